What follows belongs to an exercise in optimizing a design on an open flow for a short achievable clock period and few clock cycles; a production flow would make more cautious choices.
RTL that was checked went through simulation tests only; none was proved equivalent to the original.
Order is by start time. A run may have started before the one above it ended, and the first run may already hold edits.
Not every run is shown, and edits may drop behaviour that the tests do not exercise.
The RTL of runs 1 to 4, 6, 8 and 10 to 14 was laid out without a check of its function.
Power and IR drop assume default switching activity.

## design.v

```verilog
`timescale 1ns / 1ps
module cpu(
    input           clk,               
    input           resetn,            
    output          inst_sram_en,       
    output[31:0]    inst_sram_addr,     
    input[31:0]     inst_sram_rdata, 
    output          data_sram_en,      
    output[3:0]     data_sram_wen,    
    output[31:0]    data_sram_addr,   
    output[31:0]    data_sram_wdata,  
    input[31:0]     data_sram_rdata,  
    output[31:0]    debug_wb_pc,       
    (*mark_debug = "true"*)output          debug_wb_rf_wen,
    (*mark_debug = "true"*)output[4:0]     debug_wb_rf_wnum,
    (*mark_debug = "true"*)output[31:0]    debug_wb_rf_wdata
);
    reg[3:1] T;
    always @(posedge clk ) begin 
            if (!resetn) begin
                T <= 3'b100;
            end else begin
                T <= {T[2:1], T[3]};
            end
    end
    assign inst_sram_en = T[3];
    (*mark_debug = "true"*)wire[31:0] inst;
    assign inst = inst_sram_rdata;
    wire[25:0] jmp_part = inst[25:0];
    wire[15:0] bbt_part = inst[15:0];
    wire[1:0] sel;
    wire[31:0] pc;
    PC_select PC_select(
        .clk(clk),
        .T(T[1]),
        .resetn(resetn),
        .sel(sel),
        .jmp_part(jmp_part),
        .bbt_part(bbt_part),
        .pc_val(pc)
    );
    assign inst_sram_addr = pc;
    reg[31:0] pc_keep;
    always @(posedge clk) begin
        if (T[3])
            begin 
            pc_keep <= pc;
            end
        if (!resetn) pc_keep <= 0;
    end
    assign debug_wb_pc = pc_keep;
    wire wen;
    wire[4:0] waddr;
    wire[4:0] raddr1;
    wire[4:0] raddr2;
    wire[4:0] alu_card;
    wire mem_rd;
    wire mem_wr;
    wire jmp;
    wire mov;
    wire sll;
    wire cmp;
    wire bbt;
    (*mark_debug = "true"*)wire reg_wen;
    assign data_sram_wen = mem_wr;
    assign data_sram_en = mem_wr | mem_rd;
    wire[31:0] rs_data;
    wire[31:0] rt_data;   
    wire[31:0] wb_data;
    assign sel = (jmp)?2'b01:(bbt&rs_data[inst[20:16]])?2'b10:2'b00;
    assign reg_wen = (wen&mov)? (!rt_data):wen;
    cpu_decoder cpu_decoder(
        .inst(inst),
        .resetn(resetn),
        .wen(wen),
        .waddr(waddr),
        .raddr1(raddr1),
        .raddr2(raddr2),
        .alu_card(alu_card),
        .mem_rd(mem_rd),
        .mem_wr(mem_wr),
        .jmp(jmp),
        .mov(mov),
        .sll(sll),
        .cmp(cmp),
        .bbt(bbt)
    );
    Reg_ Reg_(
        .clk(clk),
        .resetn(resetn),
        .T3(T[3]),
        .raddr1(raddr1),
        .raddr2(raddr2),
        .we(reg_wen),
        .waddr(waddr),
        .wdata(wb_data),
        .rdata1(rs_data),
        .rdata2(rt_data)
    );
    wire[31:0] alu_res;
    wire zero;
    wire Cout;
    alu_ alu_(
        .A(rs_data),
        .B(rt_data),
        .Cin(1'b0),
        .Card(alu_card),
        .F(alu_res),
        .Cout(Cout),
        .Zero(zero)
    );
    wire[31:0] cmp_res;
    wire[31:0] sll_res;
    assign sll_res = rt_data<<inst[10:6];
    assign cmp_res[0] = (rs_data == rt_data)?1'b1:1'b0;
    assign cmp_res[1] = ($signed(rs_data)-$signed(rt_data) < 0)?1'b1:1'b0;
    assign cmp_res[3] = ($signed(rs_data)-$signed(rt_data) <= 0)?1'b1:1'b0;
    assign cmp_res[2] = (rs_data < rt_data)?1'b1:1'b0;
    assign cmp_res[4] = (rs_data <= rt_data)?1'b1:1'b0;
    assign cmp_res[9:5] = ~cmp_res[4:0];
    assign cmp_res[31:10] = 0;
    assign wb_data = cmp ? cmp_res:
    sll ? sll_res:
    (mov & zero) ? rs_data:
    mem_rd?data_sram_rdata:
    alu_res;
    assign data_sram_addr = rs_data+{{16{inst[15]}},inst[15:0]};
    assign data_sram_wdata = alu_res;
    assign debug_wb_rf_wdata = wb_data;
    assign debug_wb_rf_wen = ((waddr!=0)&reg_wen) & T[3];
    assign debug_wb_rf_wnum = waddr;
endmodule
module alu_ (
    input  [31:0]   A,
    input  [31:0]   B,
    input           Cin,
    input  [4:0]    Card,
    output [31:0]   F,
    output          Cout,
    output          Zero
);
    wire [31:0]    add1_result;
    wire [31:0]    add2_result;
    wire [31:0]    sub1_result;
    wire [31:0]    sub2_result;
    wire [31:0]    sub3_result;
    wire [31:0]    sub4_result;
    wire [31:0]    and_result;
    wire [31:0]    or_result;
    wire [31:0]    sor_result;
    wire [31:0]    nor_result;
    wire [31:0]    andnot_result;
    wire flag1, flag2;
    assign {flag1, add1_result}  = A + B;
    assign {flag2, add2_result}  = A + B + Cin;
    assign sub1_result  = A - B;
    assign sub2_result  = A - B - Cin;
    assign sub3_result  = B - A;
    assign sub4_result  = B - A - Cin;
    assign and_result  = A & B;
    assign or_result  = A | B;
    assign sor_result  = ~(A ^ B);
    assign nor_result  = A ^ B;
    assign andnot_result  = ~(A & B);
    assign F =   ({32{Card == 5'b00001}}  & add1_result )  |
                 ({32{Card == 5'b00010}}  & add2_result)  |
                 ({32{Card == 5'b00011}}  & sub1_result)  |
                 ({32{Card == 5'b00100}} & sub2_result) |
                 ({32{Card == 5'b00101}}  & sub3_result)  |
                 ({32{Card == 5'b00110}} & sub4_result) |
                 ({32{Card == 5'b00111}}  & A)  |
                 ({32{Card == 5'b01000}} & B) |
                 ({32{Card == 5'b01001}}  & ~A)  |
                 ({32{Card == 5'b01010}} & ~B) |
                 ({32{Card == 5'b01100}}  & and_result)  |
                 ({32{Card == 5'b01011}} & or_result) |
                 ({32{Card == 5'b01101}} & sor_result) |
                 ({32{Card == 5'b01110}} & nor_result) |  
                 ({32{Card == 5'b01111}} & andnot_result);         
    assign Cout = ({32{Card == 5'b00001}}  & flag1) |
                  ({32{Card == 5'b00010}}  & flag2);
    assign Zero = (F == 32'b0);
endmodule
module cpu_decoder (
    input[31:0]     inst,
    input           resetn,
    output          wen,
    output[4:0]     waddr,
    output[4:0]     raddr1,
    output[4:0]     raddr2,
    output[4:0]     alu_card,
    output          mem_rd,
    output          mem_wr,
    output          jmp,
    output          mov,
    output          sll,
    output          cmp,
    output          bbt
);
    reg flag;
    wire [4:0] rs, rt, rd;
    assign rs = inst[25:21];
    assign rt = inst[20:16];
    assign rd = inst[15:11];
    reg [12:1]inst_flag;
    wire [16:0] inst_part;
    assign inst_part = {inst[31:26],inst[10:0]};
    always @(*) begin
        if (!resetn) inst_flag = 0;
        flag = 0;
        casez(inst_part)
            17'b00000000000100000: inst_flag = 12'b000000000001;
            17'b00000000000100010: inst_flag = 12'b000000000010;
            17'b00000000000100100: inst_flag = 12'b000000000100;
            17'b00000000000100101: inst_flag = 12'b000000001000;
            17'b00000000000100110: inst_flag = 12'b000000010000;
            17'b101011???????????: inst_flag = 12'b000000100000;
            17'b100011???????????: inst_flag = 12'b000001000000;
            17'b000010???????????: inst_flag = 12'b000010000000;
            17'b00000000000001010: inst_flag = 12'b000100000000;
            17'b11111000000000000: inst_flag = 12'b010000000000;
            17'b111111???????????: inst_flag = 12'b100000000000;
            17'b000000?????000000: inst_flag = (inst[25:21]==5'b0)?(12'b001000000000):12'b0;
            default:  begin flag = 1; inst_flag = 12'b0; end
        endcase
        if (inst_flag == 12'b0) flag = 1;
    end
    assign wen = inst_flag[1] | inst_flag[2] | inst_flag[3] | inst_flag[4] | inst_flag[5] | inst_flag[7] | inst_flag[9] | inst_flag[10] | inst_flag[11];
    assign waddr = ({5{inst_flag[1] | inst_flag[2] | inst_flag[3] | inst_flag[4] | inst_flag[5] | inst_flag[9] | inst_flag[10] | inst_flag[11]}} & rd) |
                   ({5{inst_flag[7]}} & rt);
    assign raddr1 = rs;
    assign raddr2 = rt;
    assign alu_card = ({5{inst_flag[1]}} & 5'b00001) | ({5{inst_flag[2]}} & 5'b00011) | 
                      ({5{inst_flag[3]}} & 5'b01100) | ({5{inst_flag[4]}} & 5'b01011) | 
                      ({5{inst_flag[5]}} & 5'b01110) | ({5{inst_flag[9] | inst_flag[6]}} & 5'b01000) | 
                      ({5{inst_flag[11]}} & 5'b00111);
    assign mem_rd = inst_flag[7];  
    assign mem_wr = inst_flag[6];   
    assign jmp = inst_flag[8];       
    assign mov = inst_flag[9];          
    assign sll = inst_flag[10];         
    assign cmp = inst_flag[11];         
    assign bbt = inst_flag[12];         
endmodule
module PC_select (
    input clk,
    input T,
    input resetn,
    input [1:0] sel,
    input[25:0] jmp_part,
    input[15:0] bbt_part,
    output [31:0] pc_val
);
    (*mark_debug = "true"*)reg [31:0] pc;
    assign pc_val = pc;
    wire[31:0] npc = pc + 4;
    wire[31:0] jmp_pc = {npc[31:28], jmp_part[25:0], 2'b00};
    wire[31:0] bbt_pc = ({{16{bbt_part[15]}},bbt_part} << 2) + npc;
    wire[31:0] pc_res = (sel == 2'b10) ? bbt_pc : (sel == 2'b01) ? jmp_pc : npc;
    always @(posedge clk) begin             
        if (resetn == 0) 
            pc <= 32'b0;
        else if (T) 
            pc <= pc_res;
    end
endmodule
module Reg_(
    input clk,
    input T3,
    input resetn,
    input [4:0] raddr1,
    input [4:0] raddr2,
    input we,
    input [4:0] waddr,
    input [31:0] wdata,
    output [31:0] rdata1,
    output [31:0] rdata2
);
    integer i;
    reg [31:0] Reg[31:0]; 
    always @(posedge clk) begin
        if (!resetn)
            for (i = 0; i < 32; i = i + 1)
                Reg[i] <= 32'b0;
        else if (T3 & we)
            Reg[waddr] <= wdata;
    end 
    assign rdata1 = Reg[raddr1]; 
    assign rdata2 = Reg[raddr2];
endmodule 
```

## constraint.sdc

```tcl
create_clock -name core_clock -period 12.5 [get_ports {clk}]
set_input_delay 2.5000 -clock core_clock [delete_from_list [all_inputs] [get_ports {clk}]]
set_output_delay 2.5000 -clock core_clock [all_outputs]
set_load 0.01 [all_outputs]
```

## run.sh

```bash
#!/bin/bash
# synth_recipe.tcl (not shown) runs the flow's synth.tcl, then flattens the netlist and writes it again
# the make line also repeats each setting of config.mk as NAME=value (left out here)
make -C /OpenROAD-flow-scripts/flow DESIGN_CONFIG=/design/flow/config.mk WORK_HOME=/design/flow/orfs CLKGATE_MAP_FILE= SYNTH_SCRIPT=/design/flow/synth_recipe.tcl finish
```

## config.mk

```make
export PLATFORM = sky130hd
export DESIGN_NAME = cpu
export DESIGN_NICKNAME = cpu
export VERILOG_FILES = /design/flow/design.v
export SDC_FILE = /design/flow/constraint.sdc
export NUM_CORES = 4
export LEC_CHECK = 0
export CAP_MARGIN = 20
export CORE_MARGIN = 2
export CORE_UTILIZATION = 40
export SETUP_SLACK_MARGIN = 0.5
export SLEW_MARGIN = 20
```

==> results.sh, run 1 <==
export IMPL_multiInputGateArea_um2=34380
export IMPL_r2r_start="Reg_.Reg[11][0]"
export IMPL_critical_path_startpoint="inst_sram_rdata[16]"
export IMPL_setup_viol=0
export IMPL_grt_pass1_vias=56230
export IMPL_area_growth_pct=20.48
export IMPL_intPower_mw=7.278
export IMPL_ys_flop_type="edfxtp_1"
export IMPL_rsz0062_at_grt="no"
export IMPL_cts_buffers=119
export IMPL_overflow=0
export IMPL_period_share_pct=95.83
export IMPL_clk_insertion_delay_late_ns=0.79
export IMPL_drtIter0Drc=9832
export IMPL_instances_no_fill=8910
export IMPL_synth_seq_cells=1087
export IMPL_fillers=15410
export IMPL_io_pins=238
export IMPL_min_period_ns=11.98
export IMPL_ff2ff_path_depth=27
export IMPL_grt_total_usage_pct=38.08
export IMPL_first_pass_iters=10
export IMPL_drc=0
export IMPL_wire_per_inst_um=38.26
export IMPL_post_synth_instance_area_um2=68770
export IMPL_clock_path_buffers=3
export IMPL_crit_path_max_incr_delay_ns=0.56
export IMPL_vias=59520
export IMPL_nets=6798
export IMPL_hold_viol=0
export IMPL_critPathCaptureType="primary output"
export IMPL_clk_pin_slew_ns=0.06
export IMPL_worst_pin_slew_ns=1.237
export IMPL_std_cell_rows=152
export IMPL_grt_max_degree=73
export IMPL_antenna_found_initial=26
export IMPL_yosysUniqueCellTypes=104
export IMPL_cts_root_buf="clkbuf_16"
export IMPL_htree_levels=3
export IMPL_synth_edf_count=1024
export IMPL_yosys_warnings=4
export IMPL_die_y_um=418.6
export IMPL_wl_um=340900
export IMPL_fin_skew_ns=0.07415
export IMPL_slew_headroom_pct=17.28
export IMPL_p_comb_share_pct=27.3
export IMPL_final_hold_worst_slack_ns=0.4112
export IMPL_hold_buffers=0
export IMPL_io_buffers=230
export IMPL_p_seq_share_pct=38.9
export IMPL_vdd_drop_max_mv=0.1765
export IMPL_ys_async_sr_fraction_pct=0
export IMPL_cts_tree="yes"
export IMPL_p_leak_nw=30.49
export IMPL_initial_core_util_pct=40.18
export IMPL_slew_viol_final=0
export IMPL_place_congestion=1.046
export IMPL_power_density_nw_per_um2=129.3
export IMPL_hold_path_cell_count=1
export IMPL_syn_inst=6026
export IMPL_p_clk_share_pct=33.7
export IMPL_drive_gt1_share_pct=24.56
export IMPL_crit_slowest_cell="mux4_2"
export IMPL_worst_setup_path_start_kind="input port"
export IMPL_min_delay_start="T[2]"
export IMPL_outcome="no timing/DRC/antenna violations"
export IMPL_arrival_ns=9.48
export IMPL_core_um2=171200
export IMPL_drv_cap=0
export IMPL_avgViaCountPerCell=6.680
export IMPL_ff_latch_area_um2=32010
export IMPL_ys_seq_area_share_pct=46.55
export IMPL_postRouteAntennaNets=0
export IMPL_dieArea_um2=175200
export IMPL_clock_sinks=1087
export IMPL_max_freq_mhz=83.48
export IMPL_hold_class="reg2reg"
export IMPL_p_total_mw=10.71
export IMPL_path_max_fanout=15
export IMPL_syn_area_per_cell_um2=11.41
export IMPL_placed_cells=8630
export IMPL_die_w_um=418.6
export IMPL_sw_frac_of_total_pct=32.04
export IMPL_required_ns=10.00
export IMPL_critical_path_class="in2out"
export IMPL_grt_pass1_wl_um=463100
export IMPL_hpwl_um=241400
export IMPL_power_switching_mw=3.431
export IMPL_worst_path_most_repeated_cell="buf_4"
[state kept, by name, summed over array words and instances, names as in the netlist]
register,flops
T,3
PC_select.pc,30
Reg_.Reg,1024
pc_keep,30
[through the flow]
stage	worst slack [ns]	TNS [ns]	area [um^2]	util, %
6_report	0.5213	0	82850	48.40
5_1_grt	0.4974	0	82830	48.39
4_1_cts	0.5002	0	82230	48.04
3_5_place_dp	-0.2320	-0.3932	77650	45.36
3_3_place_gp	-0.2098	-0.4351	77590	45.33
2_1_floorplan	1.220	0	68790	-
[power groups by stage]
stage,sequential (mW),combinational (mW),clock [mW]
global route,4.18,3.00,3.74
finish,4.17,2.93,3.61
global placement,4.24,2.75,0
floorplan,4.22,1.38,0
detailed placement,4.25,2.74,0
CTS,4.17,2.79,3.61
[worst paths after layout]
kind              slack (ns)                    to
setup reg to reg        4.82        Reg_.Reg[6][3]
hold reg to reg         0.41                  T[3]
setup / recovery        0.52  debug_wb_rf_wdata[3]
hold / removal          0.41                  T[3]
[cells in the mapped netlist (15+ instances only)]
library cell  instances  area [um^2]
nor2_1             1073         4028
edfxtp_1           1024        30750
mux2i_1             426         4264
mux4_2              393         8851
clkbuf_1            350         1314
nor3_1              263         1316
nand2_1             235        882.1
a21oi_1             192        960.9
inv_1               166        623.1
ha_1                159         1989
o21ai_0             126        630.6
nand3_1             110        550.5
a22oi_1             105        788.3
buf_2               103        515.5
xnor2_1              80        700.7
dfxtp_1              63         1261
mux2_2               60        675.7
o22ai_1              57        356.6
a211oi_1             53        397.9
buf_4                45        337.8
o211ai_1             45        337.8
a221oi_1             41        359.1
a31oi_1              41        256.5
nand4_1              41        256.5
a21o_1               40        300.3
nor2b_1              39        244.0
nor4_1               39        244.0
o221ai_1             38        332.8
and3_1               34        212.7
nand2b_1             32        200.2
xor2_1               32        280.3
nor2_4               30        337.8
a22o_1               29        254.0
buf_1                29        108.9
or3_1                28        175.2
o21a_1               27        202.7
and2_1               24        150.1
buf_6                21        236.5
or2_2                17        106.4
o21bai_1             16        120.1
a2111oi_0            15        131.4
a221o_1              15        150.1
a222oi_1             15        150.1
[layout make-up]
cell class	count	share of cell area, %
multi-input combinational	4205	41.50
antenna	7	0.02114
sequential	1087	38.64
tap	2233	3.372
inverter	179	0.8155
clock buffer	145	3.763
timing repair buffer	977	10.93
clock inverter	77	0.9635
[repair_timing]
action / in CTS / in global routing
pin swaps: 10 / 16
buffers inserted: 12 / 27
hold endpoints to repair: 0 / 0
gates cloned: 5 / 5
gates resized for setup: 83 / 53
endpoints found under the setup margin: 32 / 32
[critical path: cells and delay by family]
family                   cells  cell delay (ns)
AO/OA/AOI/OAI               10             2.09
XOR/XNOR                     1             0.32
adder cells (fa/ha/maj)      1             0.29
buffers and inverters       14             2.68
multiplexers                 2             0.82
AND/OR/NAND/NOR              3             0.68
[kinds of logic (layout without fill, tap and decap cells)]
group                    after synthesis  after routing  synth area share [%]
XOR/XNOR                             112            112                 1.426
adder cells (fa/ha/maj)              163            163                 3.009
other                                  1             14              0.005453
multiplexers                         880            880                 20.09
buffers and inverters                740           1378                 4.965
AO/OA/AOI/OAI                        999            999                 10.26
flip-flops                          1087           1087                 46.55
AND/OR/NAND/NOR                     2044           2044                 13.69
[per-layer routing]
layer | vias up | GRT usage, % | share of wire, %
li1 | 24030 | - | -
met3 | 997 | 11.38 | 13
met4 | 22 | 25.74 | 8.5
met5 | - | 0 | 0.037
met2 | 4575 | 56.58 | 43
met1 | 29900 | 47.83 | 36
[cell usage in the layout (no fill, tap or decap), types with 24 or more instances in the layout]
| cell type | Yosys | routed |
|---|---|---|
| nor2_1 | 1073 | 1069 |
| a211oi_1 | 53 | 45 |
| o211ai_1 | 45 | 45 |
| nand2b_1 | 32 | 32 |
| mux2i_1 | 426 | 421 |
| xor2_1 | 32 | 32 |
| a22oi_1 | 105 | 104 |
| and3_1 | 34 | 31 |
| clkinv_1 | 7 | 38 |
| nand2_2 | 0 | 35 |
| o21ai_0 | 126 | 121 |
| o221ai_1 | 38 | 37 |
| xnor2_1 | 80 | 80 |
| a21oi_1 | 192 | 179 |
| buf_12 | 7 | 48 |
| a22o_1 | 29 | 26 |
| nand4_1 | 41 | 41 |
| nor4_1 | 39 | 33 |
| nand2_1 | 235 | 196 |
| nor2_4 | 30 | 32 |
| inv_1 | 166 | 161 |
| nor2b_1 | 39 | 35 |
| a31oi_1 | 41 | 31 |
| o22ai_1 | 57 | 57 |
| o21a_1 | 27 | 26 |
| buf_4 | 45 | 667 |
| clkbuf_16 | 0 | 127 |
| nor3_1 | 263 | 258 |
| clkbuf_1 | 350 | 24 |
| mux2_2 | 60 | 60 |
| clkdlybuf4s50_1 | 0 | 213 |
| nand3_2 | 2 | 24 |
| ha_1 | 159 | 155 |
| nand3_1 | 110 | 87 |
| a21o_1 | 40 | 40 |
| mux4_2 | 393 | 393 |
| or3_1 | 28 | 27 |
| dfxtp_1 | 63 | 61 |
| edfxtp_1 | 1024 | 1024 |
| a221oi_1 | 41 | 38 |
==> run 2: changes to the inputs <==
==> design.v (replaced) <==
`timescale 1ns / 1ps
module cpu(
    input           clk,
    input           resetn,
    output          inst_sram_en,
    output[31:0]    inst_sram_addr,
    input[31:0]     inst_sram_rdata,
    output          data_sram_en,
    output[3:0]     data_sram_wen,
    output[31:0]    data_sram_addr,
    output[31:0]    data_sram_wdata,
    input[31:0]     data_sram_rdata,
    output[31:0]    debug_wb_pc,
    output          debug_wb_rf_wen,
    output[4:0]     debug_wb_rf_wnum,
    output[31:0]    debug_wb_rf_wdata
);
    reg [31:0] pc_f;
    reg        v_d;
    reg [31:0] pc_d, npc_d;
    reg        v_r;
    reg [31:0] ir, pc_r, npc_r;
    reg        v_e;
    reg [31:0] a_e, b_e;
    reg        fa_e, fb_e;           
    reg [4:0]  rd_e, rt_e, sh_e;
    reg        add_e, sub_e, and_e, or_e, xor_e, sll_e, mov_e, cmp_e;
    reg        wr_e;                 
    reg        ld_e, st_e, bbt_e;
    reg [31:0] imm_e, tgt_e, pc_e;
    reg [31:0] res_m, addr_m, wdata_m, pc_m;
    reg [4:0]  rd_m;
    reg        wen_m, ld_m, st_m;
    reg [31:0] res_w, pc_w;
    reg [4:0]  rd_w;
    reg        wen_w, ld_w;
    reg [31:0] res_x, pc_x;
    reg [4:0]  rd_x;
    reg        wen_x, rep_x;
    reg [31:0] rf [0:31];
    wire [5:0]  op = ir[31:26];
    wire [4:0]  rs = ir[25:21];
    wire [4:0]  rt = ir[20:16];
    wire [4:0]  rd = ir[15:11];
    wire [10:0] lo = ir[10:0];
    wire d_rtype = (op == 6'h00);
    wire d_add  = d_rtype && lo == 11'h020;
    wire d_sub  = d_rtype && lo == 11'h022;
    wire d_and  = d_rtype && lo == 11'h024;
    wire d_or   = d_rtype && lo == 11'h025;
    wire d_xor  = d_rtype && lo == 11'h026;
    wire d_mov  = d_rtype && lo == 11'h00a;
    wire d_sll  = d_rtype && ir[5:0] == 6'd0 && rs == 5'd0;
    wire d_st   = (op == 6'h2b);
    wire d_ld   = (op == 6'h23);
    wire d_j    = (op == 6'h02);
    wire d_cmp  = (op == 6'h3e) && lo == 11'd0;
    wire d_bbt  = (op == 6'h3f);
    wire d_alu  = d_add | d_sub | d_and | d_or | d_xor;
    wire d_wr   = d_alu | d_sll | d_cmp | d_ld;
    wire use_rs = d_alu | d_mov | d_cmp | d_st | d_ld | d_bbt;
    wire use_rt = d_alu | d_mov | d_cmp | d_st | d_sll;
    wire [4:0] d_rd = d_ld ? rt : rd;
    wire haz_e = v_e & ld_e & ((use_rs & rs == rd_e) | (use_rt & rt == rd_e));
    wire haz_m = ld_m & ((use_rs & rs == rd_m) | (use_rt & rt == rd_m));
    wire stall = v_r & (haz_e | haz_m);
    wire [31:0] val_w = ld_w ? data_sram_rdata : res_w;
    wire [31:0] rd_a = (wen_m && rd_m == rs) ? res_m :
                       (wen_w && rd_w == rs) ? val_w :
                       (wen_x && rd_x == rs) ? res_x : rf[rs];
    wire [31:0] rd_b = (wen_m && rd_m == rt) ? res_m :
                       (wen_w && rd_w == rt) ? val_w :
                       (wen_x && rd_x == rt) ? res_x : rf[rt];
    wire [31:0] a = fa_e & wen_m ? res_m : a_e;
    wire [31:0] b = fb_e & wen_m ? res_m : b_e;
    wire [31:0] sum = a + b;
    wire [32:0] dif = {1'b0, a} - {1'b0, b};
    wire        eq  = (a == b);
    wire        ltu = dif[32];
    wire [4:0]  c   = {ltu | eq, dif[31] | eq, ltu, dif[31], eq};
    wire [31:0] sllv = b << sh_e;
    wire        bz  = (b == 32'd0);
    wire [31:0] res = ({32{add_e}} & sum) |
                      ({32{sub_e}} & dif[31:0]) |
                      ({32{and_e}} & (a & b)) |
                      ({32{or_e}}  & (a | b)) |
                      ({32{xor_e}} & (a ^ b)) |
                      ({32{sll_e}} & sllv) |
                      ({32{mov_e}} & a) |
                      ({32{cmp_e}} & {22'd0, ~c, c});
    wire wen_e = wr_e | (mov_e & bz);
    wire [31:0] addr = a + imm_e;
    wire redir_e = bbt_e & a[rt_e];
    wire redir_r = v_r & d_j & ~redir_e;
    wire [31:0] jtgt = {npc_r[31:28], ir[25:0], 2'b00};
    wire [31:0] pc_inc = pc_f + 32'd4;
    assign inst_sram_en   = ~stall;
    assign inst_sram_addr = pc_f;
    always @(posedge clk) begin
        if (!resetn) begin
            pc_f <= 32'd0;
            v_d  <= 1'b0;
            v_r  <= 1'b0;
            v_e  <= 1'b0;
        end else begin
            if (redir_e)      pc_f <= tgt_e;
            else if (redir_r) pc_f <= jtgt;
            else if (!stall)  pc_f <= pc_inc;
            if (redir_e | redir_r) v_d <= 1'b0;
            else if (!stall)       v_d <= 1'b1;
            if (redir_e)     v_r <= 1'b0;
            else if (!stall) v_r <= v_d & ~redir_r;
            v_e <= v_r & ~stall & ~redir_e;
        end
    end
    always @(posedge clk) begin
        if (!stall) begin
            pc_d  <= pc_f;
            npc_d <= pc_inc;
            ir    <= inst_sram_rdata;
            pc_r  <= pc_d;
            npc_r <= npc_d;
        end
    end
    wire go_e = resetn & v_r & ~stall & ~redir_e;
    always @(posedge clk) begin
        a_e   <= rd_a;
        b_e   <= rd_b;
        fa_e  <= v_e & (wr_e | mov_e) & rd_e == rs;
        fb_e  <= v_e & (wr_e | mov_e) & rd_e == rt;
        rd_e  <= d_rd;
        rt_e  <= rt;
        sh_e  <= ir[10:6];
        imm_e <= {{16{ir[15]}}, ir[15:0]};
        tgt_e <= npc_r + {{14{ir[15]}}, ir[15:0], 2'b00};
        pc_e  <= pc_r;
        add_e <= d_add;
        sub_e <= d_sub;
        and_e <= d_and;
        or_e  <= d_or;
        xor_e <= d_xor;
        sll_e <= d_sll;
        cmp_e <= d_cmp;
        mov_e <= go_e & d_mov;
        wr_e  <= go_e & d_wr;
        ld_e  <= go_e & d_ld;
        st_e  <= go_e & d_st;
        bbt_e <= go_e & d_bbt & (ir[15:0] != 16'd0);
    end
    always @(posedge clk) begin
        res_m   <= res;
        addr_m  <= addr;
        wdata_m <= b;
        pc_m    <= pc_e;
        rd_m    <= rd_e;
        wen_m   <= resetn & wen_e;
        ld_m    <= resetn & ld_e;
        st_m    <= resetn & st_e;
        res_w   <= res_m;
        pc_w    <= pc_m;
        rd_w    <= rd_m;
        wen_w   <= resetn & wen_m;
        ld_w    <= resetn & ld_m;
        res_x   <= val_w;
        pc_x    <= pc_w;
        rd_x    <= rd_w;
        wen_x   <= resetn & wen_w;
        rep_x   <= resetn & wen_w & (rd_w != 5'd0);
    end
    integer i;
    always @(posedge clk) begin
        if (!resetn) begin
            for (i = 0; i < 32; i = i + 1)
                rf[i] <= 32'd0;
        end else if (wen_x) begin
            rf[rd_x] <= res_x;
        end
    end
    assign data_sram_en    = ld_m | st_m;
    assign data_sram_wen   = {3'b000, st_m};
    assign data_sram_addr  = addr_m;
    assign data_sram_wdata = wdata_m;
    assign debug_wb_pc       = pc_x;
    assign debug_wb_rf_wen   = rep_x;
    assign debug_wb_rf_wnum  = rd_x;
    assign debug_wb_rf_wdata = res_x;
endmodule
--- a/config.mk
+++ b/config.mk
@@ -7,2 +7,3 @@
 export LEC_CHECK = 0
+export ABC_CLOCK_PERIOD_IN_PS = 3000
 export CAP_MARGIN = 20
@@ -10,3 +11,3 @@
 export CORE_UTILIZATION = 40
-export SETUP_SLACK_MARGIN = 0.5
+export SETUP_SLACK_MARGIN = 5
 export SLEW_MARGIN = 20
==> results.sh, run 2 <==
export IMPL_final_hold_worst_slack_ns=0.3227
export IMPL_die_y_um=463.3
export IMPL_regMostFlops="rf"
export IMPL_grt_total_usage_pct=26.05
export IMPL_wire_per_inst_um=30.52
export IMPL_overflow=0
export IMPL_drive_gt1_share_pct=20.16
export IMPL_io_pins=238
export IMPL_postRouteAntennaNets=0
export IMPL_area_growth_pct=13.97
export IMPL_fin_setup_tns_ns=0
export IMPL_die_w_um=463.3
export IMPL_slew_headroom_pct=25.08
export IMPL_ys_async_sr_fraction_pct=0
export IMPL_fin_skew_ns=0.05214
export IMPL_htree_levels=4
export IMPL_avgViaCountPerCell=6.044
export IMPL_cts_resized=0
export IMPL_final_common_cell="edfxtp_1"
export IMPL_hold_buffers=0
export IMPL_cts_tree="yes"
export IMPL_initial_core_util_pct=40.27
export IMPL_placed_cell_area_um2=90050
export IMPL_syn_inst=6275
export IMPL_yosysMostFrequentCell="edfxtp_1"
export IMPL_drtIter0Drc=7251
export IMPL_hold_class="reg2reg"
export IMPL_antenna_found_initial=25
export IMPL_fin_area_um2=96180
export IMPL_nets=6570
export IMPL_synth_top_area_cell="edfxtp_1"
export IMPL_clock_path_buffers=3
export IMPL_hpwl_um=178800
export IMPL_synth_edf_count=1180
export IMPL_syn_area_per_cell_um2=13.45
export IMPL_p_leak_nw=36.20
export IMPL_power_density_nw_per_um2=147.1
export IMPL_worst_setup_path_start_kind="flip-flop"
export IMPL_cts_root_buf="clkbuf_16"
export IMPL_p_total_mw=14.15
export IMPL_drc=0
export IMPL_yosys_warnings=1
export IMPL_post_place_ws_ns=6.512
export IMPL_place_congestion=0.9698
export IMPL_dieArea_um2=214700
export IMPL_period_share_pct=52.91
export IMPL_synthTopCellsByArea="edfxtp_1, mux4_2, dfxtp_1, and2_1, ha_1"
export IMPL_first_pass_iters=6
export IMPL_grt_pass1_vias=56080
export IMPL_outcome="no timing/DRC/antenna violations"
export IMPL_postCtsSetupRepairBufs=0
export IMPL_synth_common_cells="edfxtp_1, and2_1, mux4_2, dfxtp_1, clkbuf_1"
export IMPL_vdd_drop_max_mv=0.1517
export IMPL_max_freq_mhz=151.2
export IMPL_fillers=18450
export IMPL_vias=56240
export IMPL_cts_buffers=178
export IMPL_ys_flop_type="edfxtp_1"
export IMPL_critical_path_class="reg2out"
export IMPL_io_buffers=234
export IMPL_grt_pass1_wl_um=406200
export IMPL_drv_cap=0
export IMPL_fin_ws_ns=5.886
export IMPL_min_period_ns=6.614
export IMPL_yosysUniqueCellTypes=86
export IMPL_slew_viol_final=0
export IMPL_post_synth_instance_area_um2=84400
export IMPL_clock_sinks=1669
export IMPL_setup_viol=0
export IMPL_wl_um=284000
export IMPL_arrival_ns=4.11
export IMPL_required_ns=10.00
export IMPL_synth_top_area_share_pct=41.99
export IMPL_std_cell_rows=168
export IMPL_hold_viol=0
export IMPL_ys_seq_area_share_pct=53.58
export IMPL_rsz0062_at_grt="no"
export IMPL_clk_pin_slew_ns=0.06
export IMPL_path_max_fanout=77
export IMPL_critPathCaptureType="primary output"
export IMPL_synth_seq_cells=1669
export IMPL_clk_insertion_delay_late_ns=0.86
export IMPL_core_um2=209600
export IMPL_largest_reg_flops=1024
export IMPL_grt_max_degree=108
export IMPL_worst_pin_slew_ns=1.124
export IMPL_layout_common_cells="edfxtp_1, and2_1, mux4_2, dfxtp_1, a21oi_1"
## run 2: kinds of logic (layout without fill, tap and decap cells)
| kind of cell | Yosys count | in the layout | share of synthesized area (%) |
|---|---|---|---|
| adders and majority gates | 161 | 161 | 2.422 |
| and+or+nand+nor | 1836 | 1836 | 12.00 |
| DFF | 1669 | 1669 | 53.58 |
| AOI/OAI and AO/OA | 842 | 842 | 6.197 |
| buffers and inverters | 695 | 912 | 3.230 |
| muxes | 933 | 933 | 21.13 |
| xor gates and xnor gates | 138 | 138 | 1.432 |
| other | 1 | 9 | 0.004443 |
## run 2: power by group
part / internal (mW) / switching (mW)
Clock: 3.10 / 2.38
Combinational: 0.899 / 1.37
Sequential: 6.18 / 0.213
## run 2: critical path: stages, from the launching register on
cell	delay, ns
edfxtp_1	0.46
nor4_2	0.61
o2111ai_1	0.20
a21oi_1	0.31
o211a_1	0.19
o31a_1	0.20
or3b_2	0.25
nand2_8	0.36
clkdlybuf4s50_1	0.63
## run 2: path summary, 6_finish.rpt
path / cells after the start / slack [ns] / endpoint / startpoint
setup reg to reg: 15 / 6.81 / res_m[30] / wen_m
setup / recovery: 8 / 5.89 / inst_sram_en / ir[29]
hold / removal: 0 / 0.32 / pc_m[25] / pc_e[25]
hold reg to reg: 0 / 0.32 / pc_m[25] / pc_e[25]
## run 2: area by class of cell
cell class,count,area (um^2),share of cell area (%)
multi-input combinational,3913,36950,38.42
timing repair buffer,406,3685,3.831
clock buffer,236,4959,5.155
tap,2805,3510,3.649
sequential,1669,45260,47.06
inverter,175,656.9,0.6829
antenna,6,15.01,0.01561
clock inverter,95,1146,1.192
## run 2: routing by layer
| metal | up-vias | GRT usage (%) | wire, um |
|---|---|---|---|
| met2 | 3041 | 40.59 | 130500 |
| met3 | 537 | 6.219 | 28350 |
| li1 | 23670 | - | - |
| met5 | - | 0 | 71 |
| met4 | 12 | 10.63 | 12370 |
| met1 | 28980 | 34.98 | 112700 |
## run 2: metrics by stage
| stage | std cells | util (%) |
|---|---|---|
| after floorplan | 6277 | - |
| after global placement | 8968 | 42.97 |
| after detailed placement | 8968 | 42.97 |
| after CTS | 9299 | 45.88 |
| after global routing | 9303 | 45.89 |
| final | 9305 | 45.90 |
==> run 3: changes to the inputs <==
--- a/design.v
+++ b/design.v
@@ -40,2 +40,3 @@
     reg [31:0] rf [0:31];
+    reg        stall_q;              
     wire [5:0]  op = ir[31:26];
@@ -65,3 +66,20 @@
     wire haz_m = ld_m & ((use_rs & rs == rd_m) | (use_rt & rt == rd_m));
-    wire stall = v_r & (haz_e | haz_m);
+    wire stall = stall_q;
+    wire [5:0] n_op = inst_sram_rdata[31:26];
+    wire [4:0] n_rs = inst_sram_rdata[25:21];
+    wire [4:0] n_rt = inst_sram_rdata[20:16];
+    wire [10:0] n_lo = inst_sram_rdata[10:0];
+    wire n_rtype = (n_op == 6'h00);
+    wire n_use_rs = (n_rtype & (n_lo == 11'h020 | n_lo == 11'h022 | n_lo == 11'h024 |
+                                n_lo == 11'h025 | n_lo == 11'h026 | n_lo == 11'h00a)) |
+                    (n_op == 6'h3e & n_lo == 11'd0) | n_op == 6'h2b | n_op == 6'h23 | n_op == 6'h3f;
+    wire n_use_rt = (n_rtype & (n_lo == 11'h020 | n_lo == 11'h022 | n_lo == 11'h024 |
+                                n_lo == 11'h025 | n_lo == 11'h026 | n_lo == 11'h00a |
+                                (n_lo[5:0] == 6'd0 & n_rs == 5'd0))) |
+                    (n_op == 6'h3e & n_lo == 11'd0) | n_op == 6'h2b;
+    wire n_dep_r = (n_use_rs & n_rs == rt) | (n_use_rt & n_rt == rt);
+    wire n_dep_e = (n_use_rs & n_rs == rd_e) | (n_use_rt & n_rt == rd_e);
+    wire stall_n = redir_e ? 1'b0 :
+                   stall   ? (v_r & ld_e & ((use_rs & rs == rd_e) | (use_rt & rt == rd_e))) :
+                             (v_d & ((v_r & d_ld & n_dep_r) | (ld_e & n_dep_e)));
     wire [31:0] val_w = ld_w ? data_sram_rdata : res_w;
@@ -73,4 +91,4 @@
                        (wen_x && rd_x == rt) ? res_x : rf[rt];
-    wire [31:0] a = fa_e & wen_m ? res_m : a_e;
-    wire [31:0] b = fb_e & wen_m ? res_m : b_e;
+    wire [31:0] a = fa_e ? res_m : a_e;
+    wire [31:0] b = fb_e ? res_m : b_e;
     wire [31:0] sum = a + b;
@@ -93,4 +111,5 @@
     wire redir_e = bbt_e & a[rt_e];
-    wire redir_r = v_r & d_j & ~redir_e;
-    wire [31:0] jtgt = {npc_r[31:28], ir[25:0], 2'b00};
+    wire [31:0] inst = inst_sram_rdata;
+    wire redir_d = v_d & ~stall & (inst[31:26] == 6'h02) & ~redir_e;
+    wire [31:0] jtgt = {npc_d[31:28], inst[25:0], 2'b00};
     wire [31:0] pc_inc = pc_f + 32'd4;
@@ -104,10 +123,12 @@
             v_e  <= 1'b0;
+            stall_q <= 1'b0;
         end else begin
+            stall_q <= stall_n;
             if (redir_e)      pc_f <= tgt_e;
-            else if (redir_r) pc_f <= jtgt;
+            else if (redir_d) pc_f <= jtgt;
             else if (!stall)  pc_f <= pc_inc;
-            if (redir_e | redir_r) v_d <= 1'b0;
+            if (redir_e | redir_d) v_d <= 1'b0;
             else if (!stall)       v_d <= 1'b1;
             if (redir_e)     v_r <= 1'b0;
-            else if (!stall) v_r <= v_d & ~redir_r;
+            else if (!stall) v_r <= v_d;
             v_e <= v_r & ~stall & ~redir_e;
@@ -128,4 +149,4 @@
         b_e   <= rd_b;
-        fa_e  <= v_e & (wr_e | mov_e) & rd_e == rs;
-        fb_e  <= v_e & (wr_e | mov_e) & rd_e == rt;
+        fa_e  <= wen_e & rd_e == rs;
+        fb_e  <= wen_e & rd_e == rt;
         rd_e  <= d_rd;
==> flow/run.sh (new file) <==
#!/bin/bash
set -euo pipefail
MARGIN=${MARGIN:-9}
bash standard.sh synth > synth.log 2>&1
sed "s/SETUP_SLACK_MARGIN=[0-9.]*/SETUP_SLACK_MARGIN=$MARGIN/" standard.sh > layout.sh
bash layout.sh > layout.log 2>&1
==> standard.sh (new file) <==
#!/bin/bash
# synth_recipe.tcl (not shown) runs the flow's synth.tcl, then flattens the netlist and writes it again
# the make line also repeats each setting of config.mk as NAME=value (left out here)
make -C /OpenROAD-flow-scripts/flow DESIGN_CONFIG=/design/flow/config.mk WORK_HOME=/design/flow/orfs CLKGATE_MAP_FILE= SYNTH_SCRIPT=/design/flow/synth_recipe.tcl "${@:-finish}"
removed: run.sh
==> results.sh, run 3 <==
export IMPL_outcome="no timing/DRC/antenna violations"
export IMPL_clock_path_buffers=3
export IMPL_ys_seq_area_share_pct=53.30
export IMPL_yosysMostFrequentCell="edfxtp_1"
export IMPL_instances_no_fill=9841
export IMPL_drc=0
export IMPL_endpoint="data_sram_en"
export IMPL_hold_class="reg2reg"
export IMPL_drtIter0Drc=9091
export IMPL_final_common_cell="edfxtp_1"
export IMPL_hpwl_um=187200
export IMPL_placed_cell_area_um2=90720
export IMPL_syn_area_per_cell_um2=13.25
export IMPL_arrival_ns=1.60
export IMPL_cts_root_buf="clkbuf_16"
export IMPL_htree_levels=4
export IMPL_overflow=0
export IMPL_grt_total_usage_pct=29.53
export IMPL_synth_edf_count=1180
export IMPL_cts_buffers=182
export IMPL_fin_util_pct=49.78
export IMPL_required_ns=10.00
export IMPL_ys_async_sr_fraction_pct=0
export IMPL_largest_reg_flops=1024
export IMPL_first_pass_iters=6
export IMPL_period_share_pct=32.81
export IMPL_post_synth_instance_area_um2=84840
export IMPL_grt_pass1_wl_um=452400
export IMPL_synth_seq_cells=1669
export IMPL_r2r_end="res_m[9]"
export IMPL_antenna_found_initial=41
export IMPL_postRouteAntennaNets=0
export IMPL_slew_headroom_pct=17.90
export IMPL_syn_inst=6404
export IMPL_worst_setup_path_start_kind="flip-flop"
export IMPL_drive_gt1_share_pct=32.50
export IMPL_synthTopCellsByArea="edfxtp_1, mux4_2, dfxtp_1, and2_1, mux2i_1"
export IMPL_reg2reg_slack_ns=8.59
export IMPL_core_um2=211500
export IMPL_fin_ws_ns=8.399
export IMPL_path_max_fanout=2
export IMPL_grt_pass1_vias=58900
export IMPL_multiInputGateArea_um2=39790
export IMPL_setup_viol=0
export IMPL_clk_pin_slew_ns=0.06
export IMPL_regMostFlops="rf"
export IMPL_rsz0062_at_grt="yes"
export IMPL_vias=60960
export IMPL_critPathCaptureType="primary output"
export IMPL_yosys_warnings=1
export IMPL_place_congestion=0.9356
export IMPL_synth_top_area_cell="edfxtp_1"
export IMPL_power_density_nw_per_um2=142.3
export IMPL_p_leak_nw=39.77
export IMPL_fin_area_um2=105300
export IMPL_min_period_ns=4.101
export IMPL_grt_max_degree=90
export IMPL_fillers=17830
export IMPL_io_pins=238
export IMPL_io_buffers=234
export IMPL_die_w_um=464.6
export IMPL_clock_sinks=1669
export IMPL_nets=7088
export IMPL_clk_insertion_delay_late_ns=0.88
export IMPL_p_total_mw=14.98
export IMPL_r2r_start="fb_e"
export IMPL_ff2ff_path_depth=13
export IMPL_vdd_drop_max_mv=0.1344
export IMPL_fin_setup_tns_ns=0
export IMPL_fin_skew_ns=0.05217
export IMPL_ff_latch_area_um2=45610
export IMPL_std_cell_rows=169
export IMPL_worst_pin_slew_ns=1.231
export IMPL_slew_viol_final=0
export IMPL_final_hold_worst_slack_ns=0.3035
export IMPL_dieArea_um2=215800
export IMPL_yosysUniqueCellTypes=84
export IMPL_initial_core_util_pct=40.12
export IMPL_cts_tree="yes"
export IMPL_layout_common_cells="edfxtp_1, and2_1, mux4_2, dfxtp_1, buf_4"
export IMPL_wl_um=328400
export IMPL_max_freq_mhz=243.9
export IMPL_hold_viol=0
export IMPL_ys_flop_type="edfxtp_1"
export IMPL_synth_top_area_share_pct=41.76
export IMPL_drv_cap=0
export IMPL_synth_common_cells="edfxtp_1, and2_1, mux4_2, dfxtp_1, clkbuf_1"
export IMPL_avgViaCountPerCell=6.195
export IMPL_area_growth_pct=24.06
export IMPL_post_place_ws_ns=6.435
export IMPL_placed_cells=9086
export IMPL_wire_per_inst_um=33.37
export IMPL_critical_path_startpoint="ld_m"
export IMPL_die_y_um=464.6
export IMPL_critical_path_class="reg2out"
-- run 3: cell count changes after synthesis, sizes merged, moves of 21 or more --
cell / change
nand2: +164
o21ai: +75
a21oi: -60
nor2: -55
mux2: -32
clkbuf: +21
-- run 3: power breakdown --
part	internal [mW]	switching, mW
combinational	1.28	1.73
sequential	6.19	0.241
clock	3.17	2.37
total	10.6	4.34
-- run 3: layout make-up --
class / instances / share of cell area, %
antenna: 7 / 0.01664
clock buffer: 254 / 5.012
clock inverter: 82 / 0.8012
inverter: 173 / 0.6384
multi-input combinational: 4035 / 37.81
sequential: 1669 / 43.34
tap: 2821 / 3.354
timing repair buffer: 798 / 9.026
timing repair inverter: 2 / 0.009510
-- run 3: worst min-delay path by stage --
stage                     startpoint        to  cells after the start
after CTS                   pc_w[21]  pc_x[21]                      0
after detailed placement    pc_m[12]  pc_w[12]                      0
after global placement       pc_m[6]   pc_w[6]                      0
after floorplan             pc_e[10]  pc_m[10]                      0
after global routing        pc_w[21]  pc_x[21]                      0
final                       pc_w[21]  pc_x[21]                      0
-- run 3: cells by family (layout without fill, tap and decap cells) --
group                      count (synthesis)  after routing  synth area share, %
and+or+nand+nor                         1944           1947                12.37
DFF                                     1669           1669                53.30
muxes                                    913            913                20.85
AOI/OAI and AO/OA                        865            865                6.374
buffers and inverters                    705           1309                3.187
adders and majority gates                161            161                2.410
xor gates and xnor gates                 146            146                1.507
other                                      1             10             0.004420
-- run 3: worst max-delay path: stages (launching register included) --
cell and delay [ns]:
dfxtp_4 0.37, or2_4 0.25, buf_6 0.12
-- run 3: timing repair --
action | in CTS | in global routing
setup endpoints to repair | 2371 | 602
setup buffers | 277 | 71
cloned | 52 | 12
gates resized for setup | 1544 | 286
pin swaps | 121 | 130
hold buffers | 0 | 0
-- run 3: per-layer routing --
layer	global-route usage (%)	vias to the layer above	wire length, um
met1	37.99	30970	119800
li1	-	24890	-
met2	45.17	4200	147500
met5	0	-	179
met3	8.722	889	40730
met4	15.30	22	20150
==> run 4: changes to the inputs <==
--- a/design.v
+++ b/design.v
@@ -24,3 +24,2 @@
     reg [31:0] a_e, b_e;
-    reg        fa_e, fb_e;           
     reg [4:0]  rd_e, rt_e, sh_e;
@@ -32,3 +31,3 @@
     reg [4:0]  rd_m;
-    reg        wen_m, ld_m, st_m;
+    reg        wen_m, ld_m, st_m, en_m;
     reg [31:0] res_w, pc_w;
@@ -38,3 +37,3 @@
     reg [4:0]  rd_x;
-    reg        wen_x, rep_x;
+    reg        rep_x;
     reg [31:0] rf [0:31];
@@ -85,10 +84,12 @@
     wire [31:0] val_w = ld_w ? data_sram_rdata : res_w;
-    wire [31:0] rd_a = (wen_m && rd_m == rs) ? res_m :
-                       (wen_w && rd_w == rs) ? val_w :
-                       (wen_x && rd_x == rs) ? res_x : rf[rs];
-    wire [31:0] rd_b = (wen_m && rd_m == rt) ? res_m :
-                       (wen_w && rd_w == rt) ? val_w :
-                       (wen_x && rd_x == rt) ? res_x : rf[rt];
-    wire [31:0] a = fa_e ? res_m : a_e;
-    wire [31:0] b = fb_e ? res_m : b_e;
+    wire hm_a = wen_m & rd_m == rs;
+    wire hw_a = wen_w & rd_w == rs;
+    wire hm_b = wen_m & rd_m == rt;
+    wire hw_b = wen_w & rd_w == rt;
+    wire [31:0] byp_a = hm_a ? res_m : val_w;
+    wire [31:0] byp_b = hm_b ? res_m : val_w;
+    wire [31:0] rd_a = (hm_a | hw_a) ? byp_a : rf[rs];
+    wire [31:0] rd_b = (hm_b | hw_b) ? byp_b : rf[rt];
+    wire [31:0] a = a_e;
+    wire [31:0] b = b_e;
     wire [31:0] sum = a + b;
@@ -147,6 +148,4 @@
     always @(posedge clk) begin
-        a_e   <= rd_a;
-        b_e   <= rd_b;
-        fa_e  <= wen_e & rd_e == rs;
-        fb_e  <= wen_e & rd_e == rt;
+        a_e   <= (wen_e & rd_e == rs) ? res : rd_a;
+        b_e   <= (wen_e & rd_e == rt) ? res : rd_b;
         rd_e  <= d_rd;
@@ -179,2 +178,3 @@
         st_m    <= resetn & st_e;
+        en_m    <= resetn & (ld_e | st_e);
         res_w   <= res_m;
@@ -187,3 +187,2 @@
         rd_x    <= rd_w;
-        wen_x   <= resetn & wen_w;
         rep_x   <= resetn & wen_w & (rd_w != 5'd0);
@@ -195,7 +194,7 @@
                 rf[i] <= 32'd0;
-        end else if (wen_x) begin
-            rf[rd_x] <= res_x;
+        end else if (wen_w) begin
+            rf[rd_w] <= val_w;
         end
     end
-    assign data_sram_en    = ld_m | st_m;
+    assign data_sram_en    = en_m;
     assign data_sram_wen   = {3'b000, st_m};
==> results.sh, run 4 <==
export IMPL_p_leak_nw=35.42
export IMPL_area_growth_pct=20.23
export IMPL_power_density_nw_per_um2=151.5
export IMPL_post_synth_instance_area_um2=81260
export IMPL_clock_path_buffers=3
export IMPL_setup_viol=0
export IMPL_yosysUniqueCellTypes=88
export IMPL_yosys_warnings=1
export IMPL_p_comb_share_pct=17.7
export IMPL_drv_cap=0
export IMPL_fin_area_um2=97690
export IMPL_slew_headroom_pct=22.00
export IMPL_clk_insertion_delay_late_ns=0.86
export IMPL_arrival_ns=1.42
export IMPL_std_cell_rows=165
export IMPL_required_ns=10.00
export IMPL_ys_seq_area_share_pct=55.60
export IMPL_syn_inst=6165
export IMPL_synth_top_area_share_pct=43.61
export IMPL_period_share_pct=31.35
export IMPL_synth_seq_cells=1667
export IMPL_synth_edf_count=1180
export IMPL_drive_gt1_share_pct=30.05
export IMPL_vdd_drop_max_mv=0.1139
export IMPL_worst_pin_slew_ns=1.170
export IMPL_synthTopCellsByArea="edfxtp_1, mux4_2, dfxtp_1, nor2_1, ha_1"
export IMPL_wl_um=312600
export IMPL_grt_max_degree=93
export IMPL_regMostFlops="rf"
export IMPL_grt_pass1_vias=56700
export IMPL_fillers=17360
export IMPL_multiInputGateArea_um2=36580
export IMPL_fin_skew_ns=0.04226
export IMPL_overflow=0
export IMPL_sw_frac_of_total_pct=29.00
export IMPL_antenna_found_initial=15
export IMPL_cts_buffers=179
export IMPL_slew_viol_final=0
export IMPL_worst_setup_path_start_kind="flip-flop"
export IMPL_power_switching_mw=4.293
export IMPL_final_common_cell="nor2_1"
export IMPL_p_seq_share_pct=44.0
export IMPL_first_pass_iters=6
export IMPL_hpwl_um=177200
export IMPL_nets=6614
export IMPL_synth_common_cells="nor2_1, edfxtp_1, mux4_2, dfxtp_1, clkbuf_1"
export IMPL_path_max_fanout=2
export IMPL_clk_pin_slew_ns=0.06
export IMPL_synth_top_area_cell="edfxtp_1"
export IMPL_drtIter0Drc=8449
export IMPL_largest_reg_flops=1024
export IMPL_place_congestion=0.9501
export IMPL_wire_per_inst_um=33.90
export IMPL_postRouteAntennaNets=0
export IMPL_cts_root_buf="clkbuf_16"
export IMPL_placed_cell_area_um2=86970
export IMPL_ys_async_sr_fraction_pct=0
export IMPL_intPower_mw=10.51
export IMPL_fin_setup_tns_ns=0
export IMPL_yosysMostFrequentCell="nor2_1"
export IMPL_min_period_ns=3.919
export IMPL_io_pins=238
export IMPL_critical_path_class="reg2out"
export IMPL_io_buffers=234
export IMPL_grt_pass1_wl_um=430600
export IMPL_hold_class="reg2reg"
export IMPL_instances_no_fill=9220
export IMPL_htree_levels=4
export IMPL_core_um2=202100
export IMPL_drc=0
export IMPL_layout_common_cells="nor2_1, edfxtp_1, mux4_2, dfxtp_1, nand2_1"
export IMPL_cts_tree="yes"
export IMPL_placed_cells=8683
export IMPL_rsz0062_at_grt="yes"
export IMPL_avgViaCountPerCell=6.344
export IMPL_max_freq_mhz=255.2
export IMPL_p_clk_share_pct=38.3
export IMPL_initial_core_util_pct=40.20
export IMPL_ys_flop_type="edfxtp_1"
export IMPL_vias=58490
export IMPL_dieArea_um2=206800
export IMPL_hold_viol=0
export IMPL_critPathCaptureType="primary output"
export IMPL_syn_area_per_cell_um2=13.18
export IMPL_die_y_um=454.7
export IMPL_outcome="no timing/DRC/antenna violations"
export IMPL_ff_latch_area_um2=45640
export IMPL_die_w_um=454.7
export IMPL_grt_total_usage_pct=29.57
export IMPL_clock_sinks=1667
-- run 4: cell type report --
type,instances,share of cell area [%]
repair inverters,1,0.008965
well taps,2672,3.422
repair buffers,501,5.250
clock inverters,105,1.299
flip-flops and latches,1667,46.72
multi-input cells,3848,37.44
clock buffers,229,5.096
diodes,8,0.02049
inverters,189,0.7428
-- run 4: kinds of logic after synthesis --
logic type	count (synthesis)	share of synthesized area (%)
xor+xnor	139	1.498
compound gates	838	6.786
simple gates	1828	9.326
other cells	1	0.004615
mux	837	20.87
buf+inv	694	3.392
flops	1667	55.60
fa+ha+maj	161	2.516
-- run 4: worst max-delay path, cell delays in order (launching register included) --
cell,delay (ns)
dfxtp_4,0.40
inv_12,0.05
buf_6,0.11
-- run 4: path summary, 6_finish.rpt --
| kind | start | endpoint | slack [ns] | depth (start not counted) |
|---|---|---|---|---|
| setup / recovery | stall_q | inst_sram_en | 8.58 | 2 |
| hold / removal | pc_m[27] | pc_w[27] | 0.29 | 0 |
| hold reg to reg | pc_m[27] | pc_w[27] | 0.29 | 0 |
| setup reg to reg | flip-flop | b_e[28] | 8.95 | 8 |
-- run 4: power by group through the flow --
stage / clock network [mW] / logic, mW / registers [mW]
floorplan: 0 / 1.37 / 6.45
global placement: 0 / 2.20 / 6.60
detailed placement: 0 / 2.21 / 6.61
CTS: 5.72 / 2.42 / 6.50
global route: 5.93 / 2.73 / 6.53
finish: 5.67 / 2.61 / 6.52
-- run 4: layer usage --
layer,track usage (%),wire length [um],up-vias
met2,45.11,140900,4107
met4,18.20,23520,12
met5,0,115,-
met3,8.016,37590,893
li1,-,-,23730
met1,37.55,110500,29750
-- run 4: stage by stage --
| step | total power [mW] | hold slack, ns | utilization (%) | worst slack (ns) |
|---|---|---|---|---|
| detailed placement | 8.816 | 0.3121 | 43.03 | 6.081 |
| global route | 15.19 | 0.3151 | 48.33 | 8.543 |
| floorplan | 7.822 | 0.3096 | - | 8.562 |
| finish | 14.80 | 0.2944 | 48.34 | 8.581 |
| CTS | 14.64 | 0.3036 | 47.59 | 8.550 |
| global placement | 8.796 | 0.3095 | 43.03 | 6.085 |
-- run 4: timing repair --
item,in CTS,in global routing
hold buffers,0,0
resized for setup,1275,243
pin swaps,59,62
endpoints found under the setup margin,2364,475
cloned,41,10
hold endpoints to repair,0,0
buffers inserted,107,36
==> run 5: changes to the inputs <==
--- a/design.v
+++ b/design.v
@@ -37,5 +37,8 @@
     reg [4:0]  rd_x;
-    reg        rep_x;
+    reg        rep_x, wen_x;
+    reg [31:0] rtbits;
+    reg        rt_ok;
     reg [31:0] rf [0:31];
     reg        stall_q;              
+    reg        en_q;                 
     wire [5:0]  op = ir[31:26];
@@ -82,3 +85,3 @@
                    stall   ? (v_r & ld_e & ((use_rs & rs == rd_e) | (use_rt & rt == rd_e))) :
-                             (v_d & ((v_r & d_ld & n_dep_r) | (ld_e & n_dep_e)));
+                             (v_d & ~take_r & ((v_r & d_ld & n_dep_r) | (ld_e & n_dep_e)));
     wire [31:0] val_w = ld_w ? data_sram_rdata : res_w;
@@ -112,7 +115,12 @@
     wire redir_e = bbt_e & a[rt_e];
+    wire [31:0] tgt_r = npc_r + {{14{ir[15]}}, ir[15:0], 2'b00};
+    wire hx_a = wen_x & rd_x == rs;
+    wire bbt_late = ((wr_e | mov_e) & rd_e == rs) | (ld_w & rd_w == rs) | ~rt_ok;
+    wire bit_r = hm_a ? res_m[rt] : hw_a ? res_w[rt] : hx_a ? res_x[rt] : rtbits[rs];
+    wire take_r = v_r & d_bbt & (ir[15:0] != 16'd0) & ~bbt_late & bit_r & ~stall & ~redir_e;
     wire [31:0] inst = inst_sram_rdata;
-    wire redir_d = v_d & ~stall & (inst[31:26] == 6'h02) & ~redir_e;
+    wire redir_d = v_d & ~stall & (inst[31:26] == 6'h02) & ~redir_e & ~take_r;
     wire [31:0] jtgt = {npc_d[31:28], inst[25:0], 2'b00};
     wire [31:0] pc_inc = pc_f + 32'd4;
-    assign inst_sram_en   = ~stall;
+    assign inst_sram_en   = en_q;
     assign inst_sram_addr = pc_f;
@@ -125,11 +133,14 @@
             stall_q <= 1'b0;
+            en_q    <= 1'b1;
         end else begin
             stall_q <= stall_n;
+            en_q    <= ~stall_n;
             if (redir_e)      pc_f <= tgt_e;
+            else if (take_r)  pc_f <= tgt_r;
             else if (redir_d) pc_f <= jtgt;
             else if (!stall)  pc_f <= pc_inc;
-            if (redir_e | redir_d) v_d <= 1'b0;
+            if (redir_e | take_r | redir_d) v_d <= 1'b0;
             else if (!stall)       v_d <= 1'b1;
             if (redir_e)     v_r <= 1'b0;
-            else if (!stall) v_r <= v_d;
+            else if (!stall) v_r <= v_d & ~take_r;
             v_e <= v_r & ~stall & ~redir_e;
@@ -154,3 +165,3 @@
         imm_e <= {{16{ir[15]}}, ir[15:0]};
-        tgt_e <= npc_r + {{14{ir[15]}}, ir[15:0], 2'b00};
+        tgt_e <= tgt_r;
         pc_e  <= pc_r;
@@ -167,3 +178,3 @@
         st_e  <= go_e & d_st;
-        bbt_e <= go_e & d_bbt & (ir[15:0] != 16'd0);
+        bbt_e <= go_e & d_bbt & (ir[15:0] != 16'd0) & bbt_late;
     end
@@ -188,4 +199,10 @@
         rep_x   <= resetn & wen_w & (rd_w != 5'd0);
-    end
-    integer i;
+        wen_x   <= resetn & wen_w;
+    end
+    integer i, j;
+    always @(posedge clk) begin
+        for (j = 0; j < 32; j = j + 1)
+            rtbits[j] <= rf[j][n_rt];
+        rt_ok <= ~stall;
+    end
     always @(posedge clk) begin
==> results.sh, run 5 <==
export IMPL_top_layer="met5"
export IMPL_hpwl_um=238900
export IMPL_drv_cap=0
export IMPL_cp_top_family="flip-flops"
export IMPL_wl_met2_um=167700
export IMPL_drtIter0Drc=11110
export IMPL_outcome="no timing/DRC/antenna violations"
export IMPL_dieArea_um2=231700
export IMPL_critPathCaptureType="primary output"
export IMPL_area_growth_pct=22.00
export IMPL_initial_core_util_pct=40.17
export IMPL_overflow=0
export IMPL_placed_cell_area_um2=97010
export IMPL_vdd_drop_max_mv=0.1635
export IMPL_io_pins=238
export IMPL_clk_insertion_delay_late_ns=0.91
export IMPL_htree_levels=4
export IMPL_antenna_found_initial=30
export IMPL_std_cell_rows=175
export IMPL_core_um2=226800
export IMPL_avgViaCountPerCell=6.718
export IMPL_cp_depth=1
export IMPL_slew_viol_final=0
export IMPL_syn_inst=6804
export IMPL_crit_slowest_cell="dfxtp_4"
export IMPL_max_freq_mhz=252.0
export IMPL_synth_xor_area_share_pct=1.519
export IMPL_nets=7309
export IMPL_synth_top_family_by_area="multiplexers"
export IMPL_largest_reg_flops=1024
export IMPL_synth_common_cells="nor2_1, edfxtp_1, mux4_2, dfxtp_1, clkbuf_1"
export IMPL_synthTopCellsByArea="edfxtp_1, mux4_2, dfxtp_1, nor2_1, ha_1"
export IMPL_placed_cells=9573
export IMPL_rsz0062_at_grt="yes"
export IMPL_hold_viol=0
export IMPL_muxShareOfSynthArea_pct=27.95
export IMPL_cts_buffers=183
export IMPL_slew_headroom_pct=20.71
export IMPL_min_period_ns=3.967
export IMPL_path_buf_inv=1
export IMPL_place_congestion=0.9916
export IMPL_fillers=19190
export IMPL_grt_pass1_vias=63890
export IMPL_p_leak_nw=39.95
export IMPL_layout_common_cells="nor2_1, edfxtp_1, mux4_2, dfxtp_1, nand2_1"
export IMPL_yosysMostFrequentCell="nor2_1"
export IMPL_cts_tree="yes"
export IMPL_clk_pin_slew_ns=0.07
export IMPL_fin_area_um2=111200
export IMPL_instances_no_fill=10260
export IMPL_synth_adder_area_share_pct=2.244
export IMPL_synth_edf_count=1180
export IMPL_die_w_um=481.3
export IMPL_grt_max_degree=101
export IMPL_critical_path_class="reg2out"
export IMPL_vias=68910
export IMPL_io_buffers=234
export IMPL_ys_async_sr_fraction_pct=0
export IMPL_postRouteAntennaNets=0
export IMPL_crit_path_max_incr_delay_ns=0.43
export IMPL_power_density_nw_per_um2=140.9
export IMPL_clock_path_buffers=3
export IMPL_path_cells="buf_6"
export IMPL_setup_viol=0
export IMPL_drc=0
export IMPL_required_ns=10.00
export IMPL_wire_per_inst_um=37.10
export IMPL_yosysUniqueCellTypes=97
export IMPL_synthSimpleGateAreaFrac_pct=8.526
export IMPL_grt_total_usage_pct=31.15
export IMPL_synth_top_area_share_pct=38.88
export IMPL_fin_skew_ns=0.07517
export IMPL_yosys_warnings=1
export IMPL_worst_pin_slew_ns=1.177
export IMPL_period_share_pct=31.74
export IMPL_hold_path_cell_count=0
export IMPL_wl_um=380500
export IMPL_ff2ff_path_depth=9
export IMPL_ys_seq_area_share_pct=50.35
export IMPL_regMostFlops="rf"
export IMPL_die_y_um=481.3
export IMPL_cts_root_buf="clkbuf_16"
export IMPL_fin_setup_tns_ns=0
export IMPL_final_common_cell="nor2_1"
export IMPL_path_max_fanout=2
export IMPL_hold_class="reg2reg"
export IMPL_post_synth_instance_area_um2=91130
export IMPL_wl_met3_um=59220
export IMPL_synth_seq_cells=1702
export IMPL_ys_flop_type="edfxtp_1"
export IMPL_first_pass_iters=6
export IMPL_syn_area_per_cell_um2=13.39
export IMPL_drive_gt1_share_pct=35.43
export IMPL_grt_pass1_wl_um=508500
export IMPL_synth_compound_area_share_pct=6.048
export IMPL_worst_setup_path_start_kind="flip-flop"
export IMPL_clock_sinks=1702
export IMPL_drt_met1_wl_um=131600
export IMPL_fin_util_pct=49.01
export IMPL_synth_top_area_cell="edfxtp_1"
export IMPL_arrival_ns=1.47
-- run 5: cell types whose count changed in the layout (fill, tap and decap cells not counted), moves of 22 or more --
cell	change
a211oi_1	-42
buf_12	+22
buf_16	+46
buf_4	+64
clkbuf_16	+22
mux2_2	+29
mux2_4	+24
mux4_2	+340
nand2_1	+104
nand2_2	-23
nor2b_1	-22
o21ai_0	+94
o21ai_1	-42
-- run 5: final cells by class --
| cell class | count | area, um^2 | area share (%) |
|---|---|---|---|
| Clock buffer | 240 | 5057 | 4.549 |
| Clock inverter | 99 | 1344 | 1.209 |
| Sequential cell | 1702 | 46390 | 41.73 |
| Antenna cell | 12 | 30.03 | 0.02701 |
| Multi-Input combinational cell | 4352 | 45670 | 41.08 |
| Inverter | 190 | 733.2 | 0.6595 |
| Tap cell | 3009 | 3765 | 3.386 |
| Timing Repair Buffer | 653 | 8187 | 7.364 |
-- run 5: final timing paths --
kind	from	endpoint	slack, ns
worst min register to register	pc_w[21]	pc_x[21]	0.32
worst max register to register	flip-flop	a_e[9]	8.80
worst min-delay path	pc_w[21]	pc_x[21]	0.32
worst max-delay path	res_x[31]	debug_wb_rf_wdata[31]	8.53
-- run 5: cells by family (layout without fill, tap and decap cells) --
kind of cell               count (synthesis)  in the layout
and+or+nand+nor                         1883           1928
AOI/OAI and AO/OA                        847            847
xor gates and xnor gates                 158            158
other                                      1             15
adders and majority gates                161            161
DFF                                     1702           1702
buffers and inverters                    797           1182
muxes                                   1255           1255
-- run 5: timing repair --
item | CTS | global route
gates resized for setup | 1528 | 322
hold buffers | 0 | 0
pin swaps | 83 | 70
setup buffers | 135 | 83
cloned | 87 | 28
setup endpoints to repair | 1733 | 806
-- run 5: power by group --
group          total (mW)  switching, mW  internal, mW  leakage [nW]
logic                3.24           1.89          1.35          20.0
clock network        5.78           2.50          3.29          3.09
registers            6.64          0.334          6.30          16.9
total                15.7           4.72          10.9          39.9
-- run 5: per-layer routing --
metal | vias to the layer above | track usage, %
li1 | 26840 | -
met1 | 35090 | 40.47
met2 | 5953 | 47.48
met3 | 1005 | 10.92
met4 | 22 | 12.92
met5 | - | 0
-- run 5: per-stage QoR --
stage / hold slack (ns) / setup WS [ns] / total power, mW
after global placement: 0.3097 / 5.986 / 9.237
after CTS: 0.3162 / 8.514 / 15.30
after global routing: 0.3177 / 8.520 / 15.99
final: 0.3159 / 8.533 / 15.66
after detailed placement: 0.3121 / 5.932 / 9.255
after floorplan: 0.3096 / 8.221 / 8.133
Testbench counts for the RTL of run 5, summed over its fixed seeds: cycles 6,258.
==> run 6: changes to the inputs <==
--- a/design.v
+++ b/design.v
@@ -37,5 +37,5 @@
     reg [4:0]  rd_x;
-    reg        rep_x, wen_x;
+    reg        rep_x;
     reg [31:0] rtbits;
-    reg        rt_ok;
+    reg        rt_ok, hx_a, xbit;
     reg [31:0] rf [0:31];
@@ -116,5 +116,4 @@
     wire [31:0] tgt_r = npc_r + {{14{ir[15]}}, ir[15:0], 2'b00};
-    wire hx_a = wen_x & rd_x == rs;
     wire bbt_late = ((wr_e | mov_e) & rd_e == rs) | (ld_w & rd_w == rs) | ~rt_ok;
-    wire bit_r = hm_a ? res_m[rt] : hw_a ? res_w[rt] : hx_a ? res_x[rt] : rtbits[rs];
+    wire bit_r = hm_a ? res_m[rt] : hw_a ? res_w[rt] : hx_a ? xbit : rtbits[rs];
     wire take_r = v_r & d_bbt & (ir[15:0] != 16'd0) & ~bbt_late & bit_r & ~stall & ~redir_e;
@@ -199,3 +198,2 @@
         rep_x   <= resetn & wen_w & (rd_w != 5'd0);
-        wen_x   <= resetn & wen_w;
     end
@@ -206,2 +204,4 @@
         rt_ok <= ~stall;
+        hx_a  <= wen_w & rd_w == n_rs;
+        xbit  <= val_w[n_rt];
     end
==> results.sh, run 6 <==
export IMPL_r2r_end="pc_f[24]"
export IMPL_slew_headroom_pct=20.39
export IMPL_layout_common_cells="nor2_1, edfxtp_1, mux4_2, dfxtp_1, nand2_1"
export IMPL_drc=0
export IMPL_final_hold_worst_slack_ns=0.3185
export IMPL_initial_core_util_pct=40.17
export IMPL_nets=7204
export IMPL_ys_seq_area_share_pct=50.37
export IMPL_power_density_nw_per_um2=138.7
export IMPL_path_cells="buf_6"
export IMPL_io_pins=238
export IMPL_syn_inst=6757
export IMPL_placed_cell_area_um2=97150
export IMPL_ys_async_sr_fraction_pct=0
export IMPL_max_freq_mhz=253.8
export IMPL_area_growth_pct=20.96
export IMPL_die_y_um=481.3
export IMPL_final_common_cell="nor2_1"
export IMPL_synth_top_area_cell="edfxtp_1"
export IMPL_postRouteAntennaNets=0
export IMPL_path_buf_inv=1
export IMPL_regMostFlops="rf"
export IMPL_first_pass_iters=8
export IMPL_hpwl_um=249500
export IMPL_die_w_um=481.3
export IMPL_synth_edf_count=1180
export IMPL_drtIter0Drc=12000
export IMPL_core_um2=226800
export IMPL_cp_top_family="flip-flops"
export IMPL_overflow=0
export IMPL_fin_area_um2=110200
export IMPL_vdd_drop_max_mv=0.1522
export IMPL_synth_top_area_share_pct=38.88
export IMPL_htree_levels=4
export IMPL_synth_common_cells="nor2_1, edfxtp_1, mux4_2, dfxtp_1, clkbuf_1"
export IMPL_crit_path_max_incr_delay_ns=0.39
export IMPL_clock_sinks=1703
export IMPL_instances_no_fill=10150
export IMPL_avgViaCountPerCell=6.855
export IMPL_std_cell_rows=175
export IMPL_grt_total_usage_pct=31.86
export IMPL_synth_seq_cells=1703
export IMPL_post_synth_instance_area_um2=91130
export IMPL_hold_path_cell_count=0
export IMPL_wire_per_inst_um=38.36
export IMPL_wl_um=389400
export IMPL_path_max_fanout=1
export IMPL_yosys_warnings=1
export IMPL_drive_gt1_share_pct=36.18
export IMPL_worst_pin_slew_ns=1.193
export IMPL_setup_viol=0
export IMPL_largest_reg_flops=1024
export IMPL_reg2reg_slack_ns=8.93
export IMPL_rsz0062_at_grt="yes"
export IMPL_p_leak_nw=39.63
export IMPL_ff2ff_path_depth=10
export IMPL_cts_root_buf="clkbuf_16"
export IMPL_dieArea_um2=231700
export IMPL_cts_tree="yes"
export IMPL_clock_path_buffers=3
export IMPL_clk_insertion_delay_late_ns=0.91
export IMPL_yosysUniqueCellTypes=91
export IMPL_ys_flop_type="edfxtp_1"
export IMPL_hold_buffers=0
export IMPL_hold_class="reg2reg"
export IMPL_crit_slowest_cell="dfxtp_4"
export IMPL_syn_area_per_cell_um2=13.49
export IMPL_min_delay_start="pc_w[4]"
export IMPL_min_period_ns=3.940
export IMPL_slew_viol_final=0
export IMPL_r2r_start="rt_e[0]"
export IMPL_worst_hold_path_endpoint="pc_x[4]"
export IMPL_outcome="no timing/DRC/antenna violations"
export IMPL_required_ns=10.00
export IMPL_place_congestion=0.9716
export IMPL_critical_path_class="reg2out"
export IMPL_yosysMostFrequentCell="nor2_1"
export IMPL_period_share_pct=31.52
export IMPL_synthTopCellsByArea="edfxtp_1, mux4_2, dfxtp_1, nor2_1, ha_1"
export IMPL_grt_pass1_wl_um=518100
export IMPL_worst_setup_path_start_kind="flip-flop"
export IMPL_hold_viol=0
export IMPL_fin_skew_ns=0.06990
export IMPL_arrival_ns=1.44
export IMPL_drv_cap=0
export IMPL_cts_buffers=182
export IMPL_p_total_mw=15.29
export IMPL_antenna_found_initial=34
export IMPL_io_buffers=234
export IMPL_grt_max_degree=106
export IMPL_fin_setup_tns_ns=0
export IMPL_placed_cells=9510
export IMPL_vias=69580
export IMPL_grt_pass1_vias=63760
export IMPL_critPathCaptureType="primary output"
export IMPL_clk_pin_slew_ns=0.07
-- run 6: worst max path at each step --
stage               cells past startpoint               endpoint                 from
finish                                  1  debug_wb_rf_wdata[28]            res_x[28]
global placement                        5             rtbits[23]  inst_sram_rdata[16]
floorplan                               6             rtbits[10]  inst_sram_rdata[16]
CTS                                     1  debug_wb_rf_wdata[24]            res_x[24]
detailed placement                      5             rtbits[28]  inst_sram_rdata[16]
global route                            1  debug_wb_rf_wdata[24]            res_x[24]
-- run 6: area by class of cell --
type	count	area, um^2
repair buffers	619	7894
fillers	19330	116600
inverters	183	695.7
multi-input cells	4288	45280
diodes	13	32.53
clock inverters	86	994.7
flip-flops and latches	1703	46420
clock buffers	250	5140
well taps	3009	3765
-- run 6: logic make-up after synthesis --
logic type	after synthesis	synth area share, %
adder cells (fa/ha/maj)	161	2.244
other	1	0.004115
multiplexers	1218	27.73
AND/OR/NAND/NOR	1883	8.646
AO/OA/AOI/OAI	840	6.061
buffers and inverters	791	3.405
flip-flops	1703	50.37
XOR/XNOR	160	1.538
-- run 6: report_power, final --
group	switching (mW)	internal, mW	total, mW
clock network	2.49	3.07	5.55
logic	1.79	1.27	3.06
registers	0.372	6.31	6.68
total	4.64	10.6	15.3
-- run 6: per-layer routing --
metal	global-route usage [%]	vias up	wire, um	share of wire (%)
met5	0.08285	-	582	0.15
met1	41.03	35510	133800	34
met3	12.79	1171	61470	16
met4	13.44	42	24680	6.3
li1	-	26540	-	-
met2	47.64	6321	168800	43
-- run 6: repair_timing --
action / in CTS / in global routing
pin swaps: 48 / 80
resized for setup: 1604 / 282
setup endpoints to repair: 2016 / 650
hold endpoints to repair: 0 / 0
cloned: 53 / 43
buffers inserted: 119 / 77
-- run 6: metrics by stage --
step	setup WS [ns]	util, %
2_1_floorplan	8.224	-
6_report	8.560	48.59
5_1_grt	8.548	48.58
4_1_cts	8.522	47.50
3_5_place_dp	6.889	42.83
3_3_place_gp	6.909	42.83
==> run 7: changes to the inputs <==
--- a/design.v
+++ b/design.v
@@ -38,2 +38,3 @@
     reg        rep_x;
+    reg        done_w;               
     reg [31:0] rtbits;
@@ -194,7 +195,10 @@
         ld_w    <= resetn & ld_m;
-        res_x   <= val_w;
-        pc_x    <= pc_w;
-        rd_x    <= rd_w;
-        rep_x   <= resetn & wen_w & (rd_w != 5'd0);
-    end
+        res_x   <= need_x ? val_w : res_m;
+        pc_x    <= need_x ? pc_w : pc_m;
+        rd_x    <= need_x ? rd_w : rd_m;
+        rep_x   <= resetn & (need_x | early_w);
+        done_w  <= resetn & ~need_x & early_w;
+    end
+    wire need_x  = wen_w & (rd_w != 5'd0) & ~done_w;
+    wire early_w = wen_m & ~ld_m & (rd_m != 5'd0);
     integer i, j;
--- a/config.mk
+++ b/config.mk
@@ -10,3 +10,3 @@
 export CORE_MARGIN = 2
-export CORE_UTILIZATION = 40
+export CORE_UTILIZATION = 50
 export SETUP_SLACK_MARGIN = 5
==> results.sh, run 7 <==
export IMPL_max_freq_mhz=256.0
export IMPL_clock_sinks=1704
export IMPL_grt_max_degree=70
export IMPL_vias=71750
export IMPL_hpwl_um=243500
export IMPL_min_period_ns=3.906
export IMPL_ff_latch_area_um2=46320
export IMPL_regMostFlops="rf"
export IMPL_grt_total_usage_pct=40.62
export IMPL_slew_headroom_pct=18.25
export IMPL_required_ns=10.00
export IMPL_worst_hold_path_endpoint="pc_m[8]"
export IMPL_cp_top_family="flip-flops"
export IMPL_placed_cell_area_um2=97820
export IMPL_crit_slowest_cell="dfxtp_4"
export IMPL_wire_per_inst_um=40.04
export IMPL_arrival_ns=1.41
export IMPL_path_max_fanout=2
export IMPL_wl_met2_um=170200
export IMPL_yosysMostFrequentCell="nor2_1"
export IMPL_cts_tree="yes"
export IMPL_ys_async_sr_fraction_pct=0
export IMPL_path_cells="buf_6"
export IMPL_r2r_end="b_e[27]"
export IMPL_hold_viol=0
export IMPL_core_um2=183500
export IMPL_dieArea_um2=188600
export IMPL_crit_path_max_incr_delay_ns=0.39
export IMPL_clk_insertion_delay_late_ns=0.91
export IMPL_ys_seq_area_share_pct=49.61
export IMPL_clk_pin_slew_ns=0.06
export IMPL_outcome="no timing/DRC/antenna violations"
export IMPL_hold_class="reg2reg"
export IMPL_ff2ff_path_depth=11
export IMPL_synth_top_area_share_pct=38.27
export IMPL_multiInputGateArea_um2=46970
export IMPL_ys_flop_type="edfxtp_1"
export IMPL_synth_common_cells="nor2_1, edfxtp_1, mux4_2, dfxtp_1, clkbuf_1"
export IMPL_synth_top_area_cell="edfxtp_1"
export IMPL_drv_cap=0
export IMPL_die_w_um=434.3
export IMPL_die_y_um=434.3
export IMPL_top_layer="met5"
export IMPL_layout_common_cells="nor2_1, edfxtp_1, mux4_2, dfxtp_1, buf_4"
export IMPL_period_share_pct=31.25
export IMPL_yosys_warnings=1
export IMPL_avgViaCountPerCell=7.266
export IMPL_setup_viol=0
export IMPL_synth_seq_cells=1704
export IMPL_drive_gt1_share_pct=36.65
export IMPL_instances_no_fill=9875
export IMPL_fin_setup_tns_ns=0
export IMPL_vdd_drop_max_mv=0.1232
export IMPL_synthTopCellsByArea="edfxtp_1, mux4_2, dfxtp_1, nor2_1, ha_1"
export IMPL_critPathCaptureType="primary output"
export IMPL_overflow=0
export IMPL_syn_inst=6928
export IMPL_fillers=14070
export IMPL_io_pins=238
export IMPL_final_common_cell="nor2_1"
export IMPL_reg2reg_slack_ns=8.88
export IMPL_fin_skew_ns=0.05931
export IMPL_drc=0
export IMPL_placed_cells=9120
export IMPL_initial_core_util_pct=50.46
export IMPL_final_hold_worst_slack_ns=0.3236
export IMPL_antenna_found_initial=45
export IMPL_slew_viol_final=0
export IMPL_std_cell_rows=157
export IMPL_grt_pass1_vias=65800
export IMPL_post_synth_instance_area_um2=92580
export IMPL_drt_met1_wl_um=132700
export IMPL_postRouteAntennaNets=0
export IMPL_cts_buffers=182
export IMPL_synth_edf_count=1180
export IMPL_place_congestion=0.9974
export IMPL_rsz0062_at_grt="yes"
export IMPL_largest_reg_flops=1024
export IMPL_hold_path_cell_count=0
export IMPL_grt_pass1_wl_um=530900
export IMPL_critical_path_class="reg2out"
export IMPL_hold_buffers=0
export IMPL_min_delay_start="pc_e[8]"
export IMPL_area_growth_pct=21.16
export IMPL_drtIter0Drc=12910
export IMPL_syn_area_per_cell_um2=13.36
export IMPL_worst_pin_slew_ns=1.226
export IMPL_worst_setup_path_start_kind="flip-flop"
export IMPL_first_pass_iters=6
export IMPL_htree_levels=4
export IMPL_nets=7469
export IMPL_p_leak_nw=40.67
export IMPL_power_density_nw_per_um2=137.1
export IMPL_wl_um=395400
export IMPL_clock_path_buffers=3
export IMPL_io_buffers=234
export IMPL_path_buf_inv=1
export IMPL_cts_root_buf="clkbuf_16"
export IMPL_yosysUniqueCellTypes=91
export IMPL_fin_area_um2=112200
export IMPL_wl_met3_um=60570
## run 7: worst max-delay path by stage
stage                          to  slack, ns           startpoint  depth (start not counted)
2_1_floorplan          rtbits[10]       8.22  inst_sram_rdata[16]                          6
3_3_place_gp           rtbits[29]       6.30  inst_sram_rdata[16]                          6
3_5_place_dp           rtbits[12]       6.24  inst_sram_rdata[16]                          6
4_1_cts        inst_sram_addr[27]       8.56             pc_f[27]                          1
5_1_grt         inst_sram_addr[2]       8.58              pc_f[2]                          1
6_report       inst_sram_addr[27]       8.59             pc_f[27]                          1
## run 7: what timing repair did
item	in CTS	in global routing
setup buffers	168	117
pin swaps	66	90
setup endpoints to repair	2136	1048
gates resized for setup	1419	347
cloned	80	37
## run 7: metal layers
layer / vias up / GRT usage, %
met2: 6563 / 59.68
met4: 50 / 23.00
met5: - / 0
met3: 1372 / 15.03
li1: 27610 / -
met1: 36160 / 52.00
## run 7: power breakdown
part           switching [mW]  total [mW]  internal (mW)
Sequential              0.345        6.66           6.31
Combinational            1.91        3.25           1.34
Clock                    2.45        5.46           3.01
## run 7: through the flow
step	power, mW	util (%)	worst slack, ns
2_1_floorplan	8.208	-	8.217
3_3_place_gp	9.342	53.31	6.301
3_5_place_dp	9.363	53.31	6.239
4_1_cts	15.03	59.45	8.561
5_1_grt	15.66	61.12	8.584
6_report	15.37	61.13	8.594
## run 7: kinds of logic (layout without fill, tap and decap cells)
group / count (synthesis) / in the layout / synth area share (%)
buffers and inverters: 784 / 1220 / 3.352
flip-flops: 1704 / 1704 / 49.61
AND/OR/NAND/NOR: 1970 / 2002 / 9.182
XOR/XNOR: 138 / 138 / 1.306
other: 1 / 16 / 0.004051
AO/OA/AOI/OAI: 904 / 904 / 6.559
multiplexers: 1266 / 1266 / 27.78
adder cells (fa/ha/maj): 161 / 161 / 2.208
## run 7: cell type report
cell class / count / area share (%)
Inverter: 154 / 0.5343
Clock buffer: 238 / 4.501
Tap cell: 2464 / 2.749
Timing Repair Buffer: 726 / 8.203
Clock inverter: 102 / 0.8154
Multi-Input combinational cell: 4474 / 41.87
Sequential cell: 1704 / 41.30
Antenna cell: 13 / 0.02900
Testbench counts for the RTL of run 7, summed over its fixed seeds: cycles 6,234.
==> run 8: changes to the inputs <==
--- a/design.v
+++ b/design.v
@@ -121,3 +121,5 @@
     wire [31:0] inst = inst_sram_rdata;
+    wire take_r1 = (ir[15:0] == 16'd1);
     wire redir_d = v_d & ~stall & (inst[31:26] == 6'h02) & ~redir_e & ~take_r;
+    wire j_next  = (inst[25:0] == npc_d[27:2]);
     wire [31:0] jtgt = {npc_d[31:28], inst[25:0], 2'b00};
@@ -138,6 +140,6 @@
             if (redir_e)      pc_f <= tgt_e;
-            else if (take_r)  pc_f <= tgt_r;
-            else if (redir_d) pc_f <= jtgt;
+            else if (take_r & ~take_r1) pc_f <= tgt_r;
+            else if (redir_d) pc_f <= j_next ? pc_inc : jtgt;
             else if (!stall)  pc_f <= pc_inc;
-            if (redir_e | take_r | redir_d) v_d <= 1'b0;
+            if (redir_e | (take_r & ~take_r1) | (redir_d & ~j_next)) v_d <= 1'b0;
             else if (!stall)       v_d <= 1'b1;
--- a/config.mk
+++ b/config.mk
@@ -10,3 +10,3 @@
 export CORE_MARGIN = 2
-export CORE_UTILIZATION = 50
+export CORE_UTILIZATION = 40
 export SETUP_SLACK_MARGIN = 5
==> results.sh, run 8 <==
export IMPL_outcome="no timing/DRC/antenna violations"
export IMPL_initial_core_util_pct=40.11
export IMPL_ys_async_sr_fraction_pct=0
export IMPL_drtIter0Drc=13080
export IMPL_yosys_warnings=1
export IMPL_first_pass_iters=6
export IMPL_drc=0
export IMPL_p_total_mw=15.55
export IMPL_drv_cap=0
export IMPL_area_growth_pct=21.95
export IMPL_critPathCaptureType="primary output"
export IMPL_p_leak_nw=40.25
export IMPL_syn_inst=6883
export IMPL_post_synth_instance_area_um2=92050
export IMPL_fin_util_pct=48.92
export IMPL_fin_setup_tns_ns=0
export IMPL_rsz0062_at_grt="yes"
export IMPL_worst_pin_slew_ns=1.216
export IMPL_instances_no_fill=10380
export IMPL_ys_seq_area_share_pct=49.89
export IMPL_cts_buffers=182
export IMPL_die_w_um=483.7
export IMPL_arrival_ns=1.41
export IMPL_postRouteAntennaNets=0
export IMPL_avgViaCountPerCell=6.825
export IMPL_cts_root_buf="clkbuf_16"
export IMPL_yosysUniqueCellTypes=93
export IMPL_min_period_ns=3.913
export IMPL_sw_frac_of_total_pct=29.69
export IMPL_reg2reg_slack_ns=8.78
export IMPL_fin_skew_ns=0.06474
export IMPL_setup_viol=0
export IMPL_synthTopCellsByArea="edfxtp_1, mux4_2, dfxtp_1, nor2_1, ha_1"
export IMPL_largest_reg_flops=1024
export IMPL_antenna_found_initial=46
export IMPL_vdd_drop_max_mv=0.1294
export IMPL_syn_area_per_cell_um2=13.37
export IMPL_regMostFlops="rf"
export IMPL_die_y_um=483.7
export IMPL_drive_gt1_share_pct=35.82
export IMPL_yosysMostFrequentCell="nor2_1"
export IMPL_clk_insertion_delay_late_ns=0.89
export IMPL_ys_flop_type="edfxtp_1"
export IMPL_power_switching_mw=4.618
export IMPL_io_pins=238
export IMPL_slew_headroom_pct=18.74
export IMPL_p_comb_share_pct=20.0
export IMPL_muxShareOfSynthArea_pct=27.97
export IMPL_grt_pass1_vias=66040
export IMPL_hold_buffers=0
export IMPL_grt_pass1_wl_um=530000
export IMPL_overflow=0
export IMPL_ff2ff_path_depth=13
export IMPL_synth_top_family_by_area="multiplexers"
export IMPL_cts_tree="yes"
export IMPL_r2r_start="ir[18]"
export IMPL_hpwl_um=241800
export IMPL_core_um2=229500
export IMPL_std_cell_rows=176
export IMPL_wl_um=390200
export IMPL_p_seq_share_pct=42.6
export IMPL_grt_total_usage_pct=31.95
export IMPL_path_max_fanout=2
export IMPL_power_density_nw_per_um2=138.6
export IMPL_placed_cells=9671
export IMPL_nets=7404
export IMPL_r2r_end="pc_f[29]"
export IMPL_max_freq_mhz=255.5
export IMPL_synth_edf_count=1180
export IMPL_synth_compound_area_share_pct=6.064
export IMPL_synth_top_area_cell="edfxtp_1"
export IMPL_synth_adder_area_share_pct=2.221
export IMPL_grt_max_degree=105
export IMPL_hold_class="reg2reg"
export IMPL_synth_seq_cells=1704
export IMPL_wire_per_inst_um=37.58
export IMPL_hold_viol=0
export IMPL_vias=70870
export IMPL_synthSimpleGateAreaFrac_pct=8.836
export IMPL_critical_path_startpoint="pc_f[25]"
export IMPL_endpoint="inst_sram_addr[25]"
export IMPL_layout_common_cells="nor2_1, edfxtp_1, mux4_2, dfxtp_1, nand2_1"
export IMPL_p_clk_share_pct=37.4
export IMPL_intPower_mw=10.94
export IMPL_critical_path_class="reg2out"
export IMPL_worst_setup_path_start_kind="flip-flop"
export IMPL_final_common_cell="nor2_1"
export IMPL_synth_common_cells="nor2_1, edfxtp_1, mux4_2, dfxtp_1, clkbuf_1"
export IMPL_clock_sinks=1704
export IMPL_place_congestion=1.007
export IMPL_synth_xor_area_share_pct=1.694
export IMPL_io_buffers=234
export IMPL_htree_levels=4
export IMPL_dieArea_um2=234000
export IMPL_clock_path_buffers=3
export IMPL_required_ns=10.00
export IMPL_clk_pin_slew_ns=0.06
export IMPL_synth_top_area_share_pct=38.50
export IMPL_slew_viol_final=0
export IMPL_period_share_pct=31.31
==> run 8: how the worst min path moves through the flow <==
stage / depth (start not counted) / slack, ns / end / start
after CTS: 0 / 0.32 / pc_m[17] / pc_e[17]
final: 0 / 0.32 / pc_m[20] / pc_e[20]
after floorplan: 0 / 0.31 / pc_m[10] / pc_e[10]
after global routing: 0 / 0.32 / pc_m[20] / pc_e[20]
after detailed placement: 0 / 0.31 / pc_m[14] / pc_e[14]
after global placement: 0 / 0.31 / pc_m[11] / pc_e[11]
==> run 8: layout make-up <==
class                           count  area (um^2)
Clock buffer                      244         5116
Antenna cell                       23        57.56
Timing Repair Buffer              696         8954
Sequential cell                  1704        46300
Inverter                          174        678.2
Multi-Input combinational cell   4419        46050
Clock inverter                     97         1304
Fill cell                       19390       117200
Tap cell                         3026         3786
==> run 8: cells by family (layout without fill, tap and decap cells) <==
group	after synthesis	after routing
other	1	26
multiplexers	1269	1269
flip-flops	1704	1704
XOR/XNOR	178	178
adder cells (fa/ha/maj)	161	161
AND/OR/NAND/NOR	1949	1976
buffers and inverters	789	1211
AO/OA/AOI/OAI	832	832
==> run 8: routing by layer <==
metal  GRT usage (%)  wire [um]  part of all wire, %  vias up
met5          0.5103        465                 0.12        -
met4           16.09      26860                  6.9       40
met3           13.11      62460                   16     1226
met2           47.19     168100                   43     6332
met1           40.38     132400                   34    36020
li1                -          -                    -    27250
==> run 8: power by group through the flow <==
stage	clock network, mW	logic (mW)	registers, mW
6_report	5.81	3.11	6.63
5_1_grt	6.05	3.16	6.64
4_1_cts	5.83	2.83	6.61
3_5_place_dp	0	2.46	6.73
3_3_place_gp	0	2.45	6.73
2_1_floorplan	0	1.54	6.58
==> run 8: repair_timing <==
item / 4_1_cts / 5_1_grt
endpoints found under the setup margin: 1562 / 768
setup buffers: 186 / 57
gates cloned: 84 / 21
resized for setup: 1498 / 285
pin swaps: 57 / 59
==> run 8: critical path, stage by stage, from the launching register on <==
cell	delay, ns
dfxtp_1	0.31
buf_6	0.12
buf_6	0.11
==> run 8: metrics by stage <==
stage | hold slack (ns) | setup WS, ns | area (um^2)
after floorplan | 0.3096 | 8.211 | 93810
after global placement | 0.3102 | 6.263 | 98110
after detailed placement | 0.3121 | 6.222 | 98120
after CTS | 0.3156 | 8.528 | 110100
after global routing | 0.3243 | 8.539 | 112200
final | 0.3212 | 8.587 | 112200
==> run 9: changes to the inputs <==
--- a/design.v
+++ b/design.v
@@ -121,5 +121,3 @@
     wire [31:0] inst = inst_sram_rdata;
-    wire take_r1 = (ir[15:0] == 16'd1);
     wire redir_d = v_d & ~stall & (inst[31:26] == 6'h02) & ~redir_e & ~take_r;
-    wire j_next  = (inst[25:0] == npc_d[27:2]);
     wire [31:0] jtgt = {npc_d[31:28], inst[25:0], 2'b00};
@@ -140,6 +138,6 @@
             if (redir_e)      pc_f <= tgt_e;
-            else if (take_r & ~take_r1) pc_f <= tgt_r;
-            else if (redir_d) pc_f <= j_next ? pc_inc : jtgt;
+            else if (take_r)  pc_f <= tgt_r;
+            else if (redir_d) pc_f <= jtgt;
             else if (!stall)  pc_f <= pc_inc;
-            if (redir_e | (take_r & ~take_r1) | (redir_d & ~j_next)) v_d <= 1'b0;
+            if (redir_e | take_r | redir_d) v_d <= 1'b0;
             else if (!stall)       v_d <= 1'b1;
==> results.sh, run 9 <==
export IMPL_outcome="no timing/DRC/antenna violations"
export IMPL_antenna_found_initial=38
export IMPL_syn_area_per_cell_um2=13.36
export IMPL_ys_async_sr_fraction_pct=0
export IMPL_path_cells="buf_6"
export IMPL_synth_edf_count=1180
export IMPL_synth_top_area_cell="edfxtp_1"
export IMPL_arrival_ns=1.36
export IMPL_cts_buffers=183
export IMPL_area_growth_pct=21.50
export IMPL_reg2reg_slack_ns=8.90
export IMPL_period_share_pct=30.89
export IMPL_overflow=0
export IMPL_critical_path_class="reg2out"
export IMPL_regMostFlops="rf"
export IMPL_wire_per_inst_um=37.58
export IMPL_vdd_drop_max_mv=0.1524
export IMPL_postRouteAntennaNets=0
export IMPL_hold_class="reg2reg"
export IMPL_htree_levels=4
export IMPL_clk_pin_slew_ns=0.06
export IMPL_slew_viol_final=0
export IMPL_hold_viol=0
export IMPL_worst_pin_slew_ns=1.203
export IMPL_worst_setup_path_start_kind="flip-flop"
export IMPL_setup_viol=0
export IMPL_synth_top_area_share_pct=38.27
export IMPL_final_common_cell="nor2_1"
export IMPL_dieArea_um2=235300
export IMPL_slew_headroom_pct=19.62
export IMPL_grt_pass1_vias=66320
export IMPL_crit_slowest_cell="dfxtp_4"
export IMPL_min_period_ns=3.861
export IMPL_power_density_nw_per_um2=139.5
export IMPL_hpwl_um=243800
export IMPL_synth_common_cells="nor2_1, edfxtp_1, mux4_2, dfxtp_1, clkbuf_1"
export IMPL_required_ns=10.00
export IMPL_ys_flop_type="edfxtp_1"
export IMPL_yosysMostFrequentCell="nor2_1"
export IMPL_io_buffers=234
export IMPL_nets=7409
export IMPL_post_synth_instance_area_um2=92580
export IMPL_syn_inst=6928
export IMPL_grt_pass1_wl_um=528400
export IMPL_std_cell_rows=176
export IMPL_initial_core_util_pct=40.23
export IMPL_drv_cap=0
export IMPL_rsz0062_at_grt="yes"
export IMPL_first_pass_iters=6
export IMPL_grt_total_usage_pct=31.68
export IMPL_final_hold_worst_slack_ns=0.3100
export IMPL_clock_sinks=1704
export IMPL_io_pins=238
export IMPL_critPathCaptureType="primary output"
export IMPL_p_leak_nw=40.11
export IMPL_place_congestion=1.009
export IMPL_cp_top_family="flip-flops"
export IMPL_crit_path_max_incr_delay_ns=0.39
export IMPL_fin_skew_ns=0.05924
export IMPL_path_max_fanout=2
export IMPL_cts_tree="yes"
export IMPL_clk_insertion_delay_late_ns=0.88
export IMPL_vias=71350
export IMPL_cts_root_buf="clkbuf_16"
export IMPL_max_freq_mhz=259.0
export IMPL_yosysUniqueCellTypes=91
export IMPL_drc=0
export IMPL_synth_seq_cells=1704
export IMPL_fillers=19450
export IMPL_grt_max_degree=75
export IMPL_largest_reg_flops=1024
export IMPL_core_um2=230100
export IMPL_die_w_um=485.1
export IMPL_fin_setup_tns_ns=0
export IMPL_yosys_warnings=1
export IMPL_clock_path_buffers=3
export IMPL_wl_um=390100
export IMPL_synthTopCellsByArea="edfxtp_1, mux4_2, dfxtp_1, nor2_1, ha_1"
export IMPL_layout_common_cells="nor2_1, edfxtp_1, mux4_2, dfxtp_1, a21oi_1"
export IMPL_die_y_um=485.1
export IMPL_drive_gt1_share_pct=36.40
export IMPL_avgViaCountPerCell=6.874
export IMPL_drtIter0Drc=11800
export IMPL_path_buf_inv=1
export IMPL_ys_seq_area_share_pct=49.61
## run 9: cell count changes in the layout (fill, tap and decap cells not counted), sizes merged, moves of 35 or more
cell,previous run,this run
a211oi,41,111
nand2,390,309
nor2,1221,1258
xnor2,118,72
buf,606,566
a21oi,216,251
## run 9: layer usage
| layer | part of all wire [%] | vias up | GRT usage [%] |
|---|---|---|---|
| met3 | 16 | 1192 | 12.52 |
| met1 | 34 | 36180 | 40.40 |
| met2 | 43 | 6439 | 46.67 |
| li1 | - | 27490 | - |
| met5 | 0.17 | - | 0 |
| met4 | 7.1 | 50 | 16.10 |
## run 9: worst paths after layout
check / cells past startpoint / to / start
worst min register to register: 0 / pc_e[26] / pc_r[26]
worst max register to register: 12 / pc_f[4] / ir[18]
worst min-delay path: 0 / pc_e[26] / pc_r[26]
worst max-delay path: 1 / inst_sram_addr[24] / pc_f[24]
## run 9: final cells by class
| type | count | area [um^2] | area share, % |
|---|---|---|---|
| Antenna cell | 14 | 35.03 | 0.03115 |
| Clock buffer | 232 | 5020 | 4.463 |
| Clock inverter | 111 | 1353 | 1.202 |
| Inverter | 154 | 596.8 | 0.5306 |
| Multi-Input combinational cell | 4490 | 47160 | 41.93 |
| Sequential cell | 1704 | 46330 | 41.19 |
| Tap cell | 3026 | 3786 | 3.366 |
| Timing Repair Buffer | 649 | 8199 | 7.289 |
## run 9: cells by family (layout without fill, tap and decap cells)
group | after synthesis | count (layout) | share of synthesized area [%]
multiplexers | 1266 | 1266 | 27.78
buffers and inverters | 784 | 1146 | 3.352
flip-flops | 1704 | 1704 | 49.61
XOR/XNOR | 138 | 138 | 1.306
AND/OR/NAND/NOR | 1970 | 2018 | 9.182
AO/OA/AOI/OAI | 904 | 904 | 6.559
other | 1 | 17 | 0.004051
adder cells (fa/ha/maj) | 161 | 161 | 2.208
## run 9: stage by stage
step           setup WS [ns]  area [um^2]  total power [mW]  util, %  cells
2_1_floorplan          8.217        95040             8.208        -   6930
3_3_place_gp           6.073        98530             9.342    42.82   9687
3_5_place_dp           6.040        98530             9.368    42.82   9687
4_1_cts                8.575       109900             15.38    47.76  10260
5_1_grt                8.605       112500             15.99    48.87  10370
6_report               8.639       112500             15.69    48.88  10380
## run 9: worst reg2reg max path, delay by kind of cell, from the launching register on
family	cells	cell delay, ns
AO/OA/AOI/OAI	4	1.37
flip-flops	1	0.45
multiplexers	2	0.78
buffers and inverters	4	0.61
AND/OR/NAND/NOR	2	0.31
## run 9: repair_timing
item	in CTS	in global routing
endpoints found under the setup margin	2171	1238
endpoints found under the hold margin	0	0
hold buffers	0	0
gates cloned	84	36
gates resized for setup	1472	311
buffers inserted	149	67
pin swaps	68	91
## run 9: power breakdown
part / total, mW / internal (mW) / switching (mW)
clock network: 5.78 / 3.29 / 2.49
logic: 3.27 / 1.33 / 1.94
registers: 6.64 / 6.31 / 0.334
total: 15.7 / 10.9 / 4.76
Testbench counts for the RTL of run 9, summed over its fixed seeds: cycles 6,234.
==> run 10: changes to the inputs <==
--- a/design.v
+++ b/design.v
@@ -121,2 +121,3 @@
     wire [31:0] inst = inst_sram_rdata;
+    wire take_r1 = (ir[15:0] == 16'd1);
     wire redir_d = v_d & ~stall & (inst[31:26] == 6'h02) & ~redir_e & ~take_r;
@@ -138,6 +139,6 @@
             if (redir_e)      pc_f <= tgt_e;
-            else if (take_r)  pc_f <= tgt_r;
+            else if (take_r & ~take_r1) pc_f <= tgt_r;
             else if (redir_d) pc_f <= jtgt;
             else if (!stall)  pc_f <= pc_inc;
-            if (redir_e | take_r | redir_d) v_d <= 1'b0;
+            if (redir_e | (take_r & ~take_r1) | redir_d) v_d <= 1'b0;
             else if (!stall)       v_d <= 1'b1;
==> results.sh, run 10 <==
export IMPL_outcome="no timing/DRC/antenna violations"
export IMPL_clk_insertion_delay_late_ns=0.90
export IMPL_setup_viol=0
export IMPL_wire_per_inst_um=37.16
export IMPL_ys_async_sr_fraction_pct=0
export IMPL_worst_setup_path_start_kind="flip-flop"
export IMPL_vdd_drop_max_mv=0.1190
export IMPL_r2r_end="pc_f[3]"
export IMPL_synthTopCellsByArea="edfxtp_1, mux4_2, dfxtp_1, nor2_1, ha_1"
export IMPL_slew_viol_final=0
export IMPL_hpwl_um=242000
export IMPL_yosys_warnings=1
export IMPL_die_y_um=482.8
export IMPL_path_cells="buf_6"
export IMPL_min_delay_start="pc_e[22]"
export IMPL_r2r_start="ir[21]"
export IMPL_vias=69700
export IMPL_grt_pass1_vias=64390
export IMPL_std_cell_rows=175
export IMPL_ff2ff_path_depth=15
export IMPL_regMostFlops="rf"
export IMPL_final_common_cell="nor2_1"
export IMPL_use_met3_pct=12.93
export IMPL_met2_usage_pct=46.95
export IMPL_die_w_um=482.8
export IMPL_cts_tree="yes"
export IMPL_largest_reg_flops=1024
export IMPL_worst_pin_slew_ns=1.206
export IMPL_syn_inst=6890
export IMPL_clock_sinks=1704
export IMPL_ys_flop_type="edfxtp_1"
export IMPL_path_buf_inv=1
export IMPL_grt_total_usage_pct=31.77
export IMPL_place_congestion=0.9962
export IMPL_io_pins=238
export IMPL_synth_edf_count=1180
export IMPL_area_growth_pct=21.67
export IMPL_rsz0062_at_grt="yes"
export IMPL_fin_setup_tns_ns=0
export IMPL_post_synth_instance_area_um2=91690
export IMPL_cts_root_buf="clkbuf_16"
export IMPL_antenna_found_initial=37
export IMPL_crit_path_max_incr_delay_ns=0.40
export IMPL_fin_area_um2=111600
export IMPL_min_period_ns=3.909
export IMPL_hold_viol=0
export IMPL_synth_top_area_cell="edfxtp_1"
export IMPL_arrival_ns=1.41
export IMPL_clk_pin_slew_ns=0.06
export IMPL_wl_um=384300
export IMPL_clock_path_buffers=3
export IMPL_dieArea_um2=233100
export IMPL_ys_seq_area_share_pct=50.09
export IMPL_power_density_nw_per_um2=140.1
export IMPL_nets=7378
export IMPL_critPathCaptureType="primary output"
export IMPL_hold_class="reg2reg"
export IMPL_initial_core_util_pct=40.26
export IMPL_avgViaCountPerCell=6.740
export IMPL_grt_max_degree=160
export IMPL_max_freq_mhz=255.9
export IMPL_synth_top_area_share_pct=38.65
export IMPL_overflow=0
export IMPL_drtIter0Drc=12220
export IMPL_hold_path_cell_count=0
export IMPL_drive_gt1_share_pct=36.62
export IMPL_drv_cap=0
export IMPL_placed_cell_area_um2=97740
export IMPL_slew_headroom_pct=19.60
export IMPL_yosysUniqueCellTypes=94
export IMPL_critical_path_class="reg2out"
export IMPL_worst_hold_path_endpoint="pc_m[22]"
export IMPL_reg2reg_slack_ns=8.72
export IMPL_postRouteAntennaNets=0
export IMPL_cts_buffers=186
export IMPL_core_um2=227700
export IMPL_drc=0
export IMPL_p_leak_nw=39.68
export IMPL_top_usage_layer="met2"
export IMPL_path_max_fanout=5
export IMPL_synth_seq_cells=1704
export IMPL_synth_common_cells="nor2_1, edfxtp_1, mux4_2, dfxtp_1, clkbuf_1"
export IMPL_syn_area_per_cell_um2=13.31
export IMPL_cp_top_family="flip-flops"
export IMPL_io_buffers=234
export IMPL_period_share_pct=31.27
export IMPL_fin_skew_ns=0.07440
export IMPL_required_ns=10.00
export IMPL_crit_slowest_cell="dfxtp_4"
export IMPL_grt_use_met1_pct=41.08
export IMPL_grt_pass1_wl_um=519600
export IMPL_htree_levels=4
export IMPL_layout_common_cells="nor2_1, edfxtp_1, mux4_2, dfxtp_1, a21oi_1"
export IMPL_yosysMostFrequentCell="nor2_1"
export IMPL_first_pass_iters=8
==> run 10: changes by cell type in the layout (fill, tap and decap cells not counted), moves of 27 or more <==
cell,change
xnor2_1,+28
buf_12,+27
a21oi_1,+46
o21ai_0,+49
nand2_1,+80
a211oi_1,-57
==> run 10: cells by family (layout without fill, tap and decap cells) <==
logic type | count (synthesis) | count (layout) | share of synthesized area [%]
muxes | 1277 | 1277 | 28.15
and+or+nand+nor | 1945 | 1986 | 8.795
buffers and inverters | 771 | 1153 | 3.305
xor gates and xnor gates | 161 | 161 | 1.538
other | 1 | 20 | 0.004090
AOI/OAI and AO/OA | 870 | 870 | 5.887
DFF | 1704 | 1704 | 50.09
adders and majority gates | 161 | 161 | 2.230
==> run 10: cell type report <==
type / count / area (um^2)
Timing Repair Buffer: 644 / 8024
Antenna cell: 17 / 42.54
Sequential cell: 1704 / 46340
Inverter: 157 / 600.6
Clock inverter: 114 / 1449
Multi-Input combinational cell: 4458 / 46290
Tap cell: 3009 / 3765
Fill cell: 19340 / 116200
Clock buffer: 238 / 5041
==> run 10: timing repair <==
action | in CTS | in global routing
endpoints found under the setup margin | 2169 | 1137
gates resized for setup | 1582 | 282
setup buffers | 164 | 68
pin swaps | 88 | 105
gates cloned | 73 | 32
hold buffers | 0 | 0
==> run 10: routing by layer <==
metal  wire length [um]  up-vias
li1                   -    27060
met4              23700       20
met3              60780     1107
met5                167        -
met1             133800    35290
met2             165800     6226
==> run 10: how the worst max path moves through the flow <==
stage / from / endpoint / slack (ns) / depth (start not counted)
global route: pc_f[20] / inst_sram_addr[20] / 8.54 / 1
CTS: pc_f[20] / inst_sram_addr[20] / 8.52 / 1
detailed placement: inst_sram_rdata[16] / rtbits[25] / 6.28 / 6
finish: pc_f[20] / inst_sram_addr[20] / 8.59 / 1
floorplan: inst_sram_rdata[16] / rtbits[19] / 8.22 / 6
global placement: inst_sram_rdata[16] / rtbits[27] / 6.34 / 6
==> run 10: through the flow <==
stage               cells  util [%]  setup slack [ns]  total power, mW  hold slack [ns]
floorplan            6892         -             8.217            8.164           0.3096
global placement     9635     42.92             6.338            9.290           0.3101
finish              10340     48.99             8.591            15.63           0.2700
detailed placement   9635     42.92             6.282            9.312           0.3121
CTS                 10220     48.02             8.516            15.37           0.2486
global route        10330     48.97             8.537            15.96           0.2659
==> run 10: power breakdown <==
group | switching (mW) | internal [mW]
Clock | 2.54 | 3.29
Sequential | 0.326 | 6.31
Combinational | 1.85 | 1.32
Total | 4.72 | 10.9
==> run 11: changes to the inputs <==
--- a/design.v
+++ b/design.v
@@ -38,3 +38,3 @@
     reg        rep_x;
-    reg        done_w;               
+    reg        done_m, done_w;       
     reg [31:0] rtbits;
@@ -196,10 +196,12 @@
         ld_w    <= resetn & ld_m;
-        res_x   <= need_x ? val_w : res_m;
-        pc_x    <= need_x ? pc_w : pc_m;
-        rd_x    <= need_x ? rd_w : rd_m;
-        rep_x   <= resetn & (need_x | early_w);
-        done_w  <= resetn & ~need_x & early_w;
-    end
-    wire need_x  = wen_w & (rd_w != 5'd0) & ~done_w;
-    wire early_w = wen_m & ~ld_m & (rd_m != 5'd0);
+        res_x   <= pend_w ? val_w : pend_m ? res_m : res;
+        pc_x    <= pend_w ? pc_w : pend_m ? pc_m : pc_e;
+        rd_x    <= pend_w ? rd_w : pend_m ? rd_m : rd_e;
+        rep_x   <= resetn & (pend_w | (pend_m & ~ld_m) | (~pend_m & rep_e));
+        done_w  <= resetn & ~pend_w & (done_m | pend_m & ~ld_m);
+        done_m  <= resetn & ~pend_w & ~pend_m & rep_e;
+    end
+    wire pend_w = wen_w & (rd_w != 5'd0) & ~done_w;
+    wire pend_m = wen_m & (rd_m != 5'd0) & ~done_m;
+    wire rep_e  = wen_e & (rd_e != 5'd0) & ~ld_e;
     integer i, j;
==> results.sh, run 11 <==
export IMPL_initial_core_util_pct=40.17
export IMPL_hpwl_um=246900
export IMPL_path_cells="buf_12 > or4_4 > nor3_4 > a22oi_2 > nor4_4 > a41oi_4 > nor4_4 > o211ai_1 > nand2_1 > nand2_1 > a21oi_2 > inv_1"
export IMPL_die_y_um=484.0
export IMPL_multiInputGateArea_um2=47200
export IMPL_wl_um=397200
export IMPL_instances_no_fill=10540
export IMPL_regMostFlops="rf"
export IMPL_yosysMostFrequentCell="nor2_1"
export IMPL_clock_path_buffers=3
export IMPL_dieArea_um2=234300
export IMPL_slew_headroom_pct=16.98
export IMPL_critical_path_class="in2reg"
export IMPL_ys_async_sr_fraction_pct=0
export IMPL_p_clk_share_pct=35.9
export IMPL_synth_seq_cells=1705
export IMPL_drc=0
export IMPL_layout_common_cells="nor2_1, edfxtp_1, mux4_2, dfxtp_1, nand2_1"
export IMPL_cp_top_family="simple AND/OR/NAND/NOR gates"
export IMPL_area_growth_pct=23.31
export IMPL_first_pass_iters=9
export IMPL_drive_gt1_share_pct=37.38
export IMPL_clk_pin_slew_ns=0.06
export IMPL_die_w_um=484.0
export IMPL_outcome="no timing/DRC/antenna violations"
export IMPL_grt_max_degree=162
export IMPL_grt_pass1_vias=66590
export IMPL_grt_total_usage_pct=32.39
export IMPL_htree_levels=4
export IMPL_drv_cap=0
export IMPL_syn_area_per_cell_um2=13.15
export IMPL_post_synth_instance_area_um2=92170
export IMPL_place_congestion=0.9842
export IMPL_vdd_drop_max_mv=0.1607
export IMPL_fin_setup_tns_ns=0
export IMPL_synthTopCellsByArea="edfxtp_1, mux4_2, dfxtp_1, nor2_1, ha_1"
export IMPL_required_ns=13.26
export IMPL_cts_root_buf="clkbuf_16"
export IMPL_syn_inst=7009
export IMPL_clk_insertion_delay_late_ns=0.90
export IMPL_crit_path_max_incr_delay_ns=0.55
export IMPL_max_freq_mhz=245.2
export IMPL_yosysUniqueCellTypes=92
export IMPL_antenna_found_initial=37
export IMPL_setup_viol=0
export IMPL_clock_sinks=1705
export IMPL_io_buffers=234
export IMPL_nets=7574
export IMPL_grt_pass1_wl_um=539100
export IMPL_ys_seq_area_share_pct=49.85
export IMPL_ys_flop_type="edfxtp_1"
export IMPL_wire_per_inst_um=37.67
export IMPL_sw_frac_of_total_pct=30.77
export IMPL_fillers=19460
export IMPL_intPower_mw=11.13
export IMPL_fin_util_pct=49.53
export IMPL_arrival_ns=4.84
export IMPL_synth_edf_count=1180
export IMPL_ff_latch_area_um2=46430
export IMPL_placed_cell_area_um2=98070
export IMPL_cts_tree="yes"
export IMPL_rsz0062_at_grt="yes"
export IMPL_path_buf_inv=2
export IMPL_postRouteAntennaNets=0
export IMPL_power_switching_mw=4.949
export IMPL_slew_viol_final=0
export IMPL_p_comb_share_pct=22.6
export IMPL_p_leak_nw=40.60
export IMPL_drtIter0Drc=11790
export IMPL_final_common_cell="nor2_1"
export IMPL_placed_cells=9756
export IMPL_avgViaCountPerCell=6.799
export IMPL_period_share_pct=32.63
export IMPL_synth_top_area_share_pct=38.44
export IMPL_worst_setup_path_start_kind="input port"
export IMPL_synth_common_cells="nor2_1, edfxtp_1, mux4_2, dfxtp_1, clkbuf_1"
export IMPL_vias=71690
export IMPL_fin_area_um2=113700
export IMPL_power_density_nw_per_um2=141.5
export IMPL_largest_reg_flops=1024
export IMPL_critPathCaptureType="flip-flop"
export IMPL_std_cell_rows=176
export IMPL_min_period_ns=4.078
export IMPL_crit_slowest_cell="or4_4"
export IMPL_io_pins=238
export IMPL_path_max_fanout=2
export IMPL_yosys_warnings=1
export IMPL_overflow=0
export IMPL_core_um2=229500
export IMPL_p_seq_share_pct=41.5
export IMPL_hold_viol=0
export IMPL_worst_pin_slew_ns=1.240
export IMPL_hold_class="reg2reg"
export IMPL_fin_skew_ns=0.09414
export IMPL_cts_buffers=186
export IMPL_hold_buffers=0
export IMPL_synth_top_area_cell="edfxtp_1"
run 11: power groups by stage:
stage	clock [mW]	sequential (mW)	combinational, mW
after floorplan	0	6.63	1.66
after global placement	0	6.80	2.71
after detailed placement	0	6.81	2.72
after CTS	5.79	6.65	3.21
after global routing	6.00	6.69	3.69
final	5.77	6.68	3.63
run 11: logic make-up after synthesis:
kind of cell / after synthesis / synth area share, %
xor gates and xnor gates: 155 / 1.473
and+or+nand+nor: 2036 / 9.205
AOI/OAI and AO/OA: 963 / 6.791
DFF: 1705 / 49.85
buffers and inverters: 788 / 3.324
other: 1 / 0.004068
adders and majority gates: 161 / 2.218
muxes: 1200 / 27.14
run 11: repair_timing:
| action | 4_1_cts | 5_1_grt |
|---|---|---|
| setup buffers | 217 | 95 |
| setup endpoints to repair | 2329 | 963 |
| gates cloned | 88 | 27 |
| pin swaps | 150 | 116 |
| gates resized for setup | 1686 | 303 |
run 11: area by class of cell:
cell class                 count  area share, %
tap                         3026          3.331
inverter                     148         0.5152
clock inverter               113          1.046
antenna                        8        0.01761
sequential                  1705          40.85
clock buffer                 237          4.517
timing repair buffer         744          8.198
multi-input combinational   4562          41.53
run 11: metrics by stage:
| stage | setup slack [ns] | hold WS [ns] | total power [mW] |
|---|---|---|---|
| after detailed placement | 6.033 | 0.3269 | 9.530 |
| after CTS | 8.574 | 0.3309 | 15.66 |
| after global placement | 6.087 | 0.3251 | 9.515 |
| final | 8.422 | 0.3243 | 16.08 |
| after floorplan | 8.023 | 0.3233 | 8.286 |
| after global routing | 8.300 | 0.3441 | 16.39 |
run 11: layer usage:
layer  vias up  GRT usage, %  wire (um)
li1      27750             -          -
met1     36400         41.66     136600
met2      6284         48.69     173200
met3      1217         11.73      61390
met4        36         15.33      25730
met5         -             0        305
run 11: final timing paths:
kind,depth (start not counted),endpoint,slack (ns),startpoint
worst max-delay path,12,en_q,8.42,inst_sram_rdata[31]
worst max register to register,13,pc_f[31],8.63,ir[21]
worst min-delay path,0,pc_e[24],0.32,pc_r[24]
worst min register to register,0,pc_e[24],0.32,pc_r[24]
==> run 12: changes to the inputs <==
--- a/design.v
+++ b/design.v
@@ -74,10 +74,4 @@
     wire [10:0] n_lo = inst_sram_rdata[10:0];
-    wire n_rtype = (n_op == 6'h00);
-    wire n_use_rs = (n_rtype & (n_lo == 11'h020 | n_lo == 11'h022 | n_lo == 11'h024 |
-                                n_lo == 11'h025 | n_lo == 11'h026 | n_lo == 11'h00a)) |
-                    (n_op == 6'h3e & n_lo == 11'd0) | n_op == 6'h2b | n_op == 6'h23 | n_op == 6'h3f;
-    wire n_use_rt = (n_rtype & (n_lo == 11'h020 | n_lo == 11'h022 | n_lo == 11'h024 |
-                                n_lo == 11'h025 | n_lo == 11'h026 | n_lo == 11'h00a |
-                                (n_lo[5:0] == 6'd0 & n_rs == 5'd0))) |
-                    (n_op == 6'h3e & n_lo == 11'd0) | n_op == 6'h2b;
+    wire n_use_rs = (n_op != 6'h02) & ~(n_op == 6'h00 & n_lo[5:0] == 6'd0);
+    wire n_use_rt = (n_op == 6'h00) | (n_op == 6'h3e) | (n_op == 6'h2b);
     wire n_dep_r = (n_use_rs & n_rs == rt) | (n_use_rt & n_rt == rt);
@@ -122,5 +116,8 @@
     wire take_r1 = (ir[15:0] == 16'd1);
-    wire redir_d = v_d & ~stall & (inst[31:26] == 6'h02) & ~redir_e & ~take_r;
+    wire redir_d = v_d & ~stall & ~redir_e & ~take_r & (inst[31:26] == 6'h02);
     wire [31:0] jtgt = {npc_d[31:28], inst[25:0], 2'b00};
     wire [31:0] pc_inc = pc_f + 32'd4;
+    wire [31:0] pc_early = redir_e ? tgt_e :
+                           (take_r & ~take_r1) ? tgt_r :
+                           stall ? pc_f : pc_inc;
     assign inst_sram_en   = en_q;
@@ -138,6 +135,3 @@
             en_q    <= ~stall_n;
-            if (redir_e)      pc_f <= tgt_e;
-            else if (take_r & ~take_r1) pc_f <= tgt_r;
-            else if (redir_d) pc_f <= jtgt;
-            else if (!stall)  pc_f <= pc_inc;
+            pc_f <= redir_d ? jtgt : pc_early;
             if (redir_e | (take_r & ~take_r1) | redir_d) v_d <= 1'b0;
==> results.sh, run 12 <==
export IMPL_outcome="no timing/DRC/antenna violations"
export IMPL_clk_insertion_delay_late_ns=0.88
export IMPL_synth_seq_cells=1705
export IMPL_post_synth_instance_area_um2=92510
export IMPL_wl_um=397000
export IMPL_die_y_um=484.9
export IMPL_synth_top_area_cell="edfxtp_1"
export IMPL_htree_levels=4
export IMPL_crit_slowest_cell="dfxtp_4"
export IMPL_path_buf_inv=1
export IMPL_grt_pass1_wl_um=539500
export IMPL_sw_frac_of_total_pct=30.41
export IMPL_yosysMostFrequentCell="nor2_1"
export IMPL_rsz0062_at_grt="yes"
export IMPL_clock_path_buffers=3
export IMPL_final_hold_worst_slack_ns=0.3386
export IMPL_cp_top_family="flip-flops"
export IMPL_vdd_drop_max_mv=0.1069
export IMPL_drv_cap=0
export IMPL_drc=0
export IMPL_final_common_cell="nor2_1"
export IMPL_p_comb_share_pct=21.4
export IMPL_hold_viol=0
export IMPL_worst_setup_path_start_kind="flip-flop"
export IMPL_die_w_um=484.9
export IMPL_vias=72410
export IMPL_cts_root_buf="clkbuf_16"
export IMPL_avgViaCountPerCell=6.874
export IMPL_hold_buffers=0
export IMPL_fillers=19560
export IMPL_io_buffers=234
export IMPL_p_leak_nw=40.30
export IMPL_initial_core_util_pct=40.24
export IMPL_max_freq_mhz=258.2
export IMPL_clk_pin_slew_ns=0.06
export IMPL_fin_skew_ns=0.09333
export IMPL_yosys_warnings=1
export IMPL_grt_total_usage_pct=32.43
export IMPL_layout_common_cells="nor2_1, edfxtp_1, mux4_2, dfxtp_1, nand2_1"
export IMPL_ys_seq_area_share_pct=49.66
export IMPL_path_cells="buf_6"
export IMPL_fin_setup_tns_ns=0
export IMPL_slew_headroom_pct=12.21
export IMPL_core_um2=229900
export IMPL_overflow=0
export IMPL_arrival_ns=1.37
export IMPL_postRouteAntennaNets=0
export IMPL_cts_tree="yes"
export IMPL_required_ns=10.00
export IMPL_p_seq_share_pct=42.1
export IMPL_yosysUniqueCellTypes=89
export IMPL_drive_gt1_share_pct=35.16
export IMPL_regMostFlops="rf"
export IMPL_multiInputGateArea_um2=46960
export IMPL_antenna_found_initial=35
export IMPL_area_growth_pct=22.07
export IMPL_synth_top_area_share_pct=38.30
export IMPL_clock_sinks=1705
export IMPL_ff_latch_area_um2=46370
export IMPL_path_max_fanout=1
export IMPL_syn_area_per_cell_um2=13.10
export IMPL_hpwl_um=249800
export IMPL_grt_pass1_vias=67100
export IMPL_critical_path_class="reg2out"
export IMPL_grt_max_degree=82
export IMPL_p_clk_share_pct=36.4
export IMPL_setup_viol=0
export IMPL_synth_common_cells="nor2_1, edfxtp_1, mux4_2, dfxtp_1, clkbuf_1"
export IMPL_nets=7563
export IMPL_crit_path_max_incr_delay_ns=0.40
export IMPL_synthTopCellsByArea="edfxtp_1, mux4_2, dfxtp_1, nor2_1, ha_1"
export IMPL_cts_buffers=184
export IMPL_syn_inst=7063
export IMPL_wire_per_inst_um=37.69
export IMPL_worst_pin_slew_ns=1.311
export IMPL_io_pins=238
export IMPL_power_density_nw_per_um2=140.6
export IMPL_hold_class="reg2reg"
export IMPL_dieArea_um2=235100
export IMPL_place_congestion=0.9904
export IMPL_critPathCaptureType="primary output"
export IMPL_period_share_pct=30.98
export IMPL_intPower_mw=11.05
export IMPL_largest_reg_flops=1024
export IMPL_min_period_ns=3.872
export IMPL_synth_edf_count=1180
export IMPL_drtIter0Drc=12780
export IMPL_slew_viol_final=0
export IMPL_first_pass_iters=8
export IMPL_ys_flop_type="edfxtp_1"
export IMPL_power_switching_mw=4.828
export IMPL_std_cell_rows=176
export IMPL_ys_async_sr_fraction_pct=0
## run 12: changes by cell type in the layout (fill, tap and decap cells not counted), moves of 22 or more
| cell | before | now |
|---|---|---|
| nor2_1 | 1284 | 1320 |
| a21oi_1 | 259 | 235 |
| nand4_1 | 17 | 39 |
| buf_2 | 42 | 72 |
| dfxtp_1 | 320 | 350 |
| a221oi_1 | 43 | 13 |
| nand2_1 | 309 | 276 |
| buf_6 | 174 | 146 |
| inv_1 | 125 | 154 |
| nand3_1 | 45 | 75 |
| buf_4 | 282 | 219 |
## run 12: cell families after synthesis
group           count (synthesis)  share of synthesized area, %
compound gates                966                         6.915
simple gates                 2059                         9.340
flops                        1705                         49.66
fa+ha+maj                     161                         2.210
other cells                     1                      0.004054
mux                          1210                         27.01
buf+inv                       810                         3.430
xor+xnor                      151                         1.430
## run 12: what timing repair did
action | CTS | global route
setup endpoints to repair | 2110 | 713
setup buffers | 169 | 66
resized for setup | 1581 | 257
pin swaps | 83 | 74
cloned | 94 | 26
## run 12: area by class of cell
type                       count  share of cell area (%)
sequential                  1705                   41.06
multi-input combinational   4593                   41.58
tap                         3026                   3.353
timing repair buffer         683                   7.741
clock inverter                91                  0.9517
clock buffer                 254                   4.690
antenna                       12                 0.02659
inverter                     169                  0.6005
## run 12: layer usage
metal / vias to the layer above / track usage [%] / wire, um
li1: 27830 / - / -
met5: - / 0.4287 / 572
met4: 44 / 15.68 / 26590
met1: 36800 / 40.82 / 135800
met2: 6375 / 48.64 / 172900
met3: 1356 / 12.94 / 61160
## run 12: through the flow
| step | power, mW | setup slack (ns) | utilization [%] | std cells | instance area, um^2 |
|---|---|---|---|---|---|
| 2_1_floorplan | 8.274 | 8.224 | - | 7065 | 94870 |
| 3_3_place_gp | 9.496 | 6.332 | 42.81 | 9820 | 98430 |
| 3_5_place_dp | 9.514 | 6.227 | 42.82 | 9820 | 98430 |
| 4_1_cts | 15.56 | 8.602 | 48.20 | 10430 | 110800 |
| 5_1_grt | 16.17 | 8.615 | 49.11 | 10520 | 112900 |
| 6_report | 15.88 | 8.628 | 49.12 | 10530 | 112900 |
## run 12: worst paths after layout
kind / startpoint / end / slack [ns] / cells past startpoint
max: res_x[14] / debug_wb_rf_wdata[14] / 8.63 / 1
min reg2reg: pc_r[15] / pc_e[15] / 0.34 / 0
max reg2reg: ir[21] / pc_f[2] / 8.66 / 14
min: pc_r[15] / pc_e[15] / 0.34 / 0
## run 12: power by group through the flow
stage / registers [mW] / clock network, mW / logic [mW]
after global routing: 6.70 / 6.01 / 3.46
after CTS: 6.66 / 5.80 / 3.09
after detailed placement: 6.78 / 0 / 2.73
after floorplan: 6.62 / 0 / 1.65
after global placement: 6.78 / 0 / 2.72
final: 6.69 / 5.78 / 3.40
==> run 13: changes to the inputs <==
--- a/design.v
+++ b/design.v
@@ -41,2 +41,3 @@
     reg        rt_ok, hx_a, xbit;
+    reg        mm_q, wm_q, wbit;     
     reg [31:0] rf [0:31];
@@ -112,3 +113,3 @@
     wire bbt_late = ((wr_e | mov_e) & rd_e == rs) | (ld_w & rd_w == rs) | ~rt_ok;
-    wire bit_r = hm_a ? res_m[rt] : hw_a ? res_w[rt] : hx_a ? xbit : rtbits[rs];
+    wire bit_r = (mm_q & wen_m) ? res_m[rt] : (wm_q & wen_w) ? wbit : hx_a ? xbit : rtbits[rs];
     wire take_r = v_r & d_bbt & (ir[15:0] != 16'd0) & ~bbt_late & bit_r & ~stall & ~redir_e;
@@ -119,4 +120,4 @@
     wire [31:0] pc_inc = pc_f + 32'd4;
-    wire [31:0] pc_early = redir_e ? tgt_e :
-                           (take_r & ~take_r1) ? tgt_r :
+    wire [31:0] pc_early = (take_r & ~take_r1) ? tgt_r :
+                           redir_e ? tgt_e :
                            stall ? pc_f : pc_inc;
@@ -206,2 +207,5 @@
         hx_a  <= wen_w & rd_w == n_rs;
+        mm_q  <= rd_e == n_rs;
+        wm_q  <= rd_m == n_rs;
+        wbit  <= res_m[n_rt];
         xbit  <= val_w[n_rt];
==> results.sh, run 13 <==
export IMPL_overflow=0
export IMPL_ff_latch_area_um2=46440
export IMPL_placed_cells=9734
export IMPL_vias=71510
export IMPL_hold_buffers=0
export IMPL_clock_path_buffers=3
export IMPL_synth_edf_count=1180
export IMPL_period_share_pct=31.27
export IMPL_post_synth_instance_area_um2=92210
export IMPL_ff2ff_path_depth=16
export IMPL_path_max_fanout=2
export IMPL_p_clk_share_pct=36.3
export IMPL_drive_gt1_share_pct=35.89
export IMPL_io_pins=238
export IMPL_dieArea_um2=234400
export IMPL_critPathCaptureType="primary output"
export IMPL_setup_viol=0
export IMPL_cts_tree="yes"
export IMPL_drtIter0Drc=11520
export IMPL_path_cells="buf_6 > buf_6"
export IMPL_vdd_drop_max_mv=0.1085
export IMPL_ys_flop_type="edfxtp_1"
export IMPL_drc=0
export IMPL_synth_common_cells="nor2_1, edfxtp_1, mux4_2, dfxtp_1, clkbuf_1"
export IMPL_syn_inst=6989
export IMPL_ys_async_sr_fraction_pct=0
export IMPL_min_delay_start="pc_r[11]"
export IMPL_initial_core_util_pct=40.15
export IMPL_wl_um=390400
export IMPL_worst_hold_path_endpoint="pc_e[11]"
export IMPL_synth_top_area_cell="edfxtp_1"
export IMPL_final_common_cell="nor2_1"
export IMPL_slew_viol_final=1
export IMPL_synth_seq_cells=1708
export IMPL_p_comb_share_pct=20.9
export IMPL_grt_pass1_vias=66950
export IMPL_antenna_found_initial=35
export IMPL_clock_sinks=1708
export IMPL_layout_common_cells="nor2_1, edfxtp_1, mux4_2, dfxtp_1, a21oi_1"
export IMPL_syn_area_per_cell_um2=13.19
export IMPL_nets=7488
export IMPL_cts_root_buf="clkbuf_16"
export IMPL_ys_seq_area_share_pct=49.89
export IMPL_worst_path_most_repeated_cell="buf_6"
export IMPL_grt_total_usage_pct=32.04
export IMPL_place_congestion=0.9811
export IMPL_hold_viol=0
export IMPL_first_pass_iters=8
export IMPL_hpwl_um=243500
export IMPL_io_buffers=234
export IMPL_reg2reg_slack_ns=8.67
export IMPL_critical_path_class="reg2out"
export IMPL_hold_class="reg2reg"
export IMPL_power_switching_mw=4.762
export IMPL_slew_headroom_pct=-0.3203
export IMPL_placed_cell_area_um2=98120
export IMPL_fin_area_um2=112700
export IMPL_synthTopCellsByArea="edfxtp_1, mux4_2, dfxtp_1, nor2_1, ha_1"
export IMPL_cts_buffers=184
export IMPL_drv_cap=1
export IMPL_worst_setup_path_start_kind="flip-flop"
export IMPL_core_um2=229700
export IMPL_yosysUniqueCellTypes=79
export IMPL_power_density_nw_per_um2=138.7
export IMPL_clk_insertion_delay_late_ns=0.87
export IMPL_wire_per_inst_um=37.32
export IMPL_fin_ws_ns=8.591
export IMPL_htree_levels=4
export IMPL_fillers=19400
export IMPL_worst_pin_slew_ns=1.499
export IMPL_p_leak_nw=39.98
export IMPL_synth_top_area_share_pct=38.43
export IMPL_multiInputGateArea_um2=47480
export IMPL_crit_path_max_incr_delay_ns=0.32
export IMPL_required_ns=10.00
export IMPL_die_y_um=484.1
export IMPL_r2r_start="ir[21]"
export IMPL_std_cell_rows=176
export IMPL_arrival_ns=1.41
export IMPL_sw_frac_of_total_pct=30.46
export IMPL_avgViaCountPerCell=6.837
export IMPL_fin_skew_ns=0.08362
export IMPL_largest_reg_flops=1024
export IMPL_final_hold_worst_slack_ns=0.3326
export IMPL_intPower_mw=10.87
export IMPL_grt_max_degree=163
export IMPL_clk_pin_slew_ns=0.06
export IMPL_die_w_um=484.1
export IMPL_outcome="failed layout checks"
export IMPL_r2r_end="pc_f[23]"
export IMPL_postRouteAntennaNets=0
export IMPL_regMostFlops="rf"
export IMPL_fin_setup_tns_ns=0
export IMPL_max_freq_mhz=255.8
export IMPL_area_growth_pct=22.21
export IMPL_crit_slowest_cell="dfxtp_2"
export IMPL_instances_no_fill=10460
export IMPL_min_period_ns=3.909
export IMPL_yosysMostFrequentCell="nor2_1"
export IMPL_post_place_ws_ns=6.129
export IMPL_hold_path_cell_count=0
export IMPL_yosys_warnings=1
export IMPL_rsz0062_at_grt="yes"
export IMPL_grt_pass1_wl_um=534100
export IMPL_p_seq_share_pct=42.8
export IMPL_check_failures="capacitance limit, slew limit"
==> run 13: cell types whose count changed in the layout (fill, tap and decap cells not counted), moves of 17 or more <==
cell / before / now
nand2_8: 72 / 104
buf_4: 219 / 200
mux2i_1: 48 / 74
a211oi_1: 79 / 49
buf_6: 146 / 163
a22oi_1: 32 / 12
mux4_2: 1018 / 1037
a21oi_1: 235 / 281
o21ai_1: 13 / 31
nand3_1: 75 / 52
inv_1: 154 / 130
==> run 13: through the flow <==
step                      total power [mW]  utilization, %
after floorplan                      8.282               -
after global placement               9.486           42.72
after detailed placement             9.501           42.72
after CTS                            15.36           48.00
after global routing                 15.97           49.05
final                                15.63           49.06
==> run 13: worst max-delay path by stage <==
stage / startpoint / endpoint
2_1_floorplan: stall_q / pc_f[2]
3_3_place_gp: inst_sram_rdata[17] / rtbits[26]
3_5_place_dp: inst_sram_rdata[17] / rtbits[27]
4_1_cts: pc_f[19] / inst_sram_addr[19]
5_1_grt: pc_f[22] / inst_sram_addr[22]
6_report: pc_f[19] / inst_sram_addr[19]
==> run 13: area by class of cell <==
class / instances / area share (%)
multi-input combinational: 4581 / 42.14
sequential: 1708 / 41.21
tap: 3026 / 3.360
clock inverter: 120 / 1.145
timing repair buffer: 646 / 7.230
clock buffer: 227 / 4.410
antenna: 11 / 0.02443
inverter: 140 / 0.4863
==> run 13: kinds of logic after synthesis <==
group	after synthesis	synth area share [%]
mux	1252	27.81
buf+inv	775	3.210
other cells	1	0.004067
fa+ha+maj	161	2.217
xor+xnor	161	1.529
simple gates	1993	8.871
compound gates	938	6.470
flops	1708	49.89
==> run 13: repair_timing <==
| item | in CTS | in global routing |
|---|---|---|
| buffers inserted | 162 | 66 |
| pin swaps | 89 | 80 |
| gates cloned | 103 | 35 |
| resized for setup | 1541 | 288 |
| endpoints found under the setup margin | 2350 | 726 |
| endpoints found under the hold margin | 0 | 0 |
==> run 13: layer usage <==
| layer | share of wire [%] | vias up | wire [um] | track usage (%) |
|---|---|---|---|---|
| li1 | - | 27600 | - | - |
| met1 | 34 | 36280 | 134000 | 40.57 |
| met2 | 43 | 6323 | 169700 | 47.80 |
| met3 | 15 | 1275 | 59920 | 12.68 |
| met4 | 6.7 | 32 | 26300 | 15.65 |
| met5 | 0.12 | - | 476 | 0.4287 |
==> run 13: worst max-delay path: cells and delay by family (launching register included) <==
family,cells,cell delay [ns]
buffers and inverters,2,0.23
flip-flops,1,0.32
==> run 13: power groups by stage <==
stage | sequential, mW | combinational, mW | clock [mW]
floorplan | 6.63 | 1.65 | 0
global placement | 6.80 | 2.69 | 0
detailed placement | 6.81 | 2.69 | 0
CTS | 6.68 | 2.99 | 5.70
global route | 6.71 | 3.34 | 5.92
finish | 6.69 | 3.27 | 5.67
==> run 14: changes to the inputs <==
--- a/design.v
+++ b/design.v
@@ -18,2 +18,3 @@
     reg [31:0] pc_f;
+    reg [31:0] pc_out;               
     reg        v_d;
@@ -124,3 +125,3 @@
     assign inst_sram_en   = en_q;
-    assign inst_sram_addr = pc_f;
+    assign inst_sram_addr = pc_out;
     always @(posedge clk) begin
@@ -128,2 +129,3 @@
             pc_f <= 32'd0;
+            pc_out <= 32'd0;
             v_d  <= 1'b0;
@@ -137,2 +139,6 @@
             pc_f <= redir_d ? jtgt : pc_early;
+            pc_out <= redir_d ? jtgt :
+                      (take_r & ~take_r1) ? tgt_r :
+                      redir_e ? tgt_e :
+                      stall ? pc_out : pc_inc;
             if (redir_e | (take_r & ~take_r1) | redir_d) v_d <= 1'b0;
--- a/config.mk
+++ b/config.mk
@@ -8,3 +8,3 @@
 export ABC_CLOCK_PERIOD_IN_PS = 3000
-export CAP_MARGIN = 20
+export CAP_MARGIN = 40
 export CORE_MARGIN = 2
@@ -12,2 +12,2 @@
 export SETUP_SLACK_MARGIN = 5
-export SLEW_MARGIN = 20
+export SLEW_MARGIN = 40
==> results.sh, run 14 <==
export IMPL_final_common_cell="nor2_1"
export IMPL_setup_viol=0
export IMPL_die_w_um=485.3
export IMPL_path_buf_inv=1
export IMPL_fin_skew_ns=0.07493
export IMPL_cts_root_buf="clkbuf_16"
export IMPL_die_y_um=485.3
export IMPL_hold_viol=0
export IMPL_layout_common_cells="nor2_1, edfxtp_1, mux4_2, nand2_1, dfxtp_1"
export IMPL_first_pass_iters=8
export IMPL_overflow=0
export IMPL_p_total_mw=15.79
export IMPL_wl_um=387400
export IMPL_std_cell_rows=176
export IMPL_clk_pin_slew_ns=0.07
export IMPL_r2r_start="a_e[17]"
export IMPL_ys_flop_type="edfxtp_1"
export IMPL_largest_reg_flops=1024
export IMPL_wire_per_inst_um=36.77
export IMPL_cts_buffers=187
export IMPL_yosysMostFrequentCell="nor2_1"
export IMPL_crit_path_max_incr_delay_ns=0.39
export IMPL_required_ns=10.00
export IMPL_ys_async_sr_fraction_pct=0
export IMPL_r2r_end="res_x[2]"
export IMPL_path_max_fanout=2
export IMPL_synthTopCellsByArea="edfxtp_1, mux4_2, dfxtp_1, nor2_1, clkbuf_1"
export IMPL_grt_pass1_wl_um=531800
export IMPL_avgViaCountPerCell=6.728
export IMPL_cp_depth=1
export IMPL_area_growth_pct=21.78
export IMPL_synth_top_area_share_pct=38.24
export IMPL_placed_cells=9852
export IMPL_power_density_nw_per_um2=140.0
export IMPL_min_period_ns=3.900
export IMPL_initial_core_util_pct=40.26
export IMPL_arrival_ns=1.40
export IMPL_slew_viol_final=0
export IMPL_p_leak_nw=40.40
export IMPL_drv_cap=0
export IMPL_outcome="no timing/DRC/antenna violations"
export IMPL_hold_class="reg2reg"
export IMPL_clock_sinks=1708
export IMPL_synth_top_area_cell="edfxtp_1"
export IMPL_endpoint="inst_sram_addr[19]"
export IMPL_hold_buffers=0
export IMPL_io_buffers=234
export IMPL_synth_seq_cells=1708
export IMPL_worst_setup_path_start_kind="flip-flop"
export IMPL_vdd_drop_max_mv=0.1140
export IMPL_postRouteAntennaNets=0
export IMPL_critical_path_class="reg2out"
export IMPL_yosys_warnings=1
export IMPL_yosysUniqueCellTypes=83
export IMPL_drive_gt1_share_pct=35.38
export IMPL_drc=0
export IMPL_max_freq_mhz=256.4
export IMPL_hpwl_um=247600
export IMPL_rsz0062_at_grt="yes"
export IMPL_fin_util_pct=49.03
export IMPL_reg2reg_slack_ns=8.88
export IMPL_worst_pin_slew_ns=0.9880
export IMPL_synth_common_cells="nor2_1, edfxtp_1, mux4_2, dfxtp_1, clkbuf_1"
export IMPL_grt_pass1_vias=66390
export IMPL_clock_path_buffers=3
export IMPL_synth_edf_count=1180
export IMPL_instances_no_fill=10540
export IMPL_slew_headroom_pct=33.44
export IMPL_io_pins=238
export IMPL_dieArea_um2=235500
export IMPL_syn_inst=7108
export IMPL_place_congestion=0.9737
export IMPL_antenna_found_initial=38
export IMPL_cts_tree="yes"
export IMPL_regMostFlops="rf"
export IMPL_post_synth_instance_area_um2=92650
export IMPL_critical_path_startpoint="pc_out[19]"
export IMPL_path_cells="buf_6"
export IMPL_fillers=19410
export IMPL_core_um2=230100
export IMPL_drtIter0Drc=11850
export IMPL_crit_slowest_cell="dfxtp_4"
export IMPL_grt_max_degree=90
export IMPL_period_share_pct=31.20
export IMPL_ff2ff_path_depth=12
export IMPL_fin_setup_tns_ns=0
export IMPL_vias=70890
export IMPL_critPathCaptureType="primary output"
export IMPL_ys_seq_area_share_pct=49.65
export IMPL_htree_levels=4
export IMPL_grt_total_usage_pct=31.91
export IMPL_cp_top_family="flip-flops"
export IMPL_nets=7560
export IMPL_clk_insertion_delay_late_ns=0.91
export IMPL_syn_area_per_cell_um2=13.03
-- run 14: cell families (layout without fill, tap and decap cells) --
logic type	Yosys count	in the layout	share of synthesized area [%]
xor gates and xnor gates	158	158	1.494
adders and majority gates	161	161	2.207
AOI/OAI and AO/OA	1017	1017	7.071
buffers and inverters	799	1156	3.303
muxes	1225	1225	27.16
DFF	1708	1708	49.65
and+or+nand+nor	2039	2070	9.109
other	1	15	0.004047
-- run 14: area by class of cell --
class	instances	area (um^2)	share of cell area, %
clock inverters	113	1460	1.294
well taps	3026	3786	3.356
inverters	154	604.3	0.5356
multi-input cells	4634	47290	41.91
repair buffers	648	8035	7.122
diodes	12	30.03	0.02662
clock buffers	241	5160	4.573
flip-flops and latches	1708	46460	41.18
-- run 14: worst min path at each step --
stage             start        to  cells after the start
3_3_place_gp   pc_r[14]  pc_e[14]                      0
6_report       pc_e[18]  pc_m[18]                      0
4_1_cts        pc_e[18]  pc_m[18]                      0
2_1_floorplan  pc_r[10]  pc_e[10]                      0
3_5_place_dp    pc_r[8]   pc_e[8]                      0
5_1_grt        pc_e[18]  pc_m[18]                      0
-- run 14: per-stage QoR --
stage          hold slack [ns]  worst slack [ns]  instance area (um^2)
5_1_grt                 0.3319             8.562                112800
3_3_place_gp            0.3239             6.061                 98580
2_1_floorplan           0.3233             8.228                 94420
6_report                0.3283             8.600                112800
4_1_cts                 0.3244             8.550                110600
3_5_place_dp            0.3269             6.436                 98850
-- run 14: what timing repair did --
item | CTS | global route
setup buffers | 159 | 65
gates cloned | 74 | 19
pin swaps | 61 | 86
endpoints found under the hold margin | 0 | 0
gates resized for setup | 1534 | 277
setup endpoints to repair | 2420 | 470
-- run 14: layer usage --
| layer | wire, um | GRT usage, % | part of all wire [%] |
|---|---|---|---|
| met3 | 56660 | 11.02 | 15 |
| met2 | 169100 | 47.44 | 44 |
| met4 | 24490 | 15.82 | 6.3 |
| met5 | 276 | 0 | 0.071 |
| met1 | 136900 | 41.54 | 35 |
-- run 14: power by group --
part,switching [mW],internal (mW)
logic,1.89,1.34
clock network,2.54,3.36
registers,0.337,6.32
total,4.77,11.0

## afterwards: timing with drivers on the ports
No port has a modelled driver above. Below, the same layouts with a new extraction and two added sets of constraints.
Step 1 sets driving cells, clkbuf_16 on the clock port and buf_2 on the other inputs (assumed; they add their load-dependent delay and slew).
Step 2 adds t to the input delays and takes it off the output delays; t is the mean of the earliest and latest rising clock arrival at the registers after step 1. Input paths then give back, and output paths get back, about the clock's delay inside the block.
Three values: no drivers, after step 1, after step 2; two values: the first two.
| run | t (ns) | setup slack, ns | worst register clock-pin slew, ns | pins driven straight from the clock port |
|---|---|---|---|---|
| run 1 | 0.831 | 0.521 / 0.322 / 0.322 | 0.07 / 0.07 | 1 |
| run 2 | 0.919 | 5.886 / 5.803 / 6.478 | 0.07 / 0.07 | 1 |
| run 3 | 0.941 | 8.399 / 8.315 / 7.929 | 0.07 / 0.07 | 1 |
| run 4 | 0.933 | 8.581 / 8.493 / 7.676 | 0.08 / 0.08 | 1 |
| run 5 | 0.960 | 8.533 / 8.250 / 7.291 | 0.07 / 0.07 | 1 |
| run 6 | 0.970 | 8.560 / 8.458 / 7.489 | 0.07 / 0.07 | 1 |
| run 7 | 0.968 | 8.594 / 8.384 / 7.416 | 0.07 / 0.07 | 1 |
| run 8 | 0.959 | 8.587 / 8.266 / 7.308 | 0.07 / 0.07 | 1 |
| run 9 | 0.946 | 8.639 / 8.294 / 7.348 | 0.07 / 0.07 | 1 |
| run 10 | 0.945 | 8.591 / 8.421 / 7.476 | 0.07 / 0.07 | 1 |
| run 11 | 0.947 | 8.422 / 8.457 / 7.510 | 0.07 / 0.07 | 1 |
| run 12 | 0.926 | 8.628 / 8.423 / 7.497 | 0.07 / 0.07 | 1 |
| run 13 | 0.925 | 8.591 / 8.358 / 7.433 | 0.08 / 0.08 | 1 |
| run 14 | 0.962 | 8.600 / 8.482 / 7.520 | 0.07 / 0.07 | 1 |
The setup slack of run 9, which loses most, moves by -0.345 ns with the drivers and by -1.291 ns with both steps.
